Source: an optimization exercise on an open RTL-to-GDS flow (aim: small area). Production flows keep margins and buffers that such runs may drop. RTL that was checked went through simulation tests only; none was proved equivalent to the original. Order is by start time. A run may have started before the one above it ended, and the first run may already hold edits. The series may have gaps, and a smaller design here may also do less where the tests do not look. No functional check of the RTL was part of runs 2 and 6. Power is estimated from default activity; no workload was simulated.

==> design/flow/design.v <==
`timescale 1ns / 1ps
module ClockDivider(clk, rst, tick);
    parameter n = 13;
    input clk;
    input rst;
    output tick;
    reg[n - 1:0] cnt;
    always @(posedge clk or posedge rst) begin
        if (rst)
            cnt <= {n{1'b0}};
        else
            cnt <= cnt + 1;
    end
    assign tick = (cnt == {1'b0, {(n - 1){1'b1}}});
endmodule
`timescale 1ns / 1ps
module debounce(pb_debounced, pb, clk, rst, en);
  output    pb_debounced; 
  input     pb;          
  input     clk;         
  input     rst;
  input     en;
  reg [3:0] shift_reg;   
  always @(posedge clk or posedge rst) begin
    if (rst)
      shift_reg <= 4'b0000;
    else if (en) begin
      shift_reg[3:1] <= shift_reg[2:0];
      shift_reg[0] <= pb;
    end
  end
  assign pb_debounced = ((shift_reg == 4'b1111) ? 1'b1 : 1'b0);
endmodule
`timescale 1ns / 1ps
module onepulse (PB_single_pulse, clock, rst, en, PB_debounced);
  input PB_debounced;
  input clock;
  input rst;
  input en;
  output PB_single_pulse;
  reg PB_single_pulse;
  reg PB_debounced_delay;
  always @(posedge clock or posedge rst)
  begin
    if (rst) begin
      PB_single_pulse <= 1'b0;
      PB_debounced_delay <= 1'b0;
    end
    else if (en) begin
      if (PB_debounced == 1'b1 & PB_debounced_delay == 1'b0)
        PB_single_pulse <= 1'b1;
      else
        PB_single_pulse <= 1'b0;
      PB_debounced_delay <= PB_debounced;
    end
  end
endmodule
`timescale 1ns / 1ps
module LED7SEG(DIGIT, DISPLAY, clk, rst, en, BCD3, BCD2, BCD1, BCD0
    );
input clk;
input rst;
input en;
input [3:0] BCD3;
input [3:0] BCD2;
input [3:0] BCD1;
input [3:0] BCD0;
output reg [3:0] DIGIT;
output [6:0] DISPLAY;
reg [3:0] value;
	always @ (posedge clk or posedge rst) begin
		if (rst) begin
			value <= 4'd0;
			DIGIT <= 4'b1110;
		end
		else if (en) begin
		case(DIGIT) 
			4'b0111: begin
			    value <= BCD2;
				DIGIT <= 4'b1011;
			end
			4'b1011: begin
			    value <= BCD1;
				DIGIT <= 4'b1101;
			end
			4'b1101: begin
				value <= BCD0;
				DIGIT <= 4'b1110;
			end
			4'b1110: begin
				value <= BCD3;
				DIGIT <= 4'b0111;
			end
			default begin
				DIGIT <= 4'b1110;
			end
		endcase	
		end
	end
	assign DISPLAY = (value==4'd0) ? 7'b0000001 :
						(value==4'd1) ? 7'b1001111 :
						(value==4'd2) ? 7'b0010010 :
						(value==4'd3) ? 7'b0000110 :
						(value==4'd4) ? 7'b1001100 :
						(value==4'd5) ? 7'b0100100 :
						(value==4'd6) ? 7'b0100000 :
						(value==4'd7) ? 7'b0001111 :
						(value==4'd8) ? 7'b0000000 : 
						(value==4'd9) ? 7'b0000100 :
						(value==4'd10) ? 7'b0100111 :     
						(value==4'd11) ? 7'b1100011 :     
						(value==4'd12) ? 7'b0111011 :     
						(value==4'd13) ? 7'b1110010 :     
						(value==4'd14) ? 7'b0111000 :     
						(value==4'd15) ? 7'b0110000 :     
                 						7'b1111111;
endmodule
`timescale 1ns / 1ps
module lab05(clk, rst, money_5, money_10, cancel, check, count_down, LED, DIGIT, DISPLAY);
    input clk;
    input rst;
    input money_5;
    input money_10;
    input cancel;
    input check;
    input count_down;
    output reg[15:0] LED;
    output [3:0] DIGIT;
    output [6:0] DISPLAY;
    reg[3:0] BCD3,BCD2,BCD1,BCD0;
    wire tick_disp, tick_in, tick_fsm;
    ClockDivider #(.n(3)) clock_13(clk, rst, tick_disp);
    ClockDivider #(.n(5)) clock_16(clk, rst, tick_in);
    ClockDivider #(.n(8)) clock_26(clk, rst, tick_fsm);
    wire money_5_d, money_10_d, cancel_d, check_d, count_d;
    debounce m5(money_5_d, money_5, clk, rst, tick_in);
    debounce m10(money_10_d, money_10, clk, rst, tick_in);
    debounce c(cancel_d, cancel, clk, rst, tick_in);
    debounce cdeb(check_d, check, clk, rst, tick_in);
    debounce countDeb(count_d, count_down, clk, rst, tick_in);
    wire money_5_one, money_10_one, cancel_one, check_one, count_one;
    onepulse m5one(money_5_one, clk, rst, tick_in, money_5_d);
    onepulse m10one(money_10_one, clk, rst, tick_in, money_10_d);
    onepulse c_one(cancel_one, clk, rst, tick_in, cancel_d);
    onepulse cDone(check_one, clk, rst, tick_in, check_d);
    onepulse countone(count_one, clk, rst, tick_in, count_d);
    LED7SEG seven(DIGIT, DISPLAY, clk, rst, tick_disp, BCD3, BCD2, BCD1, BCD0);
    reg[3:0] next_BCD3,next_BCD2,next_BCD1,next_BCD0;
    reg [15:0] next_led;
    parameter INITIAL = 3'b000, DEPOSIT = 3'b001, RELEASE = 3'b010, CHANGE = 3'b011, AMOUNT = 3'b100;
    reg[2:0] state,next_state;
    reg[12:0] count,next_count;
    reg[8:0] bcd_delay,next_delay;
    reg[6:0] balance, next_balance;
    wire fsm_en;
    assign fsm_en = (state == INITIAL || state == DEPOSIT || state == AMOUNT)?tick_in:tick_fsm;
    always @(posedge clk or posedge rst)begin
        if(rst)begin
            state <= INITIAL;
            BCD0 <= 4'b0000;
            BCD1 <= 4'b0000;
            BCD2 <= 4'b0000;
            BCD3 <= 4'b0000;
            LED <= 16'b0;
            count <= 13'd0;
            bcd_delay<= 9'b0;
            balance <= 7'd0;
        end
        else if(fsm_en) begin
            state <= next_state;
            BCD0 <= next_BCD0;
            BCD1 <= next_BCD1;
            BCD2 <= next_BCD2;
            BCD3 <= next_BCD3;
            LED <= next_led;
            count <= next_count;
            bcd_delay<= next_delay;
            balance <= next_balance;
        end
    end
    always @(*)begin
        next_BCD0 = BCD0;
        next_BCD1 = BCD1;
        next_BCD2 = BCD2;
        next_BCD3 = BCD3;
        next_led = LED;
        next_delay = bcd_delay;
        next_balance = balance;
        next_state = state;
        next_count = count;
        case(state)
            INITIAL:begin
                next_BCD0 = 4'd0;
                next_BCD1 = 4'd0;
                next_BCD2 = 4'd0;
                next_BCD3 = 4'd0;
                next_led = LED;
                next_state = DEPOSIT;
                next_balance = 7'd0;
                next_delay = 9'd0;
            end
            DEPOSIT:begin
                next_count = count+1;
                next_state = DEPOSIT;
                if(cancel_one)begin
                    next_count = 13'd0;
                    next_BCD2 = 4'd0;
                    next_BCD3 = 4'd0;
                    next_led = 16'b0;
                    next_state = CHANGE;
                end
                else if(money_5_one)begin
                    next_count = 13'd0;
                    if(BCD0 == 0 && BCD1 == 5) begin
                          next_BCD1 = BCD1;
                          next_BCD0 = BCD0;
                          next_BCD2 = 4'd9;
                          next_BCD3 = 4'd0;
                    end                   
                    else if(BCD0 == 4'd5)begin
                        if(BCD1<4'd5)begin
                            next_BCD1 = BCD1+1;
                            next_BCD0 = 4'd0;
                            next_BCD2 = (BCD1*10 + BCD0) / 5;
                            next_BCD3 = 4'd0;       
                        end
                    end 
                    else begin
                        next_BCD0 = 4'd5;
                    end
                end
                else if(money_10_one)begin
                    next_count = 13'd0;
                    if(BCD0 == 0 && BCD1 == 5) begin
                         next_BCD1 = BCD1;
                         next_BCD0 = BCD0;
                         next_BCD2 = 4'd9;
                         next_BCD3 = 4'd0;
                    end
                    if(BCD1<5)begin
                       next_BCD1 = BCD1+4'd1;    
                       next_BCD2 = (BCD1*10 + BCD0) / 5;
                       next_BCD3 = 4'd0;                   
                    end
                end 
                else if(check_one) begin
                     next_count = 13'd0;
                     next_BCD1 = BCD1;
                     next_BCD0 = BCD0;
                     next_BCD3 = BCD3;
                     next_BCD2 = BCD2;
                     next_led = 16'b0;
                     next_state = AMOUNT;                   
                end
                else if(count == 13'b1_1111_1111_1111)begin
                    next_count = 13'd0;
                    next_BCD2 = 4'd0;
                    next_BCD3 = 4'd0;
                    next_led = 16'b0;
                    next_state = CHANGE;
                end
            end
            AMOUNT : begin
                     next_count = 13'd0;
                     next_BCD1 = BCD1;
                     next_BCD0 = BCD0;
                     next_BCD3 = BCD3;
                     next_BCD2 = BCD2;
                     next_led = 16'b0;
                     if(count_one) begin
                        next_BCD0 = BCD0;
                        next_BCD1 = BCD1;
                        next_BCD2 = BCD2-1;
                        next_BCD3 = 4'd0;
                     end
                     else if(cancel_one) begin
                         next_count = 13'd0;
                         next_BCD2 = 4'd0;
                         next_BCD3 = 4'd0;
                         next_state = CHANGE;
                     end
                     else if(check_one) begin
                         next_BCD1 = BCD1;
                         next_BCD0 = BCD0;
                         next_BCD3 = BCD3;
                         next_BCD2 = BCD2;
                         next_state = RELEASE;
                     end
            end
            RELEASE:begin
                    next_balance = (BCD1*10+BCD0) - (BCD3*10+BCD2);
                    next_led = 16'b1;
                    next_BCD3 = 4'd10;
                    next_BCD2 = 4'd11;
                    next_BCD1 = 4'd12;
                    next_BCD0 = 4'd13;
                   next_state = CHANGE;
            end
            CHANGE:begin
                if(BCD3!=0 || BCD2!=0)begin
                    next_BCD3 = 4'd0;
                    next_BCD2 = 4'd0;
                    next_BCD1 = balance/10;
                    next_BCD0 = balance - (balance/10)*10;
                    next_state = CHANGE;
                end
                else if(BCD1>0)begin
                    next_BCD1 = BCD1 - 4'd1;
                    next_state = CHANGE;
                end
                else if(BCD0>0)begin
                    next_BCD0 = BCD0 - 4'd5;
                    next_state = CHANGE;
                end
                else begin
                    next_BCD0 = 4'd0;
                    next_BCD1 = 4'd0;
                    next_BCD2 = 4'd0;
                    next_BCD3 = 4'd0;
                    next_state = INITIAL;
                end
            end
        endcase
   end
endmodule
==> design/flow/run.sh <==
#!/bin/bash
# synth_recipe.tcl (not shown) runs the flow's synth.tcl, then flattens the netlist and writes it again
# the make line also repeats each setting of config.mk as NAME=value (left out here)
make -C /OpenROAD-flow-scripts/flow DESIGN_CONFIG=/design/flow/config.mk WORK_HOME=/design/flow/orfs CLKGATE_MAP_FILE= SYNTH_SCRIPT=/design/flow/synth_recipe.tcl finish
==> design/flow/config.mk <==
export PLATFORM = sky130hd
export DESIGN_NAME = lab05
export DESIGN_NICKNAME = lab05
export VERILOG_FILES = /design/flow/design.v
export SDC_FILE = /design/flow/constraint.sdc
export NUM_CORES = 4
export LEC_CHECK = 0
export CAP_MARGIN = 20
export CORE_MARGIN = 2
export CORE_UTILIZATION = 40
export SLEW_MARGIN = 20
==> design/flow/constraint.sdc <==
create_clock -name core_clock -period 10.0 [get_ports {clk}]
set_input_delay 2.0000 -clock core_clock [delete_from_list [all_inputs] [get_ports {clk}]]
set_output_delay 2.0000 -clock core_clock [all_outputs]
set_load 0.01 [all_outputs]
==> results of run 1 <==
synthesized netlist by cell type (all sizes together) (5+ instances only):
cell type  count  area share [%]
nand2b         9            0.79
a22oi         10             1.1
nor2b         11            0.96
mux2          28             4.5
nor3b          5            0.53
nor3          16             1.3
o31ai          5            0.53
a211oi        10             1.1
o21ai         71             5.0
mux2i          9             1.3
nor4           5            0.44
nor2          73             3.9
dfrtp         88              31
a21oi         53             3.7
or3            7            0.61
clkbuf        32             1.7
and2           6            0.53
buf           27             2.3
nand3         36             2.7
o211ai        10             1.1
a31oi         17             1.5
fa             5             1.4
a221oi         6            0.98
nand4         12             1.1
and3           7            0.61
nand3b         5            0.53
o22ai          8            0.79
xnor2         21             2.6
ha            35             6.1
inv           52             2.7
nand2         81             4.3
xor2          16             2.0
cell families (layout without fill, tap and decap cells):
group | Yosys count | count (layout) | share of synthesized area (%)
buf+inv | 111 | 91 | 6.76
mux | 37 | 37 | 5.73
fa+ha+maj | 44 | 44 | 8.10
xor+xnor | 37 | 37 | 4.54
other cells | 1 | 15 | 0.0525
flops | 91 | 91 | 31.9
compound gates | 248 | 248 | 23.0
simple gates | 288 | 288 | 19.8
metal layers:
metal,wire length (um),share of wire [%],global-route usage [%],vias up
met3,987,5.9,3.86,15
met1,7940,48,26.4,2917
met4,180,1.1,3.84,0
li1,-,-,-,3054
met2,7580,45,28.8,199
met5,0,0,0,-
area by class of cell:
type                       instances  area share, %
clock buffer                       9           2.91
clock inverter                     7           1.47
inverter                          52           2.55
multi-input combinational        669           57.2
sequential                        91           29.5
tap                              225           3.63
timing repair buffer              23           2.81
stage by stage:
step / setup slack [ns] / area (sq um)
floorplan: 3.33 / 7190
global placement: 2.15 / 7410
detailed placement: 2.04 / 7410
CTS: 1.98 / 7740
global route: 1.36 / 7740
finish: 1.91 / 7740
worst max path at each step:
stage,start,cells past startpoint,endpoint,slack [ns]
2_1_floorplan,BCD1[1]$_DFFE_PP0P_,28,BCD2[0]$_DFFE_PP0P_,3.33
3_3_place_gp,BCD1[3]$_DFFE_PP0P_,27,BCD2[0]$_DFFE_PP0P_,2.15
3_5_place_dp,BCD1[3]$_DFFE_PP0P_,27,BCD2[0]$_DFFE_PP0P_,2.04
4_1_cts,BCD1[3]$_DFFE_PP0P_,27,BCD2[0]$_DFFE_PP0P_,1.98
5_1_grt,BCD1[3]$_DFFE_PP0P_,27,BCD2[0]$_DFFE_PP0P_,1.36
6_report,BCD1[3]$_DFFE_PP0P_,27,BCD2[0]$_DFFE_PP0P_,1.91
worst reg2reg max path, delay by kind of cell, from the launching register on:
kind / cells / cell delay [ns]
and+or+nand+nor: 9 / 2.63
muxes: 1 / 0.38
adders and majority gates: 5 / 1.65
DFF: 1 / 0.73
buffers and inverters: 1 / 0.07
xor gates and xnor gates: 1 / 0.22
AOI/OAI and AO/OA: 10 / 2.31
==> flow_summary.json, run 1 <==
{
  "status": "complete, no violations",
  "grt_pass1_wl_um": 28000,
  "cp-end-kind": "flop",
  "cp.arrival_ns": 8.33,
  "grt_usage_pct": 18.4,
  "routed_via_density": 5.75,
  "portBuffers": 18,
  "final_cell_count_no_fill": 1076,
  "max_slew_margin_pct": 34.2,
  "core_sq_mm": 0.0174,
  "ys.flop_type": "dfrtp_1",
  "dr.pass1.iters": 5,
  "h-tree-depth": 3,
  "antenna_found_initial": 0,
  "cts_resized": 0,
  "cts_setup_buffers": 0,
  "cp_common_cell": "ha_1",
  "reg2reg_from": "BCD1[3]$_DFFE_PP0P_",
  "routed-via-count": 6185,
  "cts_max_path_buffers": 2,
  "postSynthCellCount": 857,
  "netlist_area_sq_mm": 0.00714,
  "drc": 0,
  "clock_sinks": 91,
  "start_kind": "flop",
  "reg2regPathDepth": 27,
  "setup_violations": 0,
  "wirelength_um": 16700,
  "regArea_sq_mm": 0.00228,
  "nets": 893,
  "path_clk_slew_ns": 0.07,
  "cp_top_family": "simple AND/OR/NAND/NOR gates",
  "worst-slew-pin-transition_ns": 0.975,
  "syn2layout_area_growth_pct": 8.48,
  "overflow": 0,
  "critPathRequiredTime_ns": 10.24,
  "final_common_cell": "dfrtp_1",
  "rsz0062_at_grt": "false",
  "die_area_sq_mm": 0.0189,
  "whs_ns": 0.424,
  "top_regs": "count (13), clock_26.cnt (8), balance (7)",
  "setup_tns_ns": 0,
  "synthDistinctLibCells": 81,
  "hold_depth": 1,
  "crit_slowest_cell": "dfrtp_1",
  "num_antenna_cells": 0,
  "path_buf_inv": 1,
  "clk_latency_ns": 0.35,
  "place_hpwl_um": 12100,
  "drv_cap": 0,
  "hold_path.class": "flop to flop",
  "period_share_pct": 80.9,
  "seq_area_frac_synth_pct": 31.9,
  "synth-warning-count": 7,
  "grt_max_degree": 54,
  "drt_iter0_drc": 490,
  "grt_pass1_vias": 5547,
  "gp_congestion": 0.912,
  "fillers": 1710,
  "final_util_pct": 44.6,
  "cts-buffers-inserted": 9,
  "ys_seq_elements": 91,
  "avgSynthCellArea_sq_um": 8.33,
  "wire_per_inst_um": 15.5,
  "largest_register_ffs": 13,
  "cts_tree": "done",
  "regMostFlops": "count",
  "final_antenna_net_count": 0,
  "fmax_mhz": 124,
  "worstSetupPathType": "flop to flop",
  "cp_max_fo": 19,
  "rows": 48,
  "start_util_pct": 41.1,
  "synthArstFlopShare_pct": 100,
  "r2r_end": "BCD2[0]$_DFFE_PP0P_",
  "final_cell_mix": "dfrtp_1 (88), nand2_1 (81), nor2_1 (72), o21ai_0 (67), a21oi_1 (53)",
  "multi_input_area_sq_mm": 0.00443,
  "die_w_um": 138,
  "num_io_pins": 34,
  "postCtsHoldBufs": 0,
  "hold_viol_final": 0,
  "period_minus_slack_ns": 8.09,
  "hp-start": "clock_13.cnt[0]$_DFF_PP0_",
  "slowest_delay_ns": 0.73,
  "min_to": "clock_13.cnt[0]$_DFF_PP0_",
  "dp.cells": 1060,
  "ctsRootBufferMaster": "clkbuf_16",
  "synth_edf_count": 0,
  "slew_viol_final": 0,
  "die_h_um": 138,
  "finalClockSkew_ns": 0.00475,
  "drive_gt1_share_pct": 8.23,
  "r2r_slack_ns": 1.91
}
Power of run 1 is not shown: the default activity estimate is doubtful for this run.
==> run 2, diff against run 1 <==
==> design/flow/design.v (replaced) <==
`timescale 1ns / 1ps
module ClockDivider(clk, rst, tick_disp, tick_in, tick_fsm, pos);
    input clk;
    input rst;
    output tick_disp;
    output tick_in;
    output tick_fsm;
    output [1:0] pos;
    reg [7:0] t;
    always @(posedge clk or posedge rst) begin
        if (rst)
            t <= 8'd4;
        else
            t <= t ^ {&t[6:0], &t[5:0], &t[4:0], &t[3:0], &t[2:0], &t[1:0], t[0], 1'b1};
    end
    assign tick_disp = &t[2:0];                  
    assign tick_in   = (t[4:0] == 5'b10011);       
    assign tick_fsm  = (t == 8'b1000_0011);         
    assign pos = t[4:3];
endmodule
`timescale 1ns / 1ps
module debounce(pulse, pb, clk, rst, en);
  output    pulse;
  input     pb;
  input     clk;
  input     rst;
  input     en;
  reg [2:0] s;
  reg [2:0] nx;
  always @(*) begin
    case ({s, pb})
      4'b000_0: nx = 3'b000;  4'b000_1: nx = 3'b011;
      4'b011_0: nx = 3'b000;  4'b011_1: nx = 3'b101;
      4'b101_0: nx = 3'b000;  4'b101_1: nx = 3'b100;
      4'b100_0: nx = 3'b000;  4'b100_1: nx = 3'b111;
      4'b111_0: nx = 3'b010;  4'b111_1: nx = 3'b110;
      4'b001_0: nx = 3'b000;  4'b001_1: nx = 3'b001;
      4'b110_0: nx = 3'b000;  4'b110_1: nx = 3'b001;
      4'b010_0: nx = 3'b000;  4'b010_1: nx = 3'b011;
      default:  nx = 3'b000;
    endcase
  end
  always @(posedge clk or posedge rst) begin
    if (rst)
      s <= 3'b000;
    else if (en)
      s <= nx;
  end
  assign pulse = s[1] & ~s[0];
endmodule
`timescale 1ns / 1ps
`timescale 1ns / 1ps
module LED7SEG(DISPLAY, clk, rst, en, src);
input clk;
input rst;
input en;
input [3:0] src;
output [6:0] DISPLAY;
reg [3:0] value;
	always @ (posedge clk or posedge rst) begin
		if (rst)
			value <= 4'd0;
		else if (en)
			value <= src;
	end
	assign DISPLAY = (value==4'd0) ? 7'b0000001 :
						(value==4'd1) ? 7'b1001111 :
						(value==4'd2) ? 7'b0010010 :
						(value==4'd3) ? 7'b0000110 :
						(value==4'd4) ? 7'b1001100 :
						(value==4'd5) ? 7'b0100100 :
						(value==4'd6) ? 7'b0100000 :
						(value==4'd7) ? 7'b0001111 :
						(value==4'd8) ? 7'b0000000 :
						(value==4'd9) ? 7'b0000100 :
						(value==4'd10) ? 7'b0100111 :     
						(value==4'd11) ? 7'b1100011 :     
						(value==4'd12) ? 7'b0111011 :     
						(value==4'd13) ? 7'b1110010 :     
						(value==4'd14) ? 7'b0111000 :     
						                 7'b0110000;      
endmodule
`timescale 1ns / 1ps
module lab05(clk, rst, money_5, money_10, cancel, check, count_down, LED, DIGIT, DISPLAY);
    input clk;
    input rst;
    input money_5;
    input money_10;
    input cancel;
    input check;
    input count_down;
    output [15:0] LED;
    output [3:0] DIGIT;
    output [6:0] DISPLAY;
    function [12:0] inc13(input [12:0] x);
        integer i;
        reg c;
        begin
            c = 1'b1;
            for (i = 0; i < 13; i = i + 1) begin
                inc13[i] = x[i] ^ c;
                c = c & x[i];
            end
        end
    endfunction
    function [3:0] inc4(input [3:0] x);
        inc4 = {x[3] ^ (&x[2:0]), x[2] ^ (&x[1:0]), x[1] ^ x[0], ~x[0]};
    endfunction
    function [3:0] dec4(input [3:0] x);
        dec4 = {x[3] ^ ~(|x[2:0]), x[2] ^ ~(|x[1:0]), x[1] ^ ~x[0], ~x[0]};
    endfunction
    function [3:0] sub5(input [3:0] x);
        reg c2;
        begin
            c2 = x[1] | x[0];
            sub5 = {~(x[3] ^ (x[2] & c2)), x[2] ^ c2, ~(x[1] ^ x[0]), ~x[0]};
        end
    endfunction
    wire tick_disp, tick_in, tick_fsm;
    wire [1:0] pos;
    ClockDivider timebase(clk, rst, tick_disp, tick_in, tick_fsm, pos);
    wire m5, m10, can, chk, cnt;
    debounce d_m5(m5, money_5, clk, rst, tick_in);
    debounce d_m10(m10, money_10, clk, rst, tick_in);
    debounce d_can(can, cancel, clk, rst, tick_in);
    debounce d_chk(chk, check, clk, rst, tick_in);
    debounce d_cnt(cnt, count_down, clk, rst, tick_in);
    localparam INIT = 3'b000, DEP = 3'b001, AMT = 3'b011, REL = 3'b010,
               CHJ = 3'b110, CHG = 3'b100;
    reg [2:0] state, next_state;
    reg [3:0] R1, R2, next_R1, next_R2;
    reg h, next_h;
    reg led, next_led;
    reg [12:0] count;
    wire slow = (state == REL) | (state == CHJ) | (state == CHG);
    wire fsm_en = slow ? tick_fsm : tick_in;
    wire timeout = &count;
    wire dep_event = can | m5 | m10 | chk;
    wire J = (state == CHJ);
    wire in_chg = (state == CHG);
    wire iter = J & (count[3:0] != 4'hF);
    wire at50 = (R1[2:0] == 3'd5) & ~h;
    wire below50 = (R1[2:0] != 3'd5);
    wire [3:0] R1m1 = dec4(R1);
    wire [3:0] R2m1 = dec4(R2);
    always @(*) begin
        next_state = state;
        next_R1 = R1;
        next_R2 = R2;
        next_h = h;
        next_led = led;
        case (state)
            INIT: begin
                next_state = DEP;
            end
            DEP: begin
                if (can) begin
                    next_R2 = {1'b0, h, 1'b0, h};
                    next_h = 1'b0;
                    next_led = 1'b0;
                    next_state = CHG;
                end else if (m5) begin
                    if (at50)
                        next_R2 = 4'd9;
                    else if (h) begin
                        if (below50) begin
                            next_R1 = inc4(R1);
                            next_h = 1'b0;
                            next_R2 = {R1[2:0], h};
                        end
                    end else
                        next_h = 1'b1;
                end else if (m10) begin
                    if (at50)
                        next_R2 = 4'd9;
                    else if (below50) begin
                        next_R1 = inc4(R1);
                        next_R2 = {R1[2:0], h};
                    end
                end else if (chk) begin
                    next_led = 1'b0;
                    next_state = AMT;
                end else if (timeout) begin
                    next_R2 = {1'b0, h, 1'b0, h};
                    next_h = 1'b0;
                    next_led = 1'b0;
                    next_state = CHG;
                end
            end
            AMT: begin
                if (cnt)
                    next_R2 = R2m1;
                else if (can) begin
                    next_R2 = {1'b0, h, 1'b0, h};
                    next_h = 1'b0;
                    next_state = CHG;
                end else if (chk)
                    next_state = REL;
            end
            REL: begin
                next_R2 = {1'b0, h, 1'b0, h};
                next_h = 1'b0;
                next_led = 1'b1;
                next_state = CHJ;
            end
            CHJ: begin
                if (iter) begin
                    if (R2 == 4'd0) begin
                        next_R2 = (R1 == 4'd0) ? 4'd7 : 4'd9;
                        next_R1 = (R1 == 4'd0) ? 4'd12 : R1m1;
                    end else
                        next_R2 = R2m1;
                end else
                    next_state = CHG;
            end
            CHG: begin
                if (R1 != 4'd0)
                    next_R1 = R1m1;
                else if (R2 != 4'd0)
                    next_R2 = sub5(R2);
                else
                    next_state = INIT;
            end
            default: next_state = INIT;
        endcase
    end
    always @(posedge clk or posedge rst) begin
        if (rst) begin
            state <= INIT;
            R1 <= 4'd0;
            R2 <= 4'd0;
            h <= 1'b0;
            led <= 1'b0;
        end else if (fsm_en | iter) begin
            state <= next_state;
            R1 <= next_R1;
            R2 <= next_R2;
            h <= next_h;
            led <= next_led;
        end
    end
    always @(posedge clk or posedge rst) begin
        if (rst)
            count <= 13'd0;
        else if (state == DEP) begin
            if (tick_in)
                count <= dep_event ? 13'd0 : inc13(count);
        end else if (state == REL) begin
            if (fsm_en)
                count <= {9'd0, ~R2};
        end else if (J) begin
            if (iter)
                count <= inc13(count);
        end else
            count <= 13'd0;
    end
    reg [3:0] src;
    always @(*) begin
        case (pos)
            2'd0: src = {J, 1'b0, J, 1'b0};                          
            2'd1: src = J ? 4'd11 : (in_chg ? 4'd0 : R2);          
            2'd2: src = J ? 4'd12 : R1;                              
            default: src = J ? 4'd13 : (in_chg ? R2 : {1'b0, h, 1'b0, h});  
        endcase
    end
    LED7SEG seven(DISPLAY, clk, rst, tick_disp, src);
    assign DIGIT = (pos == 2'd0) ? 4'b1110 :
                   (pos == 2'd1) ? 4'b0111 :
                   (pos == 2'd2) ? 4'b1011 : 4'b1101;
    assign LED = {15'd0, led};
endmodule
--- a/design/flow/config.mk
+++ b/design/flow/config.mk
@@ -6,4 +6,5 @@
 export NUM_CORES = 4
 export LEC_CHECK = 0
+export ABC_AREA = 1
 export CAP_MARGIN = 20
 export CORE_MARGIN = 2
==> flow_summary.json, run 2 <==
{
  "nets": 597,
  "ys_seq_elements": 53,
  "rsz0062_at_grt": "false",
  "combPwrFrac_pct": 3.5,
  "ir_drop_mv": 0.0579,
  "period_minus_slack_ns": 4.28,
  "fin_area_sq_mm": 0.00432,
  "seqPwrFrac_pct": 59.2,
  "wirelength_um": 9150,
  "fillers": 1025,
  "dpl_cell_area_sq_mm": 0.00422,
  "hold_path.class": "flop to flop",
  "endpoint": "DISPLAY[5]",
  "cts_setup_buffers": 0,
  "grt_max_degree": 54,
  "worst-slew-pin-transition_ns": 0.685,
  "grt_pass1_vias": 3321,
  "yosysMostFrequentCell": "nand2_1",
  "synth_top_cell_area_share_pct": 32.3,
  "clk_latency_ns": 0.32,
  "final_util_pct": 44.2,
  "num_antenna_cells": 0,
  "hold_viol_final": 0,
  "setup_violations": 0,
  "synthArstFlopShare_pct": 100,
  "cts_tree": "done",
  "cp_max_fo": 6,
  "cts_max_path_buffers": 2,
  "postCtsHoldBufs": 0,
  "setup_tns_ns": 0,
  "worstSetupPathType": "flop to output pin",
  "wire_per_inst_um": 13.1,
  "die_h_um": 104,
  "ys.flop_type": "dfrtp_1",
  "routed-via-count": 3534,
  "reg2reg_from": "count[0]$_DFFE_PP0P_",
  "power_switching_mw": 0.0946,
  "r2r_end": "count[12]$_DFFE_PP0P_",
  "overflow": 0,
  "synth_edf_count": 0,
  "grt_usage_pct": 17.2,
  "drive_gt1_share_pct": 9.91,
  "final_common_cell": "nand2_1",
  "whs_ns": 0.477,
  "die_area_sq_mm": 0.0109,
  "synth.top_cells.by_area": "dfrtp_1 (32%), nand2_1 (15%), ha_1 (8.1%), inv_1 (5.3%), nand3_1 (4.8%)",
  "slew_viol_final": 0,
  "startpoint": "seven.value[2]$_DFFE_PP0P_",
  "largest_register_ffs": 13,
  "gp_congestion": 0.957,
  "routed_via_density": 5.06,
  "cp-end-kind": "output pin",
  "core_sq_mm": 0.00977,
  "r2r_slack_ns": 7.12,
  "cts-buffers-inserted": 5,
  "power.leakage_nw": 2.32,
  "postSynthCellCount": 550,
  "grt_pass1_wl_um": 15600,
  "cp.arrival_ns": 2.28,
  "syn2layout_area_growth_pct": 7.27,
  "final_cell_mix": "nand2_1 (162), inv_1 (56), dfrtp_1 (52), nor2_1 (41), nand3_1 (39)",
  "reg2regPathDepth": 14,
  "drt_iter0_drc": 200,
  "netSwitchingFraction_pct": 25.7,
  "fmax_mhz": 234,
  "hold_depth": 1,
  "synthDistinctLibCells": 46,
  "drv_cap": 0,
  "antenna_found_initial": 0,
  "cts_resized": 0,
  "ctsRootBufferMaster": "clkbuf_8",
  "num_io_pins": 34,
  "path_clk_slew_ns": 0.11,
  "final_antenna_net_count": 0,
  "synth-warning-count": 4,
  "die_w_um": 104,
  "finalClockSkew_ns": 0.00803,
  "critPathRequiredTime_ns": 8.00,
  "drc": 0,
  "dp.cells": 690,
  "start_util_pct": 41.2,
  "start_kind": "flop",
  "dr.pass1.iters": 4,
  "power_density_mw_per_mm2": 85.1,
  "yosys.area.top_type": "dfrtp_1",
  "h-tree-depth": 2,
  "clock_sinks": 53,
  "p_int_mw": 0.273,
  "p_clk_share_pct": 37.3,
  "regMostFlops": "count",
  "place_hpwl_um": 6870,
  "final_cell_count_no_fill": 698,
  "period_share_pct": 42.8,
  "max_slew_margin_pct": 54.3,
  "rows": 36,
  "avgSynthCellArea_sq_um": 7.32,
  "seq_area_frac_synth_pct": 33.0,
  "synthTopCellsByCount": "nand2_1 (162), inv_1 (57), dfrtp_1 (52)",
  "netlist_area_sq_mm": 0.00403,
  "status": "complete, no violations",
  "portBuffers": 18,
  "top_regs": "count (13), timebase.t (8)"
}
## run 2: cell types whose count changed after synthesis, moves of 12 or more
| cell | before | now |
|---|---|---|
| a31oi_1 | 17 | 3 |
| nand2_2 | 0 | 12 |
| nor2_1 | 72 | 41 |
| a21oi_1 | 53 | 23 |
| clkbuf_1 | 32 | 1 |
| o21ai_0 | 67 | 30 |
| dfrtp_1 | 88 | 52 |
| mux2_2 | 27 | 0 |
| xnor2_1 | 21 | 2 |
| nand2_1 | 81 | 162 |
## run 2: critical path, stage by stage, from the launching register on
cell and delay, ns:
dfrtp_1 0.43, ha_1 0.27, inv_1 0.17, nor2_1 0.09, a2111oi_0 0.39, clkdlybuf4s50_1 0.61
## run 2: cell families after synthesis
family,synth area share [%]
simple gates,33.5
buf+inv,11.6
compound gates,11.8
flops,33.0
fa+ha+maj,8.08
xor+xnor,1.96
other cells,0.0932
## run 2: layout make-up
cell class              instances  area, sq um  share of cell area [%]
clock buffers                   5         68.8                    1.59
clock inverters                 3         28.8                   0.666
inverters                      66          255                    5.91
multi-input cells             419         2280                    52.9
flip-flops and latches         53         1330                    30.7
well taps                     133          166                    3.85
repair buffers                 19          188                    4.35
## run 2: power groups by stage
stage	Clock, mW	Sequential (mW)	Combinational, mW
global placement	0	0.222	0.0129
floorplan	0	0.221	0.0122
detailed placement	0	0.222	0.0132
CTS	0.141	0.218	0.0132
global route	0.150	0.218	0.0149
finish	0.137	0.218	0.0128
## run 2: worst min-delay path by stage
stage,startpoint,endpoint
CTS,timebase.t[5]$_DFF_PP0_,timebase.t[5]$_DFF_PP0_
global placement,timebase.t[0]$_DFF_PP0_,timebase.t[0]$_DFF_PP0_
global route,timebase.t[0]$_DFF_PP0_,timebase.t[0]$_DFF_PP0_
floorplan,timebase.t[0]$_DFF_PP0_,timebase.t[0]$_DFF_PP0_
detailed placement,timebase.t[1]$_DFF_PP0_,timebase.t[1]$_DFF_PP0_
finish,timebase.t[0]$_DFF_PP0_,timebase.t[0]$_DFF_PP0_
## run 2: per-layer routing
layer | GRT usage [%] | routed length [um] | vias up
met5 | 0 | 0 | -
met4 | 3.96 | 91 | 0
met3 | 2.63 | 365 | 8
met2 | 28.5 | 4340 | 82
met1 | 23.7 | 4360 | 1671
li1 | - | - | 1773
## run 2: stage by stage
stage / setup slack, ns / power (mW)
after floorplan: 6.53 / 0.234
after global placement: 6.16 / 0.235
after detailed placement: 6.06 / 0.235
after CTS: 5.70 / 0.372
after global routing: 5.53 / 0.383
final: 5.72 / 0.367
==> run 3, diff against run 2 <==
--- a/design/flow/design.v
+++ b/design/flow/design.v
@@ -29,15 +29,16 @@
   reg [2:0] nx;
   always @(*) begin
-    case ({s, pb})
-      4'b000_0: nx = 3'b000;  4'b000_1: nx = 3'b011;
-      4'b011_0: nx = 3'b000;  4'b011_1: nx = 3'b101;
-      4'b101_0: nx = 3'b000;  4'b101_1: nx = 3'b100;
-      4'b100_0: nx = 3'b000;  4'b100_1: nx = 3'b111;
-      4'b111_0: nx = 3'b010;  4'b111_1: nx = 3'b110;
-      4'b001_0: nx = 3'b000;  4'b001_1: nx = 3'b001;
-      4'b110_0: nx = 3'b000;  4'b110_1: nx = 3'b001;
-      4'b010_0: nx = 3'b000;  4'b010_1: nx = 3'b011;
-      default:  nx = 3'b000;
-    endcase
+    if (pb)
+      case (s)
+        3'b000: nx = 3'b001;
+        3'b001: nx = 3'b011;
+        3'b011: nx = 3'b010;
+        3'b010: nx = 3'b110;
+        3'b110: nx = 3'b101;
+        3'b111: nx = 3'b001;
+        default: nx = 3'b100;
+      endcase
+    else
+      nx = (s == 3'b110) ? 3'b111 : 3'b000;
   end
   always @(posedge clk or posedge rst) begin
@@ -47,5 +48,5 @@
       s <= nx;
   end
-  assign pulse = s[1] & ~s[0];
+  assign pulse = s[2] & s[0];
 endmodule
 `timescale 1ns / 1ps
==> flow_summary.json, run 3 <==
{
  "status": "complete, no violations",
  "worst-slew-pin-transition_ns": 0.683,
  "yosys.area.top_type": "dfrtp_1",
  "fillers": 1019,
  "hold_depth": 1,
  "cts_resized": 0,
  "num_io_pins": 34,
  "finalClockSkew_ns": 0.00917,
  "setup_tns_ns": 0,
  "synthTopCellsByCount": "nand2_1 (145), inv_1 (74), dfrtp_1 (52)",
  "finalPower_mw": 0.371,
  "min_to": "timebase.t[0]$_DFF_PP0_",
  "synth-simple-area-share_pct": 26.3,
  "fmax_mhz": 231,
  "dr.pass1.iters": 4,
  "whs_ns": 0.426,
  "power_switching_mw": 0.0955,
  "final_antenna_net_count": 0,
  "p_int_mw": 0.275,
  "die_h_um": 103,
  "power_density_mw_per_mm2": 87.5,
  "synth_top_family_by_area": "simple AND/OR/NAND/NOR gates",
  "reg2regPathDepth": 16,
  "synth-warning-count": 4,
  "synthDistinctLibCells": 36,
  "combPwrFrac_pct": 6.7,
  "synthMuxAreaShare_pct": 0,
  "path_clk_slew_ns": 0.10,
  "core_sq_mm": 0.00964,
  "grt_usage_pct": 18.3,
  "synth.top_cells.by_area": "dfrtp_1 (33%), nand2_1 (14%), ha_1 (8.3%), inv_1 (7.1%), o21ai_0 (5.7%)",
  "avgSynthCellArea_sq_um": 7.12,
  "hold_path.class": "flop to flop",
  "drv_cap": 0,
  "dp_slack_ns": 6.02,
  "synthArstFlopShare_pct": 100,
  "drc": 0,
  "start_util_pct": 40.7,
  "clk_latency_ns": 0.32,
  "synth_fa_ha_area_share_pct": 8.29,
  "ir_drop_mv": 0.0474,
  "grt_pass1_vias": 3365,
  "die_area_sq_mm": 0.0106,
  "nets": 599,
  "power.leakage_nw": 2.20,
  "largest_register_ffs": 13,
  "dpl_cell_area_sq_mm": 0.00415,
  "synth_xor_area_share_pct": 3.35,
  "hold_viol_final": 0,
  "netlist_area_sq_mm": 0.00392,
  "hp-start": "timebase.t[0]$_DFF_PP0_",
  "seqPwrFrac_pct": 59.5,
  "antenna_found_initial": 0,
  "grt_max_degree": 54,
  "cp.arrival_ns": 2.33,
  "synth_top_cell_area_share_pct": 33.2,
  "wire_per_inst_um": 12.5,
  "gp_congestion": 0.907,
  "reg2reg_from": "count[0]$_DFFE_PP0P_",
  "cts_max_path_buffers": 2,
  "synth_compound_area_share_pct": 16.0,
  "wirelength_um": 8720,
  "cts-buffers-inserted": 5,
  "critPathRequiredTime_ns": 8.00,
  "ctsRootBufferMaster": "clkbuf_8",
  "cts_setup_buffers": 0,
  "final_util_pct": 43.9,
  "rows": 36,
  "h-tree-depth": 2,
  "routed_via_density": 4.96,
  "top_regs": "count (13), timebase.t (8)",
  "place_hpwl_um": 6670,
  "start_kind": "flop",
  "drt_iter0_drc": 129,
  "ys.flop_type": "dfrtp_1",
  "r2r_end": "count[12]$_DFFE_PP0P_",
  "p_clk_share_pct": 33.8,
  "final_cell_mix": "nand2_1 (145), inv_1 (73), dfrtp_1 (52), o21ai_0 (45), nor2_1 (37)",
  "finalWorstSetupSlack_ns": 5.67,
  "regMostFlops": "count",
  "seq_area_frac_synth_pct": 33.8,
  "max_slew_margin_pct": 54.4,
  "setup_violations": 0,
  "dp.cells": 692,
  "period_minus_slack_ns": 4.33,
  "portBuffers": 18,
  "cp_max_fo": 6,
  "clock_sinks": 53,
  "final_common_cell": "nand2_1",
  "ys_seq_elements": 53,
  "worstSetupPathType": "flop to output pin",
  "postSynthCellCount": 551,
  "yosysMostFrequentCell": "nand2_1",
  "cp-end-kind": "output pin",
  "rsz0062_at_grt": "false",
  "slew_viol_final": 0,
  "final_cell_count_no_fill": 700,
  "drive_gt1_share_pct": 4.76,
  "r2r_slack_ns": 6.96,
  "grt_pass1_wl_um": 15400,
  "period_share_pct": 43.3,
  "routed-via-count": 3475,
  "postCtsHoldBufs": 0,
  "cts_tree": "done",
  "synth_edf_count": 0,
  "overflow": 0,
  "netSwitchingFraction_pct": 25.8,
  "die_w_um": 103,
  "num_antenna_cells": 0,
  "fin_area_sq_mm": 0.00423,
  "syn2layout_area_growth_pct": 7.91
}
run 3: cell types whose count changed after synthesis, moves of 5 or more:
cell,before,now
inv_1,57,74
nand2_1,162,145
o21ai_0,30,45
nand2_2,12,2
nand4_1,3,10
o21ai_1,4,10
xor2_1,7,13
nand2_4,5,0
nand3_1,39,34
run 3: power groups by stage:
stage | clock, mW | sequential, mW | combinational, mW
after floorplan | 0 | 0.224 | 0.0219
after global placement | 0 | 0.225 | 0.0247
after detailed placement | 0 | 0.225 | 0.0252
after CTS | 0.127 | 0.221 | 0.0252
after global routing | 0.136 | 0.221 | 0.0292
final | 0.125 | 0.221 | 0.0248
run 3: worst max-delay path by stage:
| stage | startpoint | slack [ns] | to |
|---|---|---|---|
| 2_1_floorplan | seven.value[3]$_DFFE_PP0P_ | 6.70 | DISPLAY[1] |
| 3_3_place_gp | seven.value[3]$_DFFE_PP0P_ | 6.14 | DISPLAY[1] |
| 3_5_place_dp | seven.value[3]$_DFFE_PP0P_ | 6.02 | DISPLAY[1] |
| 4_1_cts | seven.value[3]$_DFFE_PP0P_ | 5.66 | DISPLAY[1] |
| 5_1_grt | seven.value[3]$_DFFE_PP0P_ | 5.47 | DISPLAY[1] |
| 6_report | seven.value[3]$_DFFE_PP0P_ | 5.67 | DISPLAY[1] |
run 3: cell families after synthesis:
kind of cell	count (synthesis)
xor+xnor	15
compound gates	110
fa+ha+maj	26
other cells	1
simple gates	243
flops	53
buf+inv	103
run 3: worst max-delay path, stage by stage, from the launching register on:
cell and delay [ns]:
dfrtp_1 0.41, inv_1 0.11, ha_1 0.25, inv_1 0.13, o21ai_0 0.26, a21oi_1 0.10
o31ai_1 0.08, o31ai_1 0.10, inv_1 0.06, clkdlybuf4s50_1 0.52
run 3: layout make-up:
class                   instances  area [sq um]  share of cell area [%]
flip-flops and latches         53          1330                    31.4
multi-input cells             409          2180                    51.4
clock inverters                 1          7.51                   0.177
repair buffers                 19           188                    4.43
inverters                      78           293                    6.91
clock buffers                   7          76.3                    1.80
well taps                     133           166                    3.93
run 3: routing by layer:
metal  GRT usage [%]  vias to the layer above  wire [um]
met1            23.7                     1606       4130
li1                -                     1801          -
met4            6.48                        0        157
met3            2.78                       13        266
met2            31.2                       55       4170
met5               0                        -          0
==> run 4, diff against run 3 <==
--- a/design/flow/design.v
+++ b/design/flow/design.v
@@ -29,16 +29,15 @@
   reg [2:0] nx;
   always @(*) begin
-    if (pb)
-      case (s)
-        3'b000: nx = 3'b001;
-        3'b001: nx = 3'b011;
-        3'b011: nx = 3'b010;
-        3'b010: nx = 3'b110;
-        3'b110: nx = 3'b101;
-        3'b111: nx = 3'b001;
-        default: nx = 3'b100;
-      endcase
-    else
-      nx = (s == 3'b110) ? 3'b111 : 3'b000;
+    case ({s, pb})
+      4'b000_0: nx = 3'b000;  4'b000_1: nx = 3'b011;
+      4'b011_0: nx = 3'b000;  4'b011_1: nx = 3'b101;
+      4'b101_0: nx = 3'b000;  4'b101_1: nx = 3'b100;
+      4'b100_0: nx = 3'b000;  4'b100_1: nx = 3'b111;
+      4'b111_0: nx = 3'b010;  4'b111_1: nx = 3'b110;
+      4'b001_0: nx = 3'b000;  4'b001_1: nx = 3'b001;
+      4'b110_0: nx = 3'b000;  4'b110_1: nx = 3'b001;
+      4'b010_0: nx = 3'b000;  4'b010_1: nx = 3'b011;
+      default:  nx = 3'b000;
+    endcase
   end
   always @(posedge clk or posedge rst) begin
@@ -48,5 +47,5 @@
       s <= nx;
   end
-  assign pulse = s[2] & s[0];
+  assign pulse = s[1] & ~s[0];
 endmodule
 `timescale 1ns / 1ps
@@ -127,6 +126,6 @@
     debounce d_chk(chk, check, clk, rst, tick_in);
     debounce d_cnt(cnt, count_down, clk, rst, tick_in);
-    localparam INIT = 3'b000, DEP = 3'b001, AMT = 3'b011, REL = 3'b010,
-               CHJ = 3'b110, CHG = 3'b100;
+    localparam INIT = 3'b000, DEP = 3'b011, AMT = 3'b001, REL = 3'b111,
+               CHJ = 3'b100, CHG = 3'b110;
     reg [2:0] state, next_state;
     reg [3:0] R1, R2, next_R1, next_R2;
@@ -241,18 +240,22 @@
         end
     end
-    always @(posedge clk or posedge rst) begin
-        if (rst)
+    wire in_dep = (state == DEP);
+    wire count_inc = (in_dep & tick_in & ~dep_event) | iter;
+    wire count_clr = (in_dep & tick_in & dep_event) | ~(in_dep | (state == REL) | J);
+    wire count_load = (state == REL) & fsm_en;
+    reg [12:0] count_carry;
+    integer k;
+    always @(*) begin
+        count_carry[0] = count_inc;
+        for (k = 1; k < 13; k = k + 1)
+            count_carry[k] = count_carry[k - 1] & count[k - 1];
+    end
+    always @(posedge clk) begin
+        if (count_clr)
             count <= 13'd0;
-        else if (state == DEP) begin
-            if (tick_in)
-                count <= dep_event ? 13'd0 : inc13(count);
-        end else if (state == REL) begin
-            if (fsm_en)
-                count <= {9'd0, ~R2};
-        end else if (J) begin
-            if (iter)
-                count <= inc13(count);
-        end else
-            count <= 13'd0;
+        else if (count_load)
+            count <= {9'd0, ~R2};
+        else
+            count <= count ^ count_carry;
     end
     reg [3:0] src;
==> design/flow/flow/run.sh (new file) <==
#!/bin/bash
# Own layout flow: the standard layout (standard.sh), except that
#  - synthesis maps logic with a stronger ABC script (flow/synth.tcl, flow/abc.script)
#    and leaves adders to ABC instead of extracting half/full adder cells;
#  - port buffers are buf_1 cells.
# The full make output goes to flow.log in the work folder.
set -euo pipefail
W=$(pwd)
bash standard.sh finish \
  "SYNTH_SCRIPT=$W/flow/synth.tcl" \
  "ADDER_MAP_FILE=" \
  "BUFFER_PORTS_ARGS=-buffer_cell sky130_fd_sc_hd__buf_1" > "$W/flow.log" 2>&1
==> design/flow/flow/abc.script (new file) <==
strash
&get -n
&deepsyn -T 30
&dch -f
&nf -R 1000
&put
topo
==> design/flow/flow/synth.tcl (new file) <==
# The standard synthesis script (synth_recipe.tcl), with one change: ABC
# maps the logic with the script abc.script beside this file instead of
# ORFS's. Registers are mapped before ABC runs, so they are the standard ones.
set own_abc_script [file join [file dirname [file normalize [info script]]] abc.script]
proc synth {args} { yosys synth -nofsm -noshare {*}$args }
proc abc {args} {
  set i [lsearch -exact $args -script]
  if { $i >= 0 } { lset args [expr {$i + 1}] $::own_abc_script }
  yosys abc {*}$args
}
source $::env(SCRIPTS_DIR)/synth.tcl
# left out here: clear keep_hierarchy, flatten, clean up, hide names made inside functions, write 1_2_yosys.v
==> design/flow/standard.sh (new file) <==
#!/bin/bash
# synth_recipe.tcl (not shown) runs the flow's synth.tcl, then flattens the netlist and writes it again
# the make line also repeats each setting of config.mk as NAME=value (left out here)
make -C /OpenROAD-flow-scripts/flow DESIGN_CONFIG=/design/flow/config.mk WORK_HOME=/design/flow/orfs CLKGATE_MAP_FILE= SYNTH_SCRIPT=/design/flow/synth_recipe.tcl "${@:-finish}"
--- a/design/flow/config.mk
+++ b/design/flow/config.mk
@@ -6,5 +6,4 @@
 export NUM_CORES = 4
 export LEC_CHECK = 0
-export ABC_AREA = 1
 export CAP_MARGIN = 20
 export CORE_MARGIN = 2
removed: design/flow/run.sh
==> flow_summary.json, run 4 <==
{
  "postCtsHoldBufs": 0,
  "ys_seq_elements": 53,
  "power.leakage_nw": 1.27,
  "rsz0062_at_grt": "false",
  "reg2reg_from": "timebase.t[4]$_DFF_PP0_",
  "clk_latency_ns": 0.31,
  "cts_max_path_buffers": 2,
  "fmax_mhz": 259,
  "cts_tree": "done",
  "postSynthCellCount": 342,
  "dr.pass1.iters": 5,
  "ctsRootBufferMaster": "clkbuf_8",
  "start_util_pct": 41.6,
  "hold_viol_final": 0,
  "final_common_cell": "nand2_1",
  "avgSynthCellArea_sq_um": 8.32,
  "largest_register_ffs": 13,
  "cp-end-kind": "output pin",
  "drv_cap": 0,
  "final_cell_mix": "nand2_1 (52), dfrtp_1 (39), a21oi_1 (39), nor2_1 (31), o21ai_0 (24)",
  "seq_area_frac_synth_pct": 44.4,
  "wire_per_inst_um": 13.5,
  "num_io_pins": 34,
  "final_antenna_net_count": 0,
  "cts-buffers-inserted": 5,
  "synth.top_cells.by_area": "dfrtp_1 (34%), dfxtp_1 (9.2%), a21oi_1 (6.9%), nand2_1 (6.9%), o21ai_0 (4.2%)",
  "max_slew_margin_pct": 53.4,
  "portBuffers": 18,
  "hold_path.class": "flop to flop",
  "netlist_area_sq_mm": 0.00284,
  "core_sq_mm": 0.00683,
  "gp_congestion": 0.919,
  "dp_slack_ns": 6.51,
  "synthArstFlopShare_pct": 75.5,
  "cts_resized": 0,
  "grt_pass1_wl_um": 10800,
  "wirelength_um": 6290,
  "clock_sinks": 53,
  "drt_iter0_drc": 155,
  "top_regs": "count (13), timebase.t (8)",
  "finalWorstSetupSlack_ns": 6.14,
  "regMostFlops": "count",
  "worstSetupPathType": "flop to output pin",
  "ir_drop_mv": 0.0678,
  "period_minus_slack_ns": 3.86,
  "routed_via_density": 5.27,
  "die_w_um": 88.3,
  "startpoint": "seven.value[0]$_DFFE_PP0P_",
  "antenna_found_initial": 0,
  "drc": 0,
  "routed-via-count": 2449,
  "nets": 375,
  "start_kind": "flop",
  "r2r_slack_ns": 6.67,
  "ys.flop_type": "dfrtp_1",
  "critPathRequiredTime_ns": 8.00,
  "cp_max_fo": 5,
  "cts_setup_buffers": 0,
  "h-tree-depth": 2,
  "die_h_um": 88.3,
  "syn2layout_area_growth_pct": 8.80,
  "setup_tns_ns": 0,
  "status": "complete, no violations",
  "synth-warning-count": 4,
  "final_util_pct": 45.3,
  "yosysMostFrequentCell": "nand2_1",
  "synthDistinctLibCells": 43,
  "finalPower_mw": 0.357,
  "grt_usage_pct": 17.5,
  "place_hpwl_um": 4520,
  "grt_pass1_vias": 2346,
  "finalClockSkew_ns": 0.00813,
  "cp.arrival_ns": 1.86,
  "path_clk_slew_ns": 0.10,
  "slew_viol_final": 0,
  "setup_violations": 0,
  "synthTopCellsByCount": "nand2_1 (52), a21oi_1 (39), dfrtp_1 (39)",
  "drive_gt1_share_pct": 3.25,
  "synth_top_cell_area_share_pct": 34.3,
  "power_density_mw_per_mm2": 115,
  "period_share_pct": 38.6,
  "overflow": 0,
  "hp-start": "timebase.t[7]$_DFF_PP0_",
  "grt_max_degree": 41,
  "num_antenna_cells": 0,
  "yosys.area.top_type": "dfrtp_1",
  "worst-slew-pin-transition_ns": 0.698,
  "rows": 30,
  "synth_edf_count": 0,
  "die_area_sq_mm": 0.00780
}
-- run 4: cell types whose count changed in the layout (fill, tap and decap cells not counted), sizes merged, moves of 9 or more --
cell | before | now
nor3 | 4 | 14
nand3 | 37 | 12
clkdlybuf4s50 | 18 | 0
buf | 1 | 21
dfxtp | 0 | 13
clkinv | 0 | 12
a21oi | 27 | 39
o21ai | 55 | 24
inv | 78 | 0
ha | 26 | 0
nor2 | 45 | 31
xor2 | 13 | 4
nand2 | 147 | 52
dfrtp | 52 | 39
-- run 4: cell families after synthesis --
| family | after synthesis | synth area share (%) |
|---|---|---|
| simple gates | 145 | 23.5 |
| compound gates | 102 | 22.0 |
| flops | 53 | 44.4 |
| xor+xnor | 14 | 4.31 |
| buf+inv | 27 | 5.68 |
| other cells | 1 | 0.132 |
-- run 4: path summary, 6_finish.rpt --
kind,to,depth (start not counted)
max,DISPLAY[0],6
min,timebase.t[7]$_DFF_PP0_,1
max reg2reg,count[12]$_SDFF_PP0_,10
min reg2reg,timebase.t[7]$_DFF_PP0_,1
max in group asynchronous,timebase.t[2]$_DFF_PP1_,3
min in group asynchronous,timebase.t[7]$_DFF_PP0_,3
-- run 4: per-stage QoR --
stage               hold slack (ns)  cells  area [sq um]
floorplan                     0.445    356          2900
global placement              0.463    457          2990
detailed placement            0.479    457          2990
CTS                           0.497    465          3090
global route                  0.513    465          3090
finish                        0.497    465          3090
-- run 4: where the power goes --
part	switching [mW]	internal, mW
combinational	0.00730	0.00163
sequential	0.000806	0.214
clock	0.0689	0.0643
total	0.0770	0.280
-- run 4: routing by layer --
metal / part of all wire, % / global-route usage (%)
met5: 0 / 0
met4: 1.4 / 5.51
met3: 3.9 / 3.82
met2: 47 / 29.4
met1: 48 / 22.7
-- run 4: area by class of cell --
class / instances / area (sq um)
Inverter: 11 / 41.3
Clock inverter: 1 / 5.00
Clock buffer: 7 / 97.6
Tap cell: 96 / 120
Sequential cell: 53 / 1260
Timing Repair Buffer: 21 / 90.1
Fill cell: 719 / 3740
Multi-Input combinational cell: 276 / 1480
-- run 4: worst max-delay path: stages (launching register included) --
cell      delay, ns
dfrtp_1        0.43
clkinv_1       0.16
nor4_1         0.32
a21oi_1        0.08
a21boi_0       0.17
a22oi_1        0.22
buf_1          0.17
==> run 5, diff against run 4 <==
--- a/design/flow/design.v
+++ b/design/flow/design.v
@@ -30,12 +30,12 @@
   always @(*) begin
     case ({s, pb})
-      4'b000_0: nx = 3'b000;  4'b000_1: nx = 3'b011;
-      4'b011_0: nx = 3'b000;  4'b011_1: nx = 3'b101;
-      4'b101_0: nx = 3'b000;  4'b101_1: nx = 3'b100;
-      4'b100_0: nx = 3'b000;  4'b100_1: nx = 3'b111;
-      4'b111_0: nx = 3'b010;  4'b111_1: nx = 3'b110;
-      4'b001_0: nx = 3'b000;  4'b001_1: nx = 3'b001;
-      4'b110_0: nx = 3'b000;  4'b110_1: nx = 3'b001;
-      4'b010_0: nx = 3'b000;  4'b010_1: nx = 3'b011;
+      4'b000_0: nx = 3'b000;  4'b000_1: nx = 3'b001;
+      4'b001_0: nx = 3'b000;  4'b001_1: nx = 3'b010;
+      4'b010_0: nx = 3'b000;  4'b010_1: nx = 3'b101;
+      4'b101_0: nx = 3'b000;  4'b101_1: nx = 3'b011;
+      4'b011_0: nx = 3'b100;  4'b011_1: nx = 3'b110;
+      4'b111_0: nx = 3'b000;  4'b111_1: nx = 3'b111;
+      4'b110_0: nx = 3'b000;  4'b110_1: nx = 3'b111;
+      4'b100_0: nx = 3'b000;  4'b100_1: nx = 3'b001;
       default:  nx = 3'b000;
     endcase
@@ -47,5 +47,5 @@
       s <= nx;
   end
-  assign pulse = s[1] & ~s[0];
+  assign pulse = s[2] & ~s[0];
 endmodule
 `timescale 1ns / 1ps
==> flow_summary.json, run 5 <==
{
  "status": "complete, no violations",
  "cp-end-kind": "output pin",
  "final_cell_mix": "nor2_1 (44), dfrtp_1 (39), nand2_1 (34), o21ai_0 (34), a21oi_1 (31)",
  "ys.flop_type": "dfrtp_1",
  "finalClockSkew_ns": 0.00805,
  "drv_cap": 0,
  "regMostFlops": "count",
  "postCtsHoldBufs": 0,
  "reg2reg_from": "timebase.t[4]$_DFF_PP0_",
  "cts_tree": "done",
  "hold_path.class": "flop to flop",
  "core_sq_mm": 0.00683,
  "finalPower_mw": 0.374,
  "num_io_pins": 34,
  "synth-simple-area-share_pct": 23.8,
  "h-tree-depth": 2,
  "wire_per_inst_um": 12.5,
  "yosysMostFrequentCell": "nor2_1",
  "grt_max_degree": 41,
  "synth_top_cell_area_share_pct": 34.3,
  "gp_congestion": 0.801,
  "antenna_found_initial": 0,
  "synth.top_cells.by_area": "dfrtp_1 (34%), dfxtp_1 (9.1%), o21ai_0 (6.0%), nor2_1 (5.8%), a21oi_1 (5.4%)",
  "netlist_area_sq_mm": 0.00285,
  "critPathRequiredTime_ns": 8.00,
  "period_minus_slack_ns": 4.03,
  "fmax_mhz": 248,
  "dr.pass1.iters": 4,
  "whs_ns": 0.479,
  "grt_pass1_wl_um": 9800,
  "top_regs": "count (13), timebase.t (8)",
  "start_kind": "flop",
  "portBuffers": 18,
  "min_to": "timebase.t[7]$_DFF_PP0_",
  "r2r_end": "count[12]$_SDFF_PP0_",
  "num_antenna_cells": 0,
  "cts_setup_buffers": 0,
  "hp-start": "timebase.t[7]$_DFF_PP0_",
  "postSynthCellCount": 338,
  "largest_register_ffs": 13,
  "synth_compound_area_share_pct": 22.1,
  "period_share_pct": 40.3,
  "synth-warning-count": 4,
  "final_antenna_net_count": 0,
  "power.leakage_nw": 1.28,
  "grt_pass1_vias": 2138,
  "wirelength_um": 5760,
  "cts-buffers-inserted": 5,
  "cts_resized": 0,
  "nets": 370,
  "ys_seq_elements": 53,
  "synth_top_family_by_area": "simple AND/OR/NAND/NOR gates",
  "synthTopCellsByCount": "nor2_1 (44), dfrtp_1 (39), nand2_1 (34), o21ai_0 (34), a21oi_1 (31)",
  "routed-via-count": 2388,
  "drc": 0,
  "clk_latency_ns": 0.31,
  "final_common_cell": "nor2_1",
  "die_area_sq_mm": 0.00781,
  "setup_tns_ns": 0,
  "synth_edf_count": 0,
  "synthArstFlopShare_pct": 75.5,
  "synth_fa_ha_area_share_pct": 0,
  "power_density_mw_per_mm2": 121,
  "path_clk_slew_ns": 0.09,
  "setup_violations": 0,
  "syn2layout_area_growth_pct": 8.83,
  "synthMuxAreaShare_pct": 0,
  "synth_xor_area_share_pct": 4.00,
  "place_hpwl_um": 4170,
  "slew_viol_final": 0,
  "grt_usage_pct": 15.8,
  "r2r_slack_ns": 6.80,
  "routed_via_density": 5.19,
  "die_h_um": 88.4,
  "die_w_um": 88.4,
  "yosys.area.top_type": "dfrtp_1",
  "ir_drop_mv": 0.0812,
  "seq_area_frac_synth_pct": 44.3,
  "hold_depth": 1,
  "worst-slew-pin-transition_ns": 0.771,
  "reg2regPathDepth": 9,
  "drive_gt1_share_pct": 3.02,
  "worstSetupPathType": "flop to output pin",
  "hold_viol_final": 0,
  "ctsRootBufferMaster": "clkbuf_8",
  "max_slew_margin_pct": 48.4,
  "start_util_pct": 41.7,
  "synthDistinctLibCells": 45,
  "cts_max_path_buffers": 2,
  "fillers": 699,
  "drt_iter0_drc": 111,
  "rows": 30,
  "avgSynthCellArea_sq_um": 8.43,
  "rsz0062_at_grt": "false",
  "cp.arrival_ns": 2.03,
  "clock_sinks": 53,
  "cp_max_fo": 7,
  "overflow": 0
}
## run 5: cell count changes after synthesis, moves of 3 or more
cell and delta:
nand3_1 -7, o22ai_1 +4, nor2b_1 +3, o21a_1 +4, xnor2_1 -6, nand2_1 -18
nor3_1 -4, o21ai_0 +10, or3_1 +3, a21oi_1 -8, nor2_1 +13, xor2_1 +5
## run 5: layer usage
| metal | vias to the layer above | share of wire, % | wire length [um] | global-route usage (%) |
|---|---|---|---|---|
| li1 | 1235 | - | - | - |
| met1 | 1108 | 51 | 2910 | 22.2 |
| met2 | 37 | 45 | 2600 | 24.8 |
| met3 | 8 | 2.7 | 156 | 3.26 |
| met4 | 0 | 1.5 | 88 | 4.68 |
| met5 | - | 0 | 0 | 0 |
## run 5: power breakdown
part / switching [mW] / internal, mW / total, mW
combinational: 0.00830 / 0.00273 / 0.0110
clock: 0.0709 / 0.0752 / 0.146
sequential: 0.00122 / 0.215 / 0.217
total: 0.0804 / 0.293 / 0.374
## run 5: cell families (layout without fill, tap and decap cells)
| group | after synthesis | after routing |
|---|---|---|
| and+or+nand+nor | 140 | 140 |
| AOI/OAI and AO/OA | 104 | 104 |
| DFF | 53 | 53 |
| buffers and inverters | 27 | 39 |
| xor gates and xnor gates | 13 | 13 |
| other | 1 | 15 |
## run 5: worst max-delay path by stage
stage,endpoint,slack (ns),from
after floorplan,DISPLAY[3],6.57,seven.value[3]$_DFFE_PP0P_
after global placement,DISPLAY[3],6.37,seven.value[3]$_DFFE_PP0P_
after detailed placement,DISPLAY[3],6.32,seven.value[3]$_DFFE_PP0P_
after CTS,DISPLAY[3],5.98,seven.value[3]$_DFFE_PP0P_
after global routing,DISPLAY[3],5.74,seven.value[2]$_DFFE_PP0P_
final,DISPLAY[3],5.97,seven.value[2]$_DFFE_PP0P_
## run 5: area by class of cell
type | count | area (sq um) | share of cell area (%)
Inverter | 11 | 41.3 | 1.33
Tap cell | 96 | 120 | 3.88
Sequential cell | 53 | 1260 | 40.7
Clock buffer | 6 | 72.6 | 2.34
Multi-Input combinational cell | 272 | 1480 | 47.8
Timing Repair Buffer | 20 | 82.6 | 2.66
Clock inverter | 2 | 38.8 | 1.25
## run 5: metrics by stage
step           worst slack [ns]  std cells  instance area [sq um]  util [%]
6_report                   5.97        460                   3100      45.4
3_5_place_dp               6.32        452                   2990      43.7
2_1_floorplan              6.57        352                   2900         -
4_1_cts                    5.98        460                   3100      45.4
5_1_grt                    5.74        460                   3100      45.4
3_3_place_gp               6.37        452                   2990      43.7
## run 5: critical path, cell delays in order (launching register included)
cell and delay [ns]:
dfrtp_1 0.45, nand2_1 0.13, o21ai_0 0.23, nor2_1 0.06, nor2_1 0.12, o21ai_0 0.11, or3b_1 0.37, o21ai_0 0.08
buf_1 0.17
==> run 6, diff against run 5 <==
--- a/design/flow/design.v
+++ b/design/flow/design.v
@@ -152,4 +152,7 @@
         case (state)
             INIT: begin
+                next_R1 = 4'd0;
+                next_R2 = 4'd0;
+                next_h = 1'b0;
                 next_state = DEP;
             end
@@ -228,14 +231,15 @@
         if (rst) begin
             state <= INIT;
-            R1 <= 4'd0;
-            R2 <= 4'd0;
-            h <= 1'b0;
             led <= 1'b0;
         end else if (fsm_en | iter) begin
             state <= next_state;
+            led <= next_led;
+        end
+    end
+    always @(posedge clk) begin
+        if (fsm_en | iter) begin
             R1 <= next_R1;
             R2 <= next_R2;
             h <= next_h;
-            led <= next_led;
         end
     end
@@ -263,5 +267,5 @@
         case (pos)
             2'd0: src = {J, 1'b0, J, 1'b0};                          
-            2'd1: src = J ? 4'd11 : (in_chg ? 4'd0 : R2);          
+            2'd1: src = J ? 4'd11 : ((in_chg | (state == INIT)) ? 4'd0 : R2);          
             2'd2: src = J ? 4'd12 : R1;                              
             default: src = J ? 4'd13 : (in_chg ? R2 : {1'b0, h, 1'b0, h});  
==> flow_summary.json, run 6 <==
{
  "status": "complete, no violations",
  "cts_resized": 0,
  "synthTopCellsByCount": "nand2_1 (51), nor2_1 (37), dfrtp_1 (30)",
  "critPathRequiredTime_ns": 8.00,
  "path_buf_inv": 2,
  "hold_depth": 1,
  "synthDistinctLibCells": 49,
  "hold_path.class": "flop to flop",
  "routed-via-count": 2506,
  "die_h_um": 89.3,
  "largest_register_ffs": 13,
  "cts_max_path_buffers": 2,
  "avgSynthCellArea_sq_um": 8.53,
  "slowest_delay_ns": 0.43,
  "power_switching_mw": 0.0762,
  "num_antenna_cells": 0,
  "synthArstFlopShare_pct": 58.5,
  "h-tree-depth": 2,
  "final_antenna_net_count": 0,
  "start_kind": "flop",
  "fmax_mhz": 260,
  "top_regs": "count (13), timebase.t (8)",
  "num_io_pins": 34,
  "grt_max_degree": 26,
  "period_share_pct": 38.4,
  "portBuffers": 18,
  "worstSetupPathType": "flop to output pin",
  "synth.top_cells.by_area": "dfrtp_1 (26%), edfxtp_1 (9.3%), dfxtp_1 (9.0%), nand2_1 (6.6%), o21ai_0 (5.0%)",
  "finalClockSkew_ns": 0.00694,
  "synth_top_cell_area_share_pct": 25.8,
  "grt_pass1_vias": 2076,
  "regMostFlops": "count",
  "yosys.area.top_type": "dfrtp_1",
  "p_clk_share_pct": 34.5,
  "path_clk_slew_ns": 0.09,
  "cp.arrival_ns": 1.84,
  "cp-end-kind": "output pin",
  "power.leakage_nw": 1.16,
  "yosysMostFrequentCell": "nand2_1",
  "min_to": "timebase.t[7]$_DFF_PP0_",
  "place_hpwl_um": 4580,
  "start_util_pct": 40.7,
  "reg2reg_from": "timebase.t[3]$_DFF_PP0_",
  "ir_drop_mv": 0.0561,
  "hp-start": "timebase.t[7]$_DFF_PP0_",
  "routed_via_density": 5.38,
  "nets": 373,
  "ys_seq_elements": 53,
  "r2r_slack_ns": 6.76,
  "dr.pass1.iters": 4,
  "drv_cap": 0,
  "setup_tns_ns": 0,
  "dp_slack_ns": 6.53,
  "seq_area_frac_synth_pct": 45.0,
  "drive_gt1_share_pct": 3.00,
  "cp_top_family": "compound AO/OA/AOI/OAI gates",
  "clock_sinks": 53,
  "finalWorstSetupSlack_ns": 6.16,
  "die_area_sq_mm": 0.00797,
  "period_minus_slack_ns": 3.84,
  "power_density_mw_per_mm2": 112,
  "slew_viol_final": 0,
  "gp_congestion": 0.882,
  "postSynthCellCount": 341,
  "clk_latency_ns": 0.30,
  "crit_slowest_cell": "dfrtp_1",
  "rsz0062_at_grt": "false",
  "cts_setup_buffers": 0,
  "grt_pass1_wl_um": 10100,
  "seqPwrFrac_pct": 62.4,
  "antenna_found_initial": 0,
  "rows": 31,
  "drc": 0,
  "reg2regPathDepth": 9,
  "drt_iter0_drc": 284,
  "synth-warning-count": 4,
  "wire_per_inst_um": 13.3,
  "ctsRootBufferMaster": "clkbuf_8",
  "netlist_area_sq_mm": 0.00291,
  "die_w_um": 89.3,
  "grt_usage_pct": 16.3,
  "wirelength_um": 6190,
  "setup_violations": 0,
  "cp_max_fo": 6,
  "cp_cell_sequence": "clkinv_1 -> nand2_1 -> a21oi_1 -> nand4b_1 -> nand2_1 -> a32o_1 -> buf_1",
  "core_sq_mm": 0.00714,
  "cp_common_cell": "nand2_1",
  "postCtsHoldBufs": 0,
  "r2r_end": "count[2]$_SDFF_PP0_",
  "overflow": 0,
  "worst-slew-pin-transition_ns": 1.02,
  "synth_edf_count": 9,
  "hold_viol_final": 0,
  "cts_tree": "done",
  "syn2layout_area_growth_pct": 8.78,
  "p_int_mw": 0.278,
  "combPwrFrac_pct": 3.1,
  "final_cell_mix": "nand2_1 (51), nor2_1 (37), dfrtp_1 (30), o21ai_0 (29), a21oi_1 (27)",
  "netSwitchingFraction_pct": 21.5,
  "ys.flop_type": "dfrtp_1",
  "max_slew_margin_pct": 32.2,
  "final_common_cell": "nand2_1",
  "cts-buffers-inserted": 5
}
## run 6: cells by family after synthesis
logic type	after synthesis	synth area share, %
compound gates	98	21.6
xor+xnor	13	3.92
buf+inv	25	5.29
flops	53	45.0
other cells	1	0.129
simple gates	151	24.1
## run 6: final cells by class
class,instances,area [sq um]
fill,758,3970
multi-input combinational,277,1500
sequential,53,1310
tap,99,124
timing repair buffer,20,103
clock buffer,6,82.6
inverter,9,33.8
clock inverter,2,8.76
## run 6: power by group through the flow
stage / Combinational (mW) / Clock, mW / Sequential (mW)
2_1_floorplan: 0.0115 / 0 / 0.225
3_3_place_gp: 0.00952 / 0 / 0.226
3_5_place_dp: 0.0111 / 0 / 0.226
4_1_cts: 0.0111 / 0.128 / 0.221
5_1_grt: 0.0129 / 0.136 / 0.222
6_report: 0.0110 / 0.122 / 0.221
## run 6: worst max path at each step
stage	startpoint	end	slack, ns	cells past startpoint
final	seven.value[3]$_DFFE_PP0P_	DISPLAY[6]	6.16	7
after global routing	seven.value[3]$_DFFE_PP0P_	DISPLAY[6]	6.03	7
after CTS	seven.value[3]$_DFFE_PP0P_	DISPLAY[6]	6.18	7
after detailed placement	seven.value[3]$_DFFE_PP0P_	DISPLAY[6]	6.53	7
after global placement	seven.value[3]$_DFFE_PP0P_	DISPLAY[6]	6.57	7
after floorplan	seven.value[3]$_DFFE_PP0P_	DISPLAY[6]	6.67	6
## run 6: metal layers
layer	vias to the layer above	track usage, %	routed length [um]
li1	1263	-	-
met1	1175	23.5	3090
met2	63	24.8	2710
met3	5	3.05	298
met4	0	5.29	90
met5	-	0	0
## run 6: worst reg2reg max path: cells and delay by family (launching register included)
kind                   cells  cell delay, ns
AO/OA/AOI/OAI              5            1.21
buffers and inverters      1            0.20
flip-flops                 1            0.47
AND/OR/NAND/NOR            3            1.25
## run 6: metrics by stage
stage | total power, mW | instance area [sq um] | util, % | cells | hold WS [ns]
2_1_floorplan | 0.237 | 2960 | - | 355 | 0.446
3_3_place_gp | 0.235 | 3040 | 42.7 | 457 | 0.463
3_5_place_dp | 0.237 | 3070 | 43.0 | 458 | 0.463
4_1_cts | 0.360 | 3160 | 44.3 | 466 | 0.481
5_1_grt | 0.371 | 3160 | 44.3 | 466 | 0.509
6_report | 0.354 | 3160 | 44.3 | 466 | 0.479
==> run 7, diff against run 6 <==
--- a/design/flow/design.v
+++ b/design/flow/design.v
@@ -152,7 +152,4 @@
         case (state)
             INIT: begin
-                next_R1 = 4'd0;
-                next_R2 = 4'd0;
-                next_h = 1'b0;
                 next_state = DEP;
             end
@@ -231,15 +228,14 @@
         if (rst) begin
             state <= INIT;
+            R1 <= 4'd0;
+            R2 <= 4'd0;
+            h <= 1'b0;
             led <= 1'b0;
         end else if (fsm_en | iter) begin
             state <= next_state;
-            led <= next_led;
-        end
-    end
-    always @(posedge clk) begin
-        if (fsm_en | iter) begin
             R1 <= next_R1;
             R2 <= next_R2;
             h <= next_h;
+            led <= next_led;
         end
     end
@@ -267,5 +263,5 @@
         case (pos)
             2'd0: src = {J, 1'b0, J, 1'b0};                          
-            2'd1: src = J ? 4'd11 : ((in_chg | (state == INIT)) ? 4'd0 : R2);          
+            2'd1: src = J ? 4'd11 : (in_chg ? 4'd0 : R2);          
             2'd2: src = J ? 4'd12 : R1;                              
             default: src = J ? 4'd13 : (in_chg ? R2 : {1'b0, h, 1'b0, h});  
==> design/flow/flow/run.sh (replaced) <==
#!/bin/bash
# Own layout flow: the standard layout (standard.sh), except that
#  - synthesis maps logic with a stronger ABC script (flow/synth.tcl, flow/abc.script)
#    and leaves adders to ABC instead of extracting half/full adder cells;
#  - port buffers are buf_1 cells;
#  - the constant outputs share one tie cell.
# The full make output goes to flow.log in the work folder.
set -euo pipefail
W=$(pwd)
bash standard.sh finish \
  "SYNTH_SCRIPT=$W/flow/synth.tcl" \
  "ADDER_MAP_FILE=" \
  "SKIP_REPAIR_TIE_FANOUT=1" \
  "BUFFER_PORTS_ARGS=-buffer_cell sky130_fd_sc_hd__buf_1" > "$W/flow.log" 2>&1
==> flow_summary.json, run 7 <==
{
  "cp_top_family": "compound AO/OA/AOI/OAI gates",
  "routed_via_density": 5.33,
  "crit_slowest_cell": "dfrtp_1",
  "power_density_mw_per_mm2": 122,
  "hold_path.class": "flop to flop",
  "synth_edf_count": 0,
  "cts_tree": "done",
  "period_share_pct": 36.7,
  "hold_viol_final": 0,
  "setup_violations": 0,
  "cts_setup_buffers": 0,
  "slowest_delay_ns": 0.45,
  "start_kind": "flop",
  "yosysMostFrequentCell": "nand2_1",
  "multi_input_area_sq_mm": 0.00142,
  "drt_iter0_drc": 162,
  "cts-buffers-inserted": 5,
  "wirelength_um": 5940,
  "ir_drop_mv": 0.0740,
  "cp-end-kind": "output pin",
  "portBuffers": 18,
  "final_antenna_net_count": 0,
  "start_util_pct": 41.7,
  "largest_register_ffs": 13,
  "antenna_found_initial": 0,
  "routed-via-count": 2388,
  "synth_top_cell_area_share_pct": 34.3,
  "final_cell_count_no_fill": 448,
  "overflow": 0,
  "core_sq_mm": 0.00683,
  "max_slew_margin_pct": 50.3,
  "rsz0062_at_grt": "false",
  "num_io_pins": 34,
  "yosys.area.top_type": "dfrtp_1",
  "cp_max_fo": 7,
  "drc": 0,
  "die_w_um": 88.4,
  "die_h_um": 88.4,
  "rows": 30,
  "power.leakage_nw": 1.19,
  "grt_max_degree": 41,
  "syn2layout_area_growth_pct": 6.94,
  "cp.arrival_ns": 1.67,
  "cts_max_path_buffers": 2,
  "finalClockSkew_ns": 0.0129,
  "regMostFlops": "count",
  "slew_viol_final": 0,
  "ys.flop_type": "dfrtp_1",
  "top_regs": "count (13), timebase.t (8)",
  "path_buf_inv": 2,
  "synth.top_cells.by_area": "dfrtp_1 (34%), dfxtp_1 (9.1%), nand2_1 (6.1%), a21oi_1 (5.1%), o21ai_0 (5.1%)",
  "dp_slack_ns": 6.71,
  "h-tree-depth": 2,
  "clock_sinks": 53,
  "place_hpwl_um": 4180,
  "netlist_area_sq_mm": 0.00285,
  "finalWorstSetupSlack_ns": 6.33,
  "synthArstFlopShare_pct": 75.5,
  "synthTopCellsByCount": "nand2_1 (46), dfrtp_1 (39), nor2_1 (34)",
  "fmax_mhz": 273,
  "nets": 358,
  "final_common_cell": "nand2_1",
  "final_cell_mix": "nand2_1 (46), dfrtp_1 (39), nor2_1 (34), a21oi_1 (29), o21ai_0 (29)",
  "drv_cap": 0,
  "grt_usage_pct": 16.3,
  "gp_congestion": 0.895,
  "die_area_sq_mm": 0.00781,
  "drive_gt1_share_pct": 3.13,
  "avgSynthCellArea_sq_um": 8.38,
  "ys_seq_elements": 53,
  "synthDistinctLibCells": 40,
  "dr.pass1.iters": 4,
  "status": "complete, no violations",
  "regArea_sq_mm": 0.00126,
  "cp_cell_sequence": "nor2b_1 -> a21oi_1 -> clkinv_1 -> a32o_1 -> buf_1",
  "worst-slew-pin-transition_ns": 0.742,
  "seq_area_frac_synth_pct": 44.3,
  "synth-warning-count": 4,
  "fillers": 693,
  "grt_pass1_vias": 2143,
  "whs_ns": 0.463,
  "period_minus_slack_ns": 3.67,
  "dp.cells": 440,
  "ctsRootBufferMaster": "clkbuf_8",
  "grt_pass1_wl_um": 10000,
  "wire_per_inst_um": 13.3,
  "clk_latency_ns": 0.31,
  "postCtsHoldBufs": 0,
  "postSynthCellCount": 340,
  "critPathRequiredTime_ns": 8.00,
  "worstSetupPathType": "flop to output pin",
  "num_antenna_cells": 0,
  "setup_tns_ns": 0,
  "cts_resized": 0,
  "path_clk_slew_ns": 0.10
}
run 7: cell types whose count changed after synthesis, moves of 4 or more:
cell and change:
and3_1 -5, clkinv_1 +5, dfrtp_1 +9, edfxtp_1 -9, nand2_1 -5, or3_1 +4
run 7: logic make-up after synthesis:
kind of cell	Yosys count	synth area share, %
other	1	0.132
and+or+nand+nor	148	24.9
buffers and inverters	30	6.06
DFF	53	44.3
muxes	1	0.395
xor gates and xnor gates	12	3.69
AOI/OAI and AO/OA	95	20.5
run 7: per-stage QoR:
step	power [mW]	area, sq um	utilization (%)
global placement	0.232	2940	43.0
detailed placement	0.232	2940	43.0
CTS	0.376	3050	44.6
global route	0.387	3050	44.6
floorplan	0.233	2850	-
finish	0.372	3050	44.6
run 7: routing by layer:
metal  GRT usage [%]  up-vias  part of all wire (%)
met1            24.1     1111                    52
met3            3.45       11                   4.2
li1                -     1227                     -
met4            5.92        0                   2.1
met5               0        -                     0
met2            23.5       39                    41
run 7: area by class of cell:
type                       count  area share (%)
tap                           96            3.94
timing repair buffer          20            2.71
multi-input combinational    257            46.5
clock inverter                 3            1.36
clock buffer                   5            2.26
inverter                      14            1.73
sequential                    53            41.5
run 7: worst paths after layout:
check | startpoint | to | slack (ns) | depth (start not counted)
worst min-delay path | count[12]$_SDFF_PP0_ | count[12]$_SDFF_PP0_ | 0.46 | 1
worst min register to register | count[12]$_SDFF_PP0_ | count[12]$_SDFF_PP0_ | 0.46 | 1
worst max register to register | timebase.t[3]$_DFF_PP0_ | count[12]$_SDFF_PP0_ | 6.89 | 10
max in group asynchronous | rst | timebase.t[2]$_DFF_PP1_ | 7.86 | 3
worst max-delay path | seven.value[2]$_DFFE_PP0P_ | DISPLAY[3] | 6.33 | 5
min in group asynchronous | rst | timebase.t[4]$_DFF_PP0_ | 1.78 | 3
run 7: worst reg2reg max path, cell delays in order, from the launching register on:
cell	delay, ns
dfrtp_1	0.48
nor2b_1	0.38
nand2_1	0.39
nor3_1	0.41
and2_0	0.22
and4_1	0.24
and2_0	0.27
and3_1	0.24
and2_0	0.20
o22ai_1	0.10
a21oi_1	0.12
run 7: power by group:
| group | switching (mW) | leakage, nW | total [mW] | internal, mW |
|---|---|---|---|---|
| clock | 0.0702 | 0.0518 | 0.144 | 0.0737 |
| combinational | 0.00838 | 0.528 | 0.0111 | 0.00273 |
| sequential | 0.00120 | 0.612 | 0.217 | 0.215 |
==> run 8, diff against run 7 <==
--- a/design/flow/config.mk
+++ b/design/flow/config.mk
@@ -9,3 +9,5 @@
 export CORE_MARGIN = 2
 export CORE_UTILIZATION = 40
+export CTS_BUF_LIST = sky130_fd_sc_hd__clkbuf_4 sky130_fd_sc_hd__clkbuf_8
+export CTS_CLUSTER_SIZE = 40
 export SLEW_MARGIN = 20
==> flow_summary.json, run 8 <==
{
  "status": "complete, no violations",
  "synth.top_cells.by_area": "dfrtp_1 (34%), dfxtp_1 (9.2%), a21oi_1 (7.4%), nand2_1 (5.0%), o21ai_0 (5.0%)",
  "rsz0062_at_grt": "false",
  "final_common_cell": "a21oi_1",
  "die_area_sq_mm": 0.00776,
  "netlist_area_sq_mm": 0.00283,
  "fmax_mhz": 258,
  "die_w_um": 88.1,
  "cp_cell_sequence": "xnor2_1 -> o21bai_1 -> a21oi_1 -> nand3b_1 -> clkinv_1 -> o21ai_0 -> o21ai_0 -> buf_1",
  "synthDistinctLibCells": 44,
  "nets": 356,
  "yosysMostFrequentCell": "a21oi_1",
  "rows": 30,
  "grt_max_degree": 41,
  "synthTopCellsByCount": "a21oi_1 (42), dfrtp_1 (39), nand2_1 (38)",
  "drt_iter0_drc": 150,
  "clock_sinks": 53,
  "grt_pass1_vias": 2211,
  "cts_setup_buffers": 0,
  "postCtsHoldBufs": 0,
  "core_sq_mm": 0.00683,
  "synthArstFlopShare_pct": 75.5,
  "place_hpwl_um": 4220,
  "cts-buffers-inserted": 5,
  "reg2regPathDepth": 13,
  "syn2layout_area_growth_pct": 6.28,
  "slew_viol_final": 0,
  "postSynthCellCount": 338,
  "routed_via_density": 5.39,
  "h-tree-depth": 2,
  "cts_resized": 0,
  "met3_usage_pct": 2.83,
  "setup_violations": 0,
  "synth_top_cell_area_share_pct": 34.5,
  "start_kind": "flop",
  "wirelength_um": 5800,
  "crit_slowest_cell": "dfrtp_1",
  "top_regs": "count (13), timebase.t (8)",
  "final_antenna_net_count": 0,
  "synth_edf_count": 0,
  "num_antenna_cells": 0,
  "drc": 0,
  "worst-slew-pin-transition_ns": 0.784,
  "antenna_found_initial": 0,
  "overflow": 0,
  "seq_area_frac_synth_pct": 44.6,
  "setup_tns_ns": 0,
  "finalClockSkew_ns": 0.00958,
  "grt_use_met1_pct": 22.3,
  "hold_viol_final": 0,
  "worstSetupPathDepth": 8,
  "whs_ns": 0.485,
  "cts_max_path_buffers": 2,
  "hold_path.class": "flop to flop",
  "num_io_pins": 34,
  "portBuffers": 18,
  "hold_depth": 1,
  "power.leakage_nw": 1.19,
  "ir_drop_mv": 0.0687,
  "synth-warning-count": 4,
  "grt_pass1_wl_um": 10000,
  "critPathRequiredTime_ns": 8.00,
  "cp_top_family": "compound AO/OA/AOI/OAI gates",
  "cp_max_fo": 9,
  "drive_gt1_share_pct": 3.43,
  "ys.flop_type": "dfrtp_1",
  "die_h_um": 88.1,
  "ys_seq_elements": 53,
  "cts_tree": "done",
  "ctsRootBufferMaster": "clkbuf_8",
  "gp_congestion": 0.831,
  "path_buf_inv": 2,
  "clk_latency_ns": 0.31,
  "cp.arrival_ns": 1.87,
  "routed-via-count": 2402,
  "avgSynthCellArea_sq_um": 8.37,
  "cp_common_cell": "o21ai_0",
  "grt_usage_pct": 16.3,
  "period_share_pct": 38.7,
  "period_minus_slack_ns": 3.87,
  "final_cell_mix": "a21oi_1 (42), dfrtp_1 (39), nand2_1 (38), nor2_1 (36), o21ai_0 (28)",
  "gr-usage-met2_pct": 25.6,
  "yosys.area.top_type": "dfrtp_1",
  "max_slew_margin_pct": 47.5,
  "top_usage_layer": "met2",
  "power_density_mw_per_mm2": 117,
  "wire_per_inst_um": 13.0,
  "regMostFlops": "count",
  "worstSetupPathType": "flop to output pin",
  "largest_register_ffs": 13,
  "start_util_pct": 41.4,
  "dr.pass1.iters": 4,
  "drv_cap": 0,
  "path_clk_slew_ns": 0.10,
  "cp-end-kind": "output pin",
  "slowest_delay_ns": 0.48
}
==> run 8: path summary, 6_finish.rpt <==
path                                            startpoint                 endpoint  slack (ns)
worst min register to register         count[5]$_SDFF_PP0_      count[5]$_SDFF_PP0_        0.49
max in group asynchronous                              rst  timebase.t[2]$_DFF_PP1_        7.89
worst min-delay path                   count[5]$_SDFF_PP0_      count[5]$_SDFF_PP0_        0.49
worst max register to register     timebase.t[3]$_DFF_PP0_     count[12]$_SDFF_PP0_        6.54
min in group asynchronous                              rst   d_can.s[0]$_DFFE_PP0N_        1.75
worst max-delay path            seven.value[3]$_DFFE_PP0P_               DISPLAY[6]        6.13
==> run 8: final cells by class <==
cell class	count	area [sq um]
inverters	13	48.8
flip-flops and latches	53	1260
fillers	729	3820
clock buffers	5	68.8
well taps	96	120
multi-input cells	256	1400
repair buffers	20	82.6
clock inverters	3	21.3
==> run 8: kinds of logic (layout without fill, tap and decap cells) <==
| family | count (synthesis) | count (layout) | synth area share (%) |
|---|---|---|---|
| and+or+nand+nor | 139 | 139 | 23.4 |
| buffers and inverters | 29 | 41 | 5.97 |
| other | 1 | 1 | 0.132 |
| muxes | 1 | 1 | 0.398 |
| xor gates and xnor gates | 12 | 12 | 3.71 |
| AOI/OAI and AO/OA | 103 | 103 | 21.8 |
| DFF | 53 | 53 | 44.6 |
==> run 8: report_power, final <==
part / switching (mW) / internal [mW]
Clock: 0.0741 / 0.0498
Combinational: 0.00828 / 0.00278
Sequential: 0.00124 / 0.215
==> run 8: layer usage <==
layer	vias up	share of wire, %
li1	1219	-
met1	1132	49
met2	42	45
met3	9	3.5
met4	0	2.1
met5	-	0
==> run 8: through the flow <==
stage | power, mW | setup WS (ns) | cells | instance area, sq um | utilization (%)
floorplan | 0.233 | 5.85 | 338 | 2830 | -
global placement | 0.232 | 6.57 | 438 | 2920 | 42.7
detailed placement | 0.233 | 6.48 | 438 | 2920 | 42.7
CTS | 0.357 | 6.13 | 446 | 3010 | 44.0
global route | 0.366 | 6.00 | 446 | 3010 | 44.0
finish | 0.352 | 6.13 | 446 | 3010 | 44.0
==> run 9, diff against run 8 <==
--- a/design/flow/flow/run.sh
+++ b/design/flow/flow/run.sh
@@ -1,5 +1,6 @@
 #!/bin/bash
 # Own layout flow: the standard layout (standard.sh), except that
-#  - synthesis maps logic with a stronger ABC script (flow/synth.tcl, flow/abc.script)
+#  - synthesis maps logic with stronger ABC scripts, keeping the smallest result
+#    (flow/synth.tcl, flow/abc*.script)
 #    and leaves adders to ABC instead of extracting half/full adder cells;
 #  - port buffers are buf_1 cells;
==> design/flow/flow/abc1.script (new file) <==
strash
&get -n
&deepsyn -T 20 -S 1
&dch -f
&nf -R 1000
&put
topo
==> design/flow/flow/abc2.script (new file) <==
strash
&get -n
&deepsyn -T 20 -S 2
&dch -f
&nf -R 1000
&put
topo
==> design/flow/flow/abc3.script (new file) <==
strash
&get -n
&deepsyn -T 20 -S 3
&dch -f
&nf -R 1000
&put
topo
==> design/flow/flow/abc4.script (new file) <==
strash
&get -n
&deepsyn -T 20 -S 4
&dch -f
&nf -R 1000
&put
topo
==> design/flow/flow/synth.tcl (replaced) <==
# The standard synthesis script (synth_recipe.tcl), with one change: ABC
# maps the logic with each of the scripts abc*.script beside this file, and
# the mapping with the smallest cell area is kept. Registers are mapped
# before ABC runs, so they are the standard ones.
set own_dir [file dirname [file normalize [info script]]]
set own_abc_scripts [lsort [glob -directory $own_dir abc*.script]]
proc synth {args} { yosys synth -nofsm -noshare {*}$args }
proc own_area {} {
  set s [tee -q -s result.string stat -liberty [lindex $::env(LIB_FILES) 0]]
  if { [regexp {Chip area for module '[^']*': ([0-9.]+)} $s -> a] } { return $a }
  return 1e30
}
proc abc {args} {
  set i [lsearch -exact $args -script]
  if { $i < 0 } { yosys abc {*}$args; return }
  yosys design -save own_pre_abc
  set best 1e30
  foreach s $::own_abc_scripts {
    yosys design -load own_pre_abc
    lset args [expr {$i + 1}] $s
    yosys abc {*}$args
    set a [own_area]
    puts "OWN_ABC [file tail $s] area $a"
    if { $a < $best } {
      set best $a
      yosys design -save own_best_abc
    }
  }
  yosys design -load own_best_abc
  puts "OWN_ABC kept area $best"
}
source $::env(SCRIPTS_DIR)/synth.tcl
# left out here: clear keep_hierarchy, flatten, clean up, hide names made inside functions, write 1_2_yosys.v
removed: design/flow/flow/abc.script
==> flow_summary.json, run 9 <==
{
  "dpl_cell_area_sq_mm": 0.00293,
  "slew_viol_final": 0,
  "yosys.area.top_type": "dfrtp_1",
  "clock_sinks": 53,
  "cts_tree": "done",
  "dr.pass1.iters": 4,
  "max_slew_margin_pct": 43.5,
  "fmax_mhz": 278,
  "num_antenna_cells": 0,
  "synth-warning-count": 4,
  "cts-buffers-inserted": 5,
  "setup_violations": 0,
  "rsz0062_at_grt": "false",
  "synthTopCellsByCount": "nand2_1 (42), dfrtp_1 (39), a21oi_1 (35), nor2_1 (35), o21ai_0 (19)",
  "worstSetupPathType": "flop to output pin",
  "yosysMostFrequentCell": "nand2_1",
  "nets": 355,
  "gp_congestion": 0.854,
  "cts_max_path_buffers": 2,
  "final_cell_mix": "nand2_1 (42), dfrtp_1 (39), a21oi_1 (35), nor2_1 (35), o21ai_0 (19)",
  "reg2regPathDepth": 15,
  "power.leakage_nw": 1.24,
  "die_h_um": 88.2,
  "final_common_cell": "nand2_1",
  "drt_iter0_drc": 155,
  "ir_drop_mv": 0.0487,
  "synth_edf_count": 0,
  "cp-end-kind": "output pin",
  "hold_viol_final": 0,
  "cts_setup_buffers": 0,
  "p_int_mw": 0.271,
  "final_antenna_net_count": 0,
  "power_density_mw_per_mm2": 116,
  "ctsRootBufferMaster": "clkbuf_8",
  "top_regs": "count (13), timebase.t (8)",
  "r2r_slack_ns": 6.52,
  "core_sq_mm": 0.00683,
  "portBuffers": 18,
  "largest_register_ffs": 13,
  "cp.arrival_ns": 1.60,
  "worst-slew-pin-transition_ns": 0.840,
  "final_util_pct": 44.1,
  "start_util_pct": 41.5,
  "cts_resized": 0,
  "startpoint": "seven.value[1]$_DFFE_PP0P_",
  "start_kind": "flop",
  "wirelength_um": 5870,
  "slowest_delay_ns": 0.46,
  "wire_per_inst_um": 13.2,
  "fillers": 718,
  "die_area_sq_mm": 0.00777,
  "cp_max_fo": 7,
  "p_clk_share_pct": 35.1,
  "finalPower_mw": 0.351,
  "place_hpwl_um": 4220,
  "rows": 30,
  "grt_pass1_vias": 2093,
  "path_clk_slew_ns": 0.10,
  "drv_cap": 0,
  "synthArstFlopShare_pct": 75.5,
  "r2r_end": "R2[2]$_DFFE_PP0P_",
  "critPathRequiredTime_ns": 8.00,
  "antenna_found_initial": 0,
  "syn2layout_area_growth_pct": 6.40,
  "power_switching_mw": 0.0798,
  "postCtsHoldBufs": 0,
  "die_w_um": 88.2,
  "combPwrFrac_pct": 3.1,
  "regMostFlops": "count",
  "routed-via-count": 2392,
  "reg2reg_from": "timebase.t[4]$_DFF_PP0_",
  "routed_via_density": 5.38,
  "synthDistinctLibCells": 40,
  "status": "complete, no violations",
  "netlist_area_sq_mm": 0.00283,
  "setup_tns_ns": 0,
  "netSwitchingFraction_pct": 22.8,
  "period_share_pct": 36.0,
  "grt_max_degree": 41,
  "synth.top_cells.by_area": "dfrtp_1 (34%), dfxtp_1 (9.2%), a21oi_1 (6.2%), nand2_1 (5.6%), nor2_1 (4.6%)",
  "h-tree-depth": 2,
  "overflow": 0,
  "ys_seq_elements": 53,
  "endpoint": "DISPLAY[0]",
  "seq_area_frac_synth_pct": 44.6,
  "grt_pass1_wl_um": 10000,
  "avgSynthCellArea_sq_um": 8.43,
  "ys.flop_type": "dfrtp_1",
  "cp_cell_sequence": "nand2b_1 -> a21oi_1 -> o21a_1 -> a21o_1 -> buf_1",
  "fin_area_sq_mm": 0.00301,
  "hold_path.class": "flop to flop",
  "finalClockSkew_ns": 0.0126,
  "drc": 0,
  "postSynthCellCount": 336,
  "drive_gt1_share_pct": 3.72,
  "synth_top_cell_area_share_pct": 34.5,
  "seqPwrFrac_pct": 61.8,
  "clk_latency_ns": 0.30,
  "num_io_pins": 34,
  "grt_usage_pct": 16.2,
  "period_minus_slack_ns": 3.60,
  "crit_slowest_cell": "dfrtp_1"
}
==> run 9: changes by cell type in the layout (fill, tap and decap cells not counted), moves of 3 or more <==
| cell | delta |
|---|---|
| o21ai_0 | -9 |
| a21oi_1 | -7 |
| o22ai_1 | +6 |
| nor2b_1 | -5 |
| and3_1 | +4 |
| nand2_1 | +4 |
| xor2_1 | +4 |
| nand2b_1 | -3 |
==> run 9: cells by family (layout without fill, tap and decap cells) <==
logic type	Yosys count	after routing	synth area share, %
and+or+nand+nor	137	137	22.7
AOI/OAI and AO/OA	96	96	20.8
xor gates and xnor gates	17	17	5.26
other	1	1	0.132
buffers and inverters	31	44	6.23
muxes	1	1	0.353
DFF	53	53	44.6
==> run 9: worst min path at each step <==
stage                            start                      end  slack [ns]  cells after the start
5_1_grt        timebase.t[7]$_DFF_PP0_  timebase.t[7]$_DFF_PP0_        0.50                      1
3_5_place_dp      count[10]$_SDFF_PP0_     count[10]$_SDFF_PP0_        0.47                      1
4_1_cts        timebase.t[7]$_DFF_PP0_  timebase.t[7]$_DFF_PP0_        0.48                      1
2_1_floorplan     count[12]$_SDFF_PP0_     count[12]$_SDFF_PP0_        0.44                      2
6_report       timebase.t[7]$_DFF_PP0_  timebase.t[7]$_DFF_PP0_        0.48                      1
3_3_place_gp      count[12]$_SDFF_PP0_     count[12]$_SDFF_PP0_        0.45                      2
==> run 9: final cells by class <==
| type | count | area, sq um | share of cell area (%) |
|---|---|---|---|
| Clock buffer | 6 | 76.3 | 2.53 |
| Tap cell | 96 | 120 | 3.99 |
| Inverter | 15 | 56.3 | 1.87 |
| Multi-Input combinational cell | 252 | 1400 | 46.4 |
| Clock inverter | 2 | 12.5 | 0.415 |
| Sequential cell | 53 | 1260 | 41.9 |
| Timing Repair Buffer | 21 | 87.6 | 2.91 |
==> run 9: critical path, delay by kind of cell, from the launching register on <==
family | cells | cell delay [ns]
AOI/OAI and AO/OA | 3 | 0.48
DFF | 1 | 0.46
and+or+nand+nor | 1 | 0.22
buffers and inverters | 1 | 0.14
==> run 9: stage by stage <==
stage	std cells	worst slack (ns)	hold WS (ns)
final	445	6.40	0.482
after global routing	445	6.21	0.499
after CTS	445	6.40	0.484
after detailed placement	437	6.62	0.466
after global placement	436	6.75	0.452
after floorplan	336	6.84	0.440
==> run 9: per-layer routing <==
layer / global-route usage (%) / share of wire, % / vias up
li1: - / - / 1213
met1: 23.9 / 49 / 1110
met2: 24.6 / 45 / 65
met3: 2.92 / 4.9 / 4
met4: 4.13 / 0.90 / 0
met5: 0 / 0 / -
==> run 9: power by group through the flow <==
| stage | clock [mW] | sequential, mW | combinational, mW |
|---|---|---|---|
| detailed placement | 0 | 0.221 | 0.0114 |
| CTS | 0.128 | 0.217 | 0.0114 |
| floorplan | 0 | 0.221 | 0.0125 |
| finish | 0.123 | 0.217 | 0.0110 |
| global route | 0.135 | 0.217 | 0.0132 |
| global placement | 0 | 0.221 | 0.0114 |
==> run 10, diff against run 9 <==
--- a/design/flow/config.mk
+++ b/design/flow/config.mk
@@ -9,5 +9,6 @@
 export CORE_MARGIN = 2
 export CORE_UTILIZATION = 40
-export CTS_BUF_LIST = sky130_fd_sc_hd__clkbuf_4 sky130_fd_sc_hd__clkbuf_8
-export CTS_CLUSTER_SIZE = 40
+export CTS_BUF_LIST = sky130_fd_sc_hd__clkbuf_8
+export CTS_CLUSTER_DIAMETER = 100
+export CTS_CLUSTER_SIZE = 30
 export SLEW_MARGIN = 20
==> flow_summary.json, run 10 <==
{
  "whs_ns": 0.482,
  "seq_area_frac_synth_pct": 44.6,
  "p_clk_share_pct": 34.4,
  "ys_seq_elements": 53,
  "reg2regPathDepth": 15,
  "cts_tree": "done",
  "cp_top_family": "compound AO/OA/AOI/OAI gates",
  "portBuffers": 18,
  "period_minus_slack_ns": 3.60,
  "dr.pass1.iters": 4,
  "fmax_mhz": 278,
  "slowest_delay_ns": 0.46,
  "yosys.area.top_type": "dfrtp_1",
  "final_util_pct": 44.1,
  "num_io_pins": 34,
  "gr-usage-met2_pct": 24.6,
  "synthDistinctLibCells": 40,
  "slew_viol_final": 0,
  "syn2layout_area_growth_pct": 6.27,
  "finalClockSkew_ns": 0.0133,
  "dp_slack_ns": 6.62,
  "routed-via-count": 2389,
  "die_w_um": 88.2,
  "grt_max_degree": 41,
  "drc": 0,
  "final_cell_count_no_fill": 445,
  "die_area_sq_mm": 0.00777,
  "met3_usage_pct": 2.92,
  "crit_slowest_cell": "dfrtp_1",
  "nets": 355,
  "rows": 30,
  "overflow": 0,
  "gp_congestion": 0.854,
  "power.leakage_nw": 1.24,
  "rsz0062_at_grt": "false",
  "synth.top_cells.by_area": "dfrtp_1 (34%), dfxtp_1 (9.2%), a21oi_1 (6.2%), nand2_1 (5.6%), nor2_1 (4.6%)",
  "synth_top_cell_area_share_pct": 34.5,
  "start_util_pct": 41.5,
  "cp_max_fo": 7,
  "drv_cap": 0,
  "grt_usage_pct": 16.2,
  "cts_resized": 0,
  "hold_path.class": "flop to flop",
  "wirelength_um": 5870,
  "place_hpwl_um": 4220,
  "synth-warning-count": 4,
  "synth_edf_count": 0,
  "grt_pass1_vias": 2093,
  "p_int_mw": 0.267,
  "drt_iter0_drc": 154,
  "drive_gt1_share_pct": 3.44,
  "largest_register_ffs": 13,
  "final_antenna_net_count": 0,
  "start_kind": "flop",
  "power_density_mw_per_mm2": 115,
  "cts_max_path_buffers": 2,
  "num_antenna_cells": 0,
  "wire_per_inst_um": 13.2,
  "cts-buffers-inserted": 5,
  "seqPwrFrac_pct": 62.4,
  "core_sq_mm": 0.00683,
  "status": "complete, no violations",
  "worstSetupPathDepth": 5,
  "final_common_cell": "nand2_1",
  "grt_use_met1_pct": 24.0,
  "avgSynthCellArea_sq_um": 8.43,
  "die_h_um": 88.2,
  "clk_latency_ns": 0.30,
  "worstSetupPathType": "flop to output pin",
  "dp.cells": 437,
  "h-tree-depth": 2,
  "critPathRequiredTime_ns": 8.00,
  "cp.arrival_ns": 1.60,
  "period_share_pct": 36.0,
  "setup_tns_ns": 0,
  "worst-slew-pin-transition_ns": 0.840,
  "postSynthCellCount": 336,
  "hold_viol_final": 0,
  "synthArstFlopShare_pct": 75.5,
  "path_clk_slew_ns": 0.10,
  "regMostFlops": "count",
  "hold_depth": 1,
  "top_usage_layer": "met2",
  "ir_drop_mv": 0.0457,
  "netlist_area_sq_mm": 0.00283,
  "max_slew_margin_pct": 43.5,
  "ctsRootBufferMaster": "clkbuf_8",
  "final_cell_mix": "nand2_1 (42), dfrtp_1 (39), a21oi_1 (35), nor2_1 (35), o21ai_0 (19)",
  "combPwrFrac_pct": 3.2,
  "grt_pass1_wl_um": 10000,
  "power_switching_mw": 0.0800,
  "netSwitchingFraction_pct": 23.0,
  "finalWorstSetupSlack_ns": 6.40,
  "ys.flop_type": "dfrtp_1",
  "cts_setup_buffers": 0,
  "clock_sinks": 53,
  "antenna_found_initial": 0,
  "cp_cell_sequence": "nand2b_1 -> a21oi_1 -> o21a_1 -> a21o_1 -> buf_1",
  "cp-end-kind": "output pin",
  "routed_via_density": 5.37,
  "yosysMostFrequentCell": "nand2_1",
  "postCtsHoldBufs": 0,
  "synthTopCellsByCount": "nand2_1 (42), dfrtp_1 (39), a21oi_1 (35), nor2_1 (35), o21ai_0 (19)",
  "setup_violations": 0,
  "top_regs": "count (13), timebase.t (8)",
  "path_buf_inv": 1
}
-- run 10: cell counts after synthesis --
Identical to the previous run, type by type.
-- run 10: final cells by class --
| type | count | area, sq um |
|---|---|---|
| Clock buffer | 5 | 68.8 |
| Inverter | 15 | 56.3 |
| Timing Repair Buffer | 21 | 87.6 |
| Fill cell | 717 | 3820 |
| Sequential cell | 53 | 1260 |
| Multi-Input combinational cell | 252 | 1400 |
| Tap cell | 96 | 120 |
| Clock inverter | 3 | 16.3 |
-- run 10: routing by layer --
metal / vias to the layer above / share of wire [%]
met5: - / 0
met4: 0 / 0.90
met3: 4 / 4.9
met2: 63 / 45
met1: 1110 / 49
li1: 1212 / -
-- run 10: logic make-up after synthesis --
logic type | synth area share (%)
other cells | 0.132
xor+xnor | 5.26
simple gates | 22.7
buf+inv | 6.23
mux | 0.353
compound gates | 20.8
flops | 44.6
-- run 10: path summary, 6_finish.rpt --
kind,from,end,slack [ns]
setup / recovery,seven.value[1]$_DFFE_PP0P_,DISPLAY[0],6.40
hold / removal,timebase.t[7]$_DFF_PP0_,timebase.t[7]$_DFF_PP0_,0.48
setup reg to reg,timebase.t[4]$_DFF_PP0_,R2[2]$_DFFE_PP0P_,6.52
hold reg to reg,timebase.t[7]$_DFF_PP0_,timebase.t[7]$_DFF_PP0_,0.48
max in group asynchronous,rst,timebase.t[2]$_DFF_PP1_,7.87
min in group asynchronous,rst,d_m5.s[2]$_DFFE_PP0N_,1.77
-- run 10: worst reg2reg max path, stage by stage (launching register included) --
cell and delay [ns]:
dfrtp_1 0.46, nor2b_1 0.35, clkinv_1 0.19, or3_1 0.55, o32ai_1 0.35, o31a_1 0.30, o21ai_0 0.13, a21oi_1 0.17
nor3_1 0.07, nor2_1 0.18, a21o_1 0.17, clkinv_1 0.09, o41ai_1 0.09, a21oi_1 0.11, nor2_1 0.11, a21oi_1 0.05
-- run 10: metrics by stage --
step                      power, mW  area (sq um)
after CTS                     0.352          3010
final                         0.347          3010
after detailed placement      0.232          2930
after floorplan               0.233          2830
after global routing          0.362          3010
after global placement        0.232          2920
-- run 10: power groups by stage --
stage                     Sequential, mW  Clock (mW)  Combinational [mW]
after floorplan                    0.221           0              0.0125
after detailed placement           0.221           0              0.0114
after global routing               0.217       0.131              0.0132
after global placement             0.221           0              0.0114
after CTS                          0.217       0.124              0.0114
final                              0.217       0.119              0.0110
==> run 11, diff against run 10 <==
--- a/design/flow/config.mk
+++ b/design/flow/config.mk
@@ -9,6 +9,6 @@
 export CORE_MARGIN = 2
 export CORE_UTILIZATION = 40
-export CTS_BUF_LIST = sky130_fd_sc_hd__clkbuf_8
-export CTS_CLUSTER_DIAMETER = 100
-export CTS_CLUSTER_SIZE = 30
+export CTS_BUF_LIST = sky130_fd_sc_hd__clkbuf_16
+export CTS_CLUSTER_DIAMETER = 200
+export CTS_CLUSTER_SIZE = 60
 export SLEW_MARGIN = 20
==> flow_summary.json, run 11 <==
{
  "period_minus_slack_ns": 3.58,
  "dpl_cell_area_sq_mm": 0.00293,
  "syn2layout_area_growth_pct": 8.26,
  "nets": 355,
  "hold_path.class": "flop to flop",
  "synth.top_cells.by_area": "dfrtp_1 (34%), dfxtp_1 (9.2%), a21oi_1 (6.2%), nand2_1 (5.6%), nor2_1 (4.6%)",
  "num_io_pins": 34,
  "grt_max_degree": 41,
  "avgSynthCellArea_sq_um": 8.43,
  "ys.flop_type": "dfrtp_1",
  "clk_latency_ns": 0.29,
  "die_w_um": 88.2,
  "status": "complete, no violations",
  "synth_fa_ha_area_share_pct": 0,
  "worstSetupPathType": "flop to output pin",
  "ir_drop_mv": 0.0587,
  "antenna_found_initial": 0,
  "drive_gt1_share_pct": 3.44,
  "synth_edf_count": 0,
  "synthDistinctLibCells": 40,
  "setup_tns_ns": 0,
  "h-tree-depth": 2,
  "grt_usage_pct": 16.3,
  "hold_viol_final": 0,
  "die_area_sq_mm": 0.00777,
  "hold_depth": 1,
  "top_regs": "count (13), timebase.t (8)",
  "setup_violations": 0,
  "max_slew_margin_pct": 46.6,
  "synthTopCellsByCount": "nand2_1 (42), dfrtp_1 (39), a21oi_1 (35), nor2_1 (35), o21ai_0 (19)",
  "grt_pass1_vias": 2090,
  "postCtsHoldBufs": 0,
  "die_h_um": 88.2,
  "overflow": 0,
  "min_to": "timebase.t[7]$_DFF_PP0_",
  "wirelength_um": 5900,
  "cts_max_path_buffers": 2,
  "clock_sinks": 53,
  "r2r_end": "R2[2]$_DFFE_PP0P_",
  "yosysMostFrequentCell": "nand2_1",
  "synth_xor_area_share_pct": 5.26,
  "gp_congestion": 0.854,
  "hp-start": "timebase.t[7]$_DFF_PP0_",
  "synth_top_cell_area_share_pct": 34.5,
  "cp-end-kind": "output pin",
  "power.leakage_nw": 1.27,
  "fin_area_sq_mm": 0.00307,
  "final_cell_count_no_fill": 445,
  "dp.cells": 437,
  "finalClockSkew_ns": 0.00962,
  "fmax_mhz": 279,
  "whs_ns": 0.478,
  "ctsRootBufferMaster": "clkbuf_16",
  "cp.arrival_ns": 1.58,
  "regMostFlops": "count",
  "synth_compound_area_share_pct": 20.8,
  "num_antenna_cells": 0,
  "drc": 0,
  "netlist_area_sq_mm": 0.00283,
  "cts_resized": 0,
  "cts_tree": "done",
  "wire_per_inst_um": 13.3,
  "start_kind": "flop",
  "path_clk_slew_ns": 0.07,
  "synthMuxAreaShare_pct": 0.353,
  "largest_register_ffs": 13,
  "cp_max_fo": 7,
  "synth-simple-area-share_pct": 22.7,
  "final_antenna_net_count": 0,
  "place_hpwl_um": 4220,
  "rows": 30,
  "final_cell_mix": "nand2_1 (42), dfrtp_1 (39), a21oi_1 (35), nor2_1 (35), o21ai_0 (19)",
  "rsz0062_at_grt": "false",
  "slew_viol_final": 0,
  "reg2reg_from": "timebase.t[4]$_DFF_PP0_",
  "synth_top_family_by_area": "simple AND/OR/NAND/NOR gates",
  "worst-slew-pin-transition_ns": 0.794,
  "final_common_cell": "nand2_1",
  "r2r_slack_ns": 6.55,
  "reg2regPathDepth": 15,
  "power_density_mw_per_mm2": 130,
  "routed_via_density": 5.35,
  "portBuffers": 18,
  "cts-buffers-inserted": 5,
  "drv_cap": 0,
  "synth-warning-count": 4,
  "yosys.area.top_type": "dfrtp_1",
  "cts_setup_buffers": 0,
  "final_util_pct": 44.9,
  "period_share_pct": 35.8,
  "dr.pass1.iters": 4,
  "critPathRequiredTime_ns": 8.00,
  "ys_seq_elements": 53,
  "grt_pass1_wl_um": 10100,
  "seq_area_frac_synth_pct": 44.6,
  "start_util_pct": 41.5,
  "drt_iter0_drc": 169,
  "core_sq_mm": 0.00683,
  "synthArstFlopShare_pct": 75.5,
  "postSynthCellCount": 336,
  "routed-via-count": 2382
}
-- run 11: per-layer routing --
layer | GRT usage [%] | part of all wire, % | up-vias
met3 | 2.92 | 3.8 | 7
met4 | 4.13 | 1.2 | 0
met5 | 0 | 0 | -
met2 | 24.7 | 45 | 51
li1 | - | - | 1215
met1 | 24.3 | 50 | 1109
-- run 11: cell type report --
type | count | area (sq um)
Sequential cell | 53 | 1260
Fill cell | 710 | 3760
Clock buffer | 5 | 125
Inverter | 15 | 56.3
Clock inverter | 3 | 16.3
Multi-Input combinational cell | 252 | 1400
Tap cell | 96 | 120
Timing Repair Buffer | 21 | 87.6
-- run 11: critical path: stages, from the launching register on --
cell and delay, ns:
dfrtp_1 0.45, nand2b_1 0.22, a21oi_1 0.20, o21a_1 0.17, a21o_1 0.11, buf_1 0.14
-- run 11: worst max-delay path by stage --
stage	startpoint	endpoint	slack, ns	cells after the start
3_3_place_gp	timebase.t[3]$_DFF_PP0_	R2[2]$_DFFE_PP0P_	6.75	15
3_5_place_dp	timebase.t[3]$_DFF_PP0_	R2[2]$_DFFE_PP0P_	6.62	15
2_1_floorplan	seven.value[1]$_DFFE_PP0P_	DISPLAY[0]	6.84	5
4_1_cts	seven.value[1]$_DFFE_PP0P_	DISPLAY[0]	6.42	6
5_1_grt	timebase.t[4]$_DFF_PP0_	R2[2]$_DFFE_PP0P_	6.22	15
6_report	seven.value[1]$_DFFE_PP0P_	DISPLAY[0]	6.42	5
-- run 11: logic make-up after synthesis --
kind of cell           count (synthesis)
flip-flops                            53
other                                  1
multiplexers                           1
AO/OA/AOI/OAI                         96
XOR/XNOR                              17
buffers and inverters                 31
AND/OR/NAND/NOR                      137
-- run 11: metrics by stage --
| step | worst slack [ns] | power (mW) |
|---|---|---|
| finish | 6.42 | 0.398 |
| detailed placement | 6.62 | 0.232 |
| floorplan | 6.84 | 0.233 |
| global placement | 6.75 | 0.232 |
| CTS | 6.42 | 0.401 |
| global route | 6.22 | 0.412 |
-- run 11: where the power goes --
group	internal, mW	switching (mW)
Clock	0.0923	0.0778
Combinational	0.00273	0.00829
Sequential	0.215	0.00121
==> run 12, diff against run 11 <==
==> design/flow/config.mk (replaced) <==
export PLATFORM = sky130hd
export DESIGN_NAME = lab05
export DESIGN_NICKNAME = lab05
export VERILOG_FILES = /design/flow/design.v
export SDC_FILE = /design/flow/constraint.sdc
export NUM_CORES = 4
export LEC_CHECK = 0
export CAP_MARGIN = 0
export CORE_MARGIN = 2
export CORE_UTILIZATION = 40
export CTS_BUF_LIST = sky130_fd_sc_hd__clkbuf_4 sky130_fd_sc_hd__clkbuf_8
export CTS_CLUSTER_SIZE = 40
export SLEW_MARGIN = 0
==> flow_summary.json, run 12 <==
{
  "status": "complete, no violations",
  "hold_path.class": "flop to flop",
  "fmax_mhz": 278,
  "synth_top_cell_area_share_pct": 34.5,
  "critPathRequiredTime_ns": 8.00,
  "largest_register_ffs": 13,
  "grt_pass1_wl_um": 10400,
  "power_density_mw_per_mm2": 126,
  "h-tree-depth": 2,
  "grt_usage_pct": 16.8,
  "synthArstFlopShare_pct": 75.5,
  "drt_iter0_drc": 146,
  "synth.top_cells.by_area": "dfrtp_1 (34%), dfxtp_1 (9.2%), a21oi_1 (6.2%), nand2_1 (5.6%), nor2_1 (4.6%)",
  "portBuffers": 18,
  "p_int_mw": 0.300,
  "p_clk_share_pct": 40.4,
  "finalPower_mw": 0.382,
  "power_switching_mw": 0.0823,
  "final_antenna_net_count": 0,
  "final_cell_mix": "nand2_1 (42), dfrtp_1 (39), a21oi_1 (35), nor2_1 (35), o21ai_0 (19)",
  "cts_setup_buffers": 0,
  "dr.pass1.iters": 5,
  "power.leakage_nw": 1.25,
  "ys_seq_elements": 53,
  "gp_congestion": 0.854,
  "cts_resized": 0,
  "start_util_pct": 41.5,
  "drv_cap": 0,
  "path_clk_slew_ns": 0.10,
  "slew_viol_final": 0,
  "overflow": 0,
  "clock_sinks": 53,
  "die_area_sq_mm": 0.00777,
  "worst-slew-pin-transition_ns": 1.24,
  "ir_drop_mv": 0.0591,
  "yosys.area.top_type": "dfrtp_1",
  "top_regs": "count (13), timebase.t (8)",
  "seqPwrFrac_pct": 56.7,
  "rsz0062_at_grt": "false",
  "die_w_um": 88.2,
  "combPwrFrac_pct": 2.9,
  "synthDistinctLibCells": 40,
  "final_common_cell": "nand2_1",
  "grt_max_degree": 41,
  "hold_viol_final": 0,
  "wirelength_um": 5990,
  "fillers": 710,
  "core_sq_mm": 0.00683,
  "yosysMostFrequentCell": "nand2_1",
  "wire_per_inst_um": 13.5,
  "cts_tree": "done",
  "regMostFlops": "count",
  "worstSetupPathType": "flop to output pin",
  "synth_edf_count": 0,
  "multi_input_area_sq_mm": 0.00140,
  "routed_via_density": 5.41,
  "max_slew_margin_pct": 16.6,
  "seq_area_frac_synth_pct": 44.6,
  "postCtsHoldBufs": 0,
  "num_io_pins": 34,
  "cp-end-kind": "output pin",
  "postSynthCellCount": 336,
  "final_util_pct": 44.5,
  "dp.cells": 436,
  "antenna_found_initial": 0,
  "die_h_um": 88.2,
  "nets": 354,
  "rows": 30,
  "final_cell_count_no_fill": 444,
  "finalClockSkew_ns": 0.0127,
  "synth-warning-count": 4,
  "drc": 0,
  "ys.flop_type": "dfrtp_1",
  "period_share_pct": 36.0,
  "period_minus_slack_ns": 3.60,
  "ctsRootBufferMaster": "clkbuf_8",
  "setup_violations": 0,
  "cp_max_fo": 7,
  "routed-via-count": 2400,
  "cp_cell_sequence": "nand2b_1 -> nand2_1 -> nor2_1 -> o21a_1 -> a21o_1 -> buf_1",
  "regArea_sq_mm": 0.00126,
  "avgSynthCellArea_sq_um": 8.43,
  "dpl_cell_area_sq_mm": 0.00292,
  "cts-buffers-inserted": 5,
  "synthTopCellsByCount": "nand2_1 (42), dfrtp_1 (39), a21oi_1 (35), nor2_1 (35), o21ai_0 (19)",
  "grt_pass1_vias": 2140,
  "cp.arrival_ns": 1.60,
  "clk_latency_ns": 0.31,
  "start_kind": "flop",
  "netSwitchingFraction_pct": 21.5,
  "slowest_delay_ns": 0.46,
  "crit_slowest_cell": "dfrtp_1",
  "fin_area_sq_mm": 0.00304,
  "netlist_area_sq_mm": 0.00283,
  "setup_tns_ns": 0,
  "drive_gt1_share_pct": 3.45,
  "cts_max_path_buffers": 2,
  "syn2layout_area_growth_pct": 7.29,
  "num_antenna_cells": 0,
  "place_hpwl_um": 4270
}
==> run 12: cell counts after synthesis <==
No cell type changed its count.
==> run 12: final timing paths <==
path                                           endpoint                  startpoint  slack [ns]  cells past startpoint
worst max-delay path                         DISPLAY[0]  seven.value[1]$_DFFE_PP0P_        6.40                      6
worst min-delay path            timebase.t[7]$_DFF_PP0_     timebase.t[7]$_DFF_PP0_        0.48                      1
worst max register to register        R2[2]$_DFFE_PP0P_     timebase.t[3]$_DFF_PP0_        6.46                     15
worst min register to register  timebase.t[7]$_DFF_PP0_     timebase.t[7]$_DFF_PP0_        0.48                      1
max in group asynchronous       timebase.t[2]$_DFF_PP1_                         rst        7.87                      3
min in group asynchronous         d_m5.s[2]$_DFFE_PP0N_                         rst        1.76                      3
==> run 12: layout make-up <==
| cell class | count | share of cell area, % |
|---|---|---|
| Clock inverter | 2 | 1.19 |
| Timing Repair Buffer | 20 | 2.72 |
| Sequential cell | 53 | 41.5 |
| Clock buffer | 6 | 2.72 |
| Tap cell | 96 | 3.95 |
| Inverter | 15 | 1.85 |
| Multi-Input combinational cell | 252 | 46.0 |
==> run 12: cells by family after synthesis <==
logic type / synth area share, %
AND/OR/NAND/NOR: 22.7
other: 0.132
AO/OA/AOI/OAI: 20.8
flip-flops: 44.6
multiplexers: 0.353
buffers and inverters: 6.23
XOR/XNOR: 5.26
==> run 12: per-stage QoR <==
stage	hold WS (ns)	setup slack [ns]
floorplan	0.440	6.84
global placement	0.452	6.75
detailed placement	0.466	6.56
CTS	0.483	6.39
global route	0.502	6.13
finish	0.480	6.40
==> run 12: power by group through the flow <==
stage | registers, mW | logic (mW) | clock network (mW)
2_1_floorplan | 0.221 | 0.0125 | 0
3_3_place_gp | 0.221 | 0.0114 | 0
3_5_place_dp | 0.221 | 0.0114 | 0
4_1_cts | 0.217 | 0.0114 | 0.158
5_1_grt | 0.217 | 0.0134 | 0.166
6_report | 0.217 | 0.0111 | 0.154
==> run 12: metal layers <==
layer	part of all wire (%)	track usage, %	wire length [um]	vias to the layer above
li1	-	-	-	1207
met4	1.1	4.55	67	0
met1	51	25.0	3030	1142
met5	0	0	0	-
met2	44	25.3	2660	46
met3	3.8	2.83	229	5
==> run 12: worst max-delay path: cells and delay by family, from the launching register on <==
| kind | cells | cell delay, ns |
|---|---|---|
| and+or+nand+nor | 3 | 0.37 |
| DFF | 1 | 0.46 |
| buffers and inverters | 1 | 0.12 |
| AOI/OAI and AO/OA | 2 | 0.35 |
==> run 13, diff against run 12 <==
==> design/flow/flow/abc12.script (new file) <==
strash
&get -n
&deepsyn -T 20 -S 12
&dch -f
&nf -R 1000
&put
topo
==> design/flow/flow/abc7.script (new file) <==
strash
&get -n
&deepsyn -T 20 -S 7
&dch -f
&nf -R 1000
&put
topo
--- a/design/flow/config.mk
+++ b/design/flow/config.mk
@@ -6,8 +6,8 @@
 export NUM_CORES = 4
 export LEC_CHECK = 0
-export CAP_MARGIN = 0
+export CAP_MARGIN = 20
 export CORE_MARGIN = 2
 export CORE_UTILIZATION = 40
 export CTS_BUF_LIST = sky130_fd_sc_hd__clkbuf_4 sky130_fd_sc_hd__clkbuf_8
 export CTS_CLUSTER_SIZE = 40
-export SLEW_MARGIN = 0
+export SLEW_MARGIN = 20
==> flow_summary.json, run 13 <==
{
  "status": "complete, no violations",
  "cts_max_path_buffers": 2,
  "portBuffers": 18,
  "synth.top_cells.by_area": "dfrtp_1 (34%), dfxtp_1 (9.2%), a21oi_1 (6.2%), nand2_1 (5.6%), nor2_1 (4.6%)",
  "regArea_sq_mm": 0.00126,
  "drc": 0,
  "overflow": 0,
  "critPathRequiredTime_ns": 8.00,
  "start_kind": "flop",
  "period_minus_slack_ns": 3.60,
  "synthArstFlopShare_pct": 75.5,
  "rows": 30,
  "path_clk_slew_ns": 0.10,
  "drv_cap": 0,
  "worst-slew-pin-transition_ns": 0.840,
  "place_hpwl_um": 4220,
  "finalClockSkew_ns": 0.0126,
  "die_area_sq_mm": 0.00777,
  "power.leakage_nw": 1.24,
  "grt_use_met1_pct": 23.9,
  "gp_congestion": 0.854,
  "top_regs": "count (13), timebase.t (8)",
  "die_h_um": 88.2,
  "cts-buffers-inserted": 5,
  "cp.arrival_ns": 1.60,
  "cp_max_fo": 7,
  "ctsRootBufferMaster": "clkbuf_8",
  "final_cell_mix": "nand2_1 (42), dfrtp_1 (39), a21oi_1 (35), nor2_1 (35), o21ai_0 (19)",
  "cp-end-kind": "output pin",
  "wirelength_um": 5870,
  "reg2reg_from": "timebase.t[4]$_DFF_PP0_",
  "routed-via-count": 2392,
  "final_antenna_net_count": 0,
  "routed_via_density": 5.38,
  "regMostFlops": "count",
  "yosys.area.top_type": "dfrtp_1",
  "drive_gt1_share_pct": 3.72,
  "gr-usage-met2_pct": 24.6,
  "synth_top_cell_area_share_pct": 34.5,
  "avgSynthCellArea_sq_um": 8.43,
  "multi_input_area_sq_mm": 0.00140,
  "core_sq_mm": 0.00683,
  "drt_iter0_drc": 155,
  "met3_usage_pct": 2.92,
  "period_share_pct": 36.0,
  "wire_per_inst_um": 13.2,
  "h-tree-depth": 2,
  "hold_viol_final": 0,
  "synthTopCellsByCount": "nand2_1 (42), dfrtp_1 (39), a21oi_1 (35), nor2_1 (35), o21ai_0 (19)",
  "fmax_mhz": 278,
  "dr.pass1.iters": 4,
  "power_density_mw_per_mm2": 116,
  "cts_tree": "done",
  "grt_usage_pct": 16.2,
  "fillers": 718,
  "worstSetupPathType": "flop to output pin",
  "synthDistinctLibCells": 40,
  "ys.flop_type": "dfrtp_1",
  "clk_latency_ns": 0.30,
  "hold_path.class": "flop to flop",
  "num_io_pins": 34,
  "postCtsHoldBufs": 0,
  "whs_ns": 0.482,
  "cts_setup_buffers": 0,
  "syn2layout_area_growth_pct": 6.40,
  "num_antenna_cells": 0,
  "postSynthCellCount": 336,
  "grt_pass1_vias": 2093,
  "slew_viol_final": 0,
  "grt_pass1_wl_um": 10000,
  "final_common_cell": "nand2_1",
  "cts_resized": 0,
  "die_w_um": 88.2,
  "max_slew_margin_pct": 43.5,
  "rsz0062_at_grt": "false",
  "grt_max_degree": 41,
  "top_usage_layer": "met2",
  "antenna_found_initial": 0,
  "yosysMostFrequentCell": "nand2_1",
  "seq_area_frac_synth_pct": 44.6,
  "largest_register_ffs": 13,
  "ys_seq_elements": 53,
  "nets": 355,
  "netlist_area_sq_mm": 0.00283,
  "start_util_pct": 41.5,
  "hp-start": "timebase.t[7]$_DFF_PP0_",
  "startpoint": "seven.value[1]$_DFFE_PP0P_",
  "synth_edf_count": 0,
  "clock_sinks": 53,
  "synth-warning-count": 4,
  "setup_violations": 0,
  "ir_drop_mv": 0.0487,
  "setup_tns_ns": 0
}
==> run 13: changes by cell type in the layout (fill, tap and decap cells not counted) <==
cell and change:
clkbuf_4 +1, inv_4 +1, bufinv_16 -1, clkbuf_8 -1, buf_2 +1
==> run 13: logic make-up (layout without fill, tap and decap cells) <==
group,count (synthesis),count (layout),share of synthesized area [%]
AND/OR/NAND/NOR,137,137,22.7
multiplexers,1,1,0.353
flip-flops,53,53,44.6
XOR/XNOR,17,17,5.26
other,1,1,0.132
buffers and inverters,31,44,6.23
AO/OA/AOI/OAI,96,96,20.8
==> run 13: worst paths after layout <==
| kind | end | slack (ns) | cells after the start |
|---|---|---|---|
| max in group asynchronous | timebase.t[2]$_DFF_PP1_ | 7.87 | 3 |
| setup reg to reg | R2[2]$_DFFE_PP0P_ | 6.52 | 15 |
| setup / recovery | DISPLAY[0] | 6.40 | 5 |
| hold / removal | timebase.t[7]$_DFF_PP0_ | 0.48 | 1 |
| hold reg to reg | timebase.t[7]$_DFF_PP0_ | 0.48 | 1 |
| min in group asynchronous | d_m5.s[2]$_DFFE_PP0N_ | 1.77 | 3 |
==> run 13: final cells by class <==
| type | instances | area share, % |
|---|---|---|
| timing repair buffer | 21 | 2.91 |
| multi-input combinational | 252 | 46.4 |
| sequential | 53 | 41.9 |
| inverter | 15 | 1.87 |
| clock inverter | 2 | 0.415 |
| clock buffer | 6 | 2.53 |
| tap | 96 | 3.99 |
==> run 13: layer usage <==
metal  vias to the layer above  wire length (um)
met1                      1110              2890
met2                        65              2630
met3                         4               288
met5                         -                 0
met4                         0                53
li1                       1213                 -
==> run 13: through the flow <==
stage	instances	cell area, sq um	power [mW]	setup WS (ns)	utilization, %
finish	445	3010	0.351	6.40	44.1
global route	445	3010	0.365	6.21	44.1
CTS	445	3010	0.356	6.40	44.1
detailed placement	437	2930	0.232	6.62	42.8
global placement	436	2920	0.232	6.75	42.7
floorplan	336	2830	0.233	6.84	-
==> run 13: critical path, stage by stage, from the launching register on <==
cell	delay, ns
dfrtp_1	0.46
nand2b_1	0.22
a21oi_1	0.20
o21a_1	0.17
a21o_1	0.11
buf_1	0.14
==> run 13: report_power, final <==
| group | leakage, nW | switching, mW | total [mW] | internal, mW |
|---|---|---|---|---|
| Sequential | 0.612 | 0.00122 | 0.217 | 0.215 |
| Combinational | 0.580 | 0.00827 | 0.0110 | 0.00273 |
| Clock | 0.0495 | 0.0703 | 0.123 | 0.0526 |

-- re-timing with driven ports --
How much do the figures lean on ideal ports? The routed layouts below were timed once more, with nothing changed but the port constraints. Step 1 (the two cells are an assumption about what drives the block):
set clk [get_ports {clk}]
set_driving_cell -lib_cell sky130_fd_sc_hd__clkbuf_16 $clk
set_driving_cell -lib_cell sky130_fd_sc_hd__buf_2 [delete_from_list [all_inputs] $clk]
Step 2, shift: input delay + t, output delay - t, t = (earliest + latest rising clock arrival at the registers) / 2. This alone moves slack from input paths to output paths. a / b / c = ideal ports / drivers / drivers and shift; a / b = the first two.
run | t (ns) | setup slack, ns | slew at the worst register clock pin (ns)
run 1 | 0.390 | 1.913 / 1.913 / 1.913 | 0.07 / 0.07
run 2 | 0.346 | 5.717 / 5.687 / 6.033 | 0.11 / 0.11
run 3 | 0.344 | 5.669 / 5.636 / 5.980 | 0.10 / 0.10
run 4 | 0.335 | 6.143 / 6.110 / 6.445 | 0.10 / 0.10
run 5 | 0.336 | 5.970 / 5.942 / 6.278 | 0.10 / 0.10
run 6 | 0.333 | 6.161 / 6.126 / 6.459 | 0.09 / 0.09
run 7 | 0.331 | 6.335 / 6.307 / 6.637 | 0.10 / 0.10
run 8 | 0.341 | 6.131 / 6.099 / 6.440 | 0.10 / 0.10
run 9 | 0.327 | 6.397 / 6.367 / 6.517 | 0.10 / 0.10
run 10 | 0.327 | 6.399 / 6.369 / 6.517 | 0.10 / 0.10
run 11 | 0.319 | 6.418 / 6.387 / 6.546 | 0.07 / 0.07
run 12 | 0.332 | 6.399 / 6.371 / 6.462 | 0.10 / 0.10
run 13 | 0.327 | 6.397 / 6.367 / 6.517 | 0.10 / 0.10
After both steps every run listed still meets setup and hold.
